This design comes from an exercise in tuning for small area, a short achievable clock period and few clock cycles on the open sky130 flow, not from production work.
Only simulation tests tie the RTL to the original design; equivalence was not proved.
Runs are listed by start time; runs that overlapped did not see each other's results, and the first one shown may already differ from the original design.
Not every run is shown, and edits may drop behaviour that the tests do not exercise.
No activity file was given, so power comes from the tool's default toggle rates.

### flow/config.mk
export PLATFORM = sky130hd
export DESIGN_NAME = SRT4
export DESIGN_NICKNAME = SRT4
export VERILOG_FILES = /design/flow/design.v
export SDC_FILE = /design/flow/constraint.sdc
export NUM_CORES = 4
export LEC_CHECK = 0
export CAP_MARGIN = 20
export CORE_MARGIN = 2
export CORE_UTILIZATION = 40
export SLEW_MARGIN = 20
### flow/constraint.sdc
create_clock -name core_clock -period 10.0 [get_ports {clk}]
set_input_delay 2.0000 -clock core_clock [delete_from_list [all_inputs] [get_ports {clk}]]
set_output_delay 2.0000 -clock core_clock [all_outputs]
set_load 0.01 [all_outputs]
### flow/design.v
module find_1#
(
    parameter WID=8
)
(
    d_i     ,
    pos_o   
);
input   [WID-1:0]    d_i;
output  reg[WID-1:0]     pos_o;
wire [WID-1:0] pos_oh;
reg [WID-1:0] op_t; 
integer i;
always @(*) begin
	for(i=0; i<WID; i=i+1) begin
		op_t[i] <= d_i[WID-1-i];
	end
end
assign pos_oh = op_t & (~op_t+1);	 
integer j;
always @(*) begin
	pos_o <= {WID{1'b1}};
	for(j=0; j<WID; j=j+1) begin
		if(pos_oh[j]==1) begin
			pos_o <= j-1;
		end
	end
end
endmodule
module q_sel #(
    parameter WIDTH = 8
) (
    rem     ,
    d       ,
    q       ,
    neg
);
input[5:0]   rem;
input[3:0]   d;
output[1:0]  q;
output       neg;
wire    table_8,table_9,table_10,table_11,table_12,table_13,table_14,table_15;
assign table_8  = d==4'b1000;
assign table_9  = d==4'b1001;
assign table_10 = d==4'b1010;
assign table_11 = d==4'b1011;
assign table_12 = d==4'b1100;
assign table_13 = d==4'b1101;
assign table_14 = d==4'b1110;
assign table_15 = d==4'b1111;
wire   q2       ;
wire   q0       ;
assign neg = 
            table_8 &&(rem>=6'b110100&&rem<6'b111110)
            ||table_9 &&(rem>=6'b110010&&rem<6'b111101)
            ||table_10&&(rem>=6'b110001&&rem<6'b111101)
            ||table_11&&(rem>=6'b110000&&rem<6'b111101)
            ||table_12&&(rem>=6'b101110&&rem<6'b111100)
            ||table_13&&(rem>=6'b101101&&rem<6'b111100)
            ||table_14&&(rem>=6'b101100&&rem<6'b111100)
            ||table_15&&(rem>=6'b101010&&rem<6'b111100);
assign q2 = 
            table_8 &&((rem>=6'b110100&&rem<6'b111010)||(rem>=6'b000110&&rem<=6'b001011))
            ||table_9 &&((rem>=6'b110010&&rem<6'b111001)||(rem>=6'b000111&&rem<=6'b001101))
            ||table_10&&((rem>=6'b110001&&rem<6'b111000)||(rem>=6'b001000&&rem<=6'b001110))
            ||table_11&&((rem>=6'b110000&&rem<6'b110111)||(rem>=6'b001000&&rem<=6'b001111))
            ||table_12&&((rem>=6'b101110&&rem<6'b110110)||(rem>=6'b001001&&rem<=6'b010001))
            ||table_13&&((rem>=6'b101101&&rem<6'b110110)||(rem>=6'b001010&&rem<=6'b010010))
            ||table_14&&((rem>=6'b101100&&rem<6'b110101)||(rem>=6'b001010&&rem<=6'b010011))
            ||table_15&&((rem>=6'b101010&&rem<6'b110100)||(rem>=6'b001011&&rem<=6'b010101));
assign q0 = 
            table_8 &&((rem>=6'b111110&&rem<=6'b111111)||  (rem>=0&&rem<6'b000010))
            ||table_9 &&((rem>=6'b111101&&rem<=6'b111111)||(rem>=0&&rem<6'b000010))
            ||table_10&&((rem>=6'b111101&&rem<=6'b111111)||(rem>=0&&rem<6'b000010))
            ||table_11&&((rem>=6'b111101&&rem<=6'b111111)||(rem>=0&&rem<6'b000010))
            ||table_12&&((rem>=6'b111100&&rem<=6'b111111)||(rem>=0&&rem<6'b000011))
            ||table_13&&((rem>=6'b111100&&rem<=6'b111111)||(rem>=0&&rem<6'b000011))
            ||table_14&&((rem>=6'b111100&&rem<=6'b111111)||(rem>=0&&rem<6'b000011))
            ||table_15&&((rem>=6'b111100&&rem<=6'b111111)||(rem>=0&&rem<6'b000100));
assign q =   q2 ? 2'b10 
            :q0 ? 2'b00
            :2'b01;
endmodule
module SRT4 #(
    parameter WID=64
) (
    clk         ,
    rst         ,
    dividend    ,
    divisor     ,
    sign        ,
    valid       ,
    ready       ,
    quotient    ,
    error       ,
    remainder      
);
input           clk;
input           rst;
input[WID-1:0]  dividend;
input[WID-1:0]  divisor;
input           sign;
input           valid;
output          error;
output          ready; 
output[WID-1:0]  quotient;
output[WID-1:0]  remainder;
wire [2*WID:0]  rem; 
reg             ready_o;
wire[WID-1:0]   pos_1;
wire[1:0]       q;
wire            neg;
reg[WID-1:0]    div_shift;
reg[WID-1:0]    dividend_r;
reg[WID-1:0]    divisor_r;
reg[1:0]        div_sign; 
reg             sign_r;    
wire[3:0]       qds_table;
wire[WID-1:0]   dividend_u;
wire[WID-1:0]   divisor_u;
wire[WID:0]     shift_divisor_X2;
wire[WID:0]     shift_divisor;
wire[WID:0]     shift_divisor_X2n;
wire[WID:0]     shift_divisor_n;
reg[WID:0]      Q;
reg[WID:0]      QM;  
reg[2*WID:0]    shift_rem;
reg[WID-1:0]    shift_dividend;
reg[WID:0]      div_cnt;
reg[WID:0]      fin_q;
reg[WID:0]      fin_rem;
wire[WID:0]     q_signed;
wire[WID:0]     rem_signed;
wire[WID:0]     q_unsigned;
wire[WID:0]     rem_unsigned;
reg[2:0]        state;
assign dividend_u = sign&&dividend[WID-1]?(~dividend+1):dividend;
assign divisor_u  = sign&&divisor[WID-1]?(~divisor+1):divisor;
always @(posedge clk) begin
    if(rst)begin
        sign_r <= 'b0;
    end
    else if(valid)begin
        sign_r <= sign;
    end
end
always @(posedge clk) begin
    if(rst)begin
        dividend_r <= 'b0;
        divisor_r  <= 'b0;
        div_sign   <= 'b0;
    end
    else if(valid)begin
        dividend_r <= dividend_u;
        divisor_r  <= divisor_u;
        div_sign   <= {dividend[WID-1],divisor[WID-1]};
    end
end
find_1#
(
    .WID(WID)
)
find_1(
    .d_i     (divisor_u),
    .pos_o   (pos_1)
);
q_sel #(
    .WIDTH(WID)
)q_sel (
    .rem     (shift_rem[2*WID:2*WID-5]),
    .d       (qds_table),
    .q       (q),
    .neg     (neg)
);
always @(posedge clk) begin
    if(rst)begin
        div_shift <= 'b0;
    end
    else if(state==IDLE&&valid)begin
        div_shift <= pos_1+1;
    end
end
assign rem              = {{(WID+1){0}},dividend_r}<<div_shift;
assign qds_table        = shift_divisor[WID-1:WID-4];
assign shift_divisor    = divisor_r<<div_shift;
assign shift_divisor_n  = (~shift_divisor)+1;
assign shift_divisor_X2 = shift_divisor<<1;
assign shift_divisor_X2n=(~shift_divisor_X2)+1; 
parameter       IDLE = 3'b000,
                DIV_PRE = 3'b001,
                DIV_WORKING = 3'b010,
                DIV_END = 3'b011,
                DIV_1   = 3'b100,
                DIV_ERROR=3'b101;
always @(posedge clk) begin
    if(rst)begin
        state <= IDLE;
    end
    else begin
        case (state)
            IDLE:begin
                if(valid)begin
                    if(divisor==0)begin
                        state <= DIV_ERROR;
                    end
                    else if(divisor==1)begin
                        state <= DIV_1; 
                    end
                    else begin
                        state <= DIV_PRE;
                    end
                end
            end
            DIV_PRE:state <= DIV_WORKING;
            DIV_WORKING:begin
                if(div_cnt=='b0)
                    state <= DIV_END;
            end
            DIV_END:begin
                state <= IDLE;
            end
            DIV_ERROR:begin
                state <= IDLE;
            end  
            DIV_1:begin
                state <= IDLE;
            end
            default: state <= IDLE;
        endcase
    end
end
always @(posedge clk) begin
    if(rst)begin
        shift_rem <= 'b0;
    end
    else if(state==DIV_PRE)begin
        shift_rem <= rem;
    end
    else begin
        case ({neg,q})
            3'b000:shift_rem <= {shift_rem[2*WID-2:WID-2]+0                 ,shift_rem[WID-3:0],2'b0};
            3'b001:shift_rem <= {shift_rem[2*WID-2:WID-2]+shift_divisor_n   ,shift_rem[WID-3:0],2'b0};
            3'b010:shift_rem <= {shift_rem[2*WID-2:WID-2]+shift_divisor_X2n ,shift_rem[WID-3:0],2'b0};
            3'b100:shift_rem <= {shift_rem[2*WID-2:WID-2]+0                 ,shift_rem[WID-3:0],2'b0};
            3'b101:shift_rem <= {shift_rem[2*WID-2:WID-2]+shift_divisor     ,shift_rem[WID-3:0],2'b0};
            3'b110:shift_rem <= {shift_rem[2*WID-2:WID-2]+shift_divisor_X2  ,shift_rem[WID-3:0],2'b0};
            default: ;
        endcase 
    end
end
always @(posedge clk) begin
    if(rst)begin
        Q <= 'b0;
        QM<= 'b0;
    end
    else if(state==DIV_WORKING)begin
        if(~neg)begin
            Q <= {Q[WID-3:0],q};
        end
        else begin
            Q <= {QM[WID-3:0],1'b1,q[0]};
        end
        if ((~neg)&(|q))begin
            QM <= {Q[WID-3:0],1'b0,q[1]};
        end
        else begin
            QM <= {QM[WID-3:0],~q};
        end
    end
    else begin
        Q <= 'b0;
        QM<= 'b0;
    end
end
always @(posedge clk) begin
    if(rst)begin
        fin_q   <= 'b0;
        fin_rem <= 'b0;
    end
    else if(state==IDLE&&valid&&divisor==1)begin
        fin_rem <= 'b0;
        fin_q   <= {1'b0,dividend_u};
    end
    else if(state==DIV_END)begin
        if((shift_rem[2*WID]))begin
            fin_rem <= shift_rem[2*WID:WID] + shift_divisor;
            fin_q   <= Q-1;
        end
        else begin
            fin_rem <= shift_rem[2*WID:WID];
            fin_q   <= Q ;
        end
    end
end
always @(posedge clk) begin
    if(rst)begin
        div_cnt <= 'b0;
    end
    else if(valid)begin
        div_cnt <= (WID>>1)-1;
    end
    else if(state==DIV_WORKING)begin
        div_cnt <= div_cnt - 1 ;
    end
end
always @(posedge clk) begin
    if(rst)begin
        ready_o <= 'b0;
    end
    else if(state==DIV_END)begin
        ready_o <= 1'b1;
    end
    else begin
        ready_o <= 1'b0;
    end
end
assign  q_signed     = (div_sign==2'b11||div_sign==2'b00)?fin_q:(~fin_q+1);
assign  rem_signed   = (div_sign[1]==1'b1)?(~(fin_rem>>div_shift)+1):(fin_rem>>div_shift);
assign  q_unsigned   = fin_q;
assign  rem_unsigned = fin_rem>>div_shift;
assign  ready    = state==DIV_1?1'b1:ready_o;
assign  quotient = sign_r?q_signed:q_unsigned;
assign  remainder= sign_r?rem_signed:rem_unsigned;
assign  error    = state==DIV_ERROR;
endmodule
### flow/run.sh
#!/bin/bash
# synth_recipe.tcl (not shown) runs the flow's synth.tcl, then flattens the netlist and writes it again
# the make line also repeats each setting of config.mk as NAME=value (left out here)
make -C /OpenROAD-flow-scripts/flow DESIGN_CONFIG=/design/flow/config.mk WORK_HOME=/design/flow/orfs CLKGATE_MAP_FILE= SYNTH_SCRIPT=/design/flow/synth_recipe.tcl finish
==> flow_summary.json, run 1 <==
{
  "status": "finished clean",
  "clk_latency_ps": 740,
  "routed_wl_um": 299000,
  "p_sw_frac": 0.479,
  "cp-end-kind": "flip-flop",
  "fin_crit_sh": 0.938,
  "initial_core_util": 0.402,
  "fin_crit_ps": 9380,
  "whs_path_depth": 2,
  "clockBufferDepth": 3,
  "fin_ws_ps": 624,
  "preCtsSetupSlack_ps": 905,
  "power_leakage_uw": 0.0270,
  "num_vias": 69626,
  "area_growth_pct": 10.6,
  "synth_seq_cells": 608,
  "numClockSinks": 608,
  "track_usage": 0.352,
  "cp_max_fo": 72,
  "synthCells": 8805,
  "synth-main-ff-cell": "dfxtp_1",
  "drv_slew": 0,
  "ys_async_sr_fraction": 0,
  "reg2reg_setup_slack_ps": 620,
  "p_seq_frac": 0.220,
  "final.setup.tns_ps": 0,
  "regToRegEndpoint": "shift_rem[128]",
  "reg2regPathDepth": 24,
  "p_comb_frac": 0.561,
  "grt_pass1_vias": 64681,
  "final_cells": 10787,
  "yosys-top-cells-area": "dfxtp_1 (19%), a21oi_1 (7.2%), nor2_1 (6.6%), ha_1 (6.6%), nand2_1 (5.4%)",
  "p_int_uw": 7140,
  "hold_start": "QM[61]",
  "final_cell_mix": "nor2_1 (1,116), nand2_1 (916), a21oi_1 (911)",
  "timing.rr.start": "div_shift[1]",
  "vdd_drop_max_v": 0.000132,
  "critical_path_required_ps": 10550,
  "wl_per_cell_um": 27.8,
  "die_x_um": 403,
  "pin_count": 262,
  "grt_pass1_wl_um": 436000,
  "viasPerCell": 6.45,
  "synth_top_area_share": 0.191,
  "seq_area_um2": 12200,
  "switching_power_uw": 6560,
  "antenna_found_initial": 16,
  "antenna_left": 0,
  "slew_headroom": 0.182,
  "cts_htree_levels": 3,
  "core_um2": 158000,
  "synth.distinct_cells": 110,
  "grt_max_degree": 97,
  "tightestPinTransition_ps": 1230,
  "rsz0062_at_grt": "no",
  "cts_setup_buffers": 0,
  "synth_area_leader_cell": "dfxtp_1",
  "syn_avg_cell_area_um2": 7.23,
  "post-route-drc-count": 0,
  "total_power_uw": 13700,
  "cts_hold_buf": 0,
  "setup_viol": 0,
  "yosysSeqAreaShare": 0.191,
  "root_buffer": "clkbuf_16",
  "rows": 146,
  "fin_skew_ps": 62.0,
  "startpoint": "div_shift[1]",
  "grt_overflow": 0,
  "p_clk_frac": 0.218,
  "multi_input_area_um2": 48200,
  "drtIter0Drc": 8688,
  "fillers": 16304,
  "dp_hpwl_um": 232000,
  "worst-endpoint-arrival_ps": 9930,
  "whs_endpoint": "Q[63]",
  "clk_pin_slew_ps": 70,
  "fp.dieH_um": 403,
  "place.gp.congestion": 1.03,
  "drv_cap": 0,
  "first_pass_iters": 6,
  "p_per_area_nw_per_um2": 195,
  "dpl.cell_count": 10646,
  "timing.fmax_mhz": 107,
  "criticalPathCategory": "reg -> reg",
  "numCtsBuffers": 76,
  "synth_area_um2": 63600,
  "final_common_cell": "nor2_1",
  "fin_nets": 9126,
  "finalHoldViolations": 0,
  "dieArea_um2": 162000,
  "hp-class": "reg -> reg",
  "cts_tree": "built",
  "layout-drive-gt1-share": 0.0697,
  "cts_resized": 0,
  "port_buffers": 261,
  "yosys_warnings": 2,
  "synth_edf_count": 0,
  "start_kind": "flip-flop",
  "synth_fp_nets": 9278
}
cells in the mapped netlist, types with 111 or more instances:
cell and count:
mux2i_1 290, xor2_1 201, nand2_1 922, a211oi_1 254
dfxtp_1 608, o21ai_0 393, inv_1 247, nand3_1 159
xnor2_1 377, ha_1 336, mux4_2 128, a22oi_1 111
clkbuf_1 478, a21oi_1 912, nor2_1 1123, o22ai_1 114
nor3_1 263
cell type report:
class                      instances  area share
multi-input combinational       7308       0.685
sequential                       608       0.173
timing repair buffer             398      0.0523
tap                             2072      0.0369
clock buffer                     106      0.0318
inverter                         261      0.0141
clock inverter                    31     0.00639
antenna                            3    0.000107
worst max path at each step:
stage	slack, ps	end	cells after the start
after floorplan	1990	shift_rem[128]	35
after CTS	810	shift_rem[128]	22
final	620	shift_rem[128]	24
after global routing	340	shift_rem[128]	24
after detailed placement	910	shift_rem[128]	22
after global placement	1180	shift_rem[128]	22
registers in the layout, summed over array words and instances, names as in the netlist, 3 cells and up:
name        count
Q              64
QM             62
div_cnt        65
div_shift      24
dividend_r     64
divisor_r      64
fin_q          64
fin_rem        65
shift_rem     129
state           3
critical path: stages (launching register included):
cell,delay [ps]
dfxtp_4,1000
mux2i_1,280
o21ai_0,640
nand2_1,110
o21ai_0,150
nand2_1,120
o22ai_1,610
nand2_1,400
ha_1,520
or4_1,630
a211oi_1,580
nor4b_1,170
nor4_1,630
a2111oi_1,150
buf_4,200
nor3_1,510
a2111o_1,280
a31oi_1,120
buf_4,180
o41ai_1,520
a221oi_1,260
a2111oi_0,570
a21oi_1,140
a221oi_1,280
o31ai_1,110
stage by stage:
| stage | hold WS (ps) | area, um^2 | utilization |
|---|---|---|---|
| after floorplan | 422 | 63600 | - |
| after global placement | 427 | 67600 | 0.427 |
| after detailed placement | 433 | 67600 | 0.428 |
| after CTS | 406 | 70300 | 0.445 |
| after global routing | 435 | 70300 | 0.445 |
| final | 389 | 70300 | 0.445 |
cell families (layout without fill, tap and decap cells):
group | count (synthesis) | count (layout) | share of synthesized area
fa+ha+maj | 341 | 341 | 0.0676
simple gates | 3209 | 3209 | 0.233
xor+xnor | 578 | 578 | 0.0796
flops | 608 | 608 | 0.191
compound gates | 2671 | 2671 | 0.267
other cells | 0 | 3 | 0
buf+inv | 889 | 796 | 0.0545
mux | 509 | 509 | 0.107
power groups by stage:
stage | combinational, uW | clock, uW | sequential, uW
floorplan | 5290 | 0 | 2820
global placement | 7440 | 0 | 3050
detailed placement | 7410 | 0 | 3050
CTS | 7460 | 3030 | 3000
global route | 8190 | 3120 | 3030
finish | 7690 | 2990 | 3020
per-layer routing:
| layer | vias to the layer above | share of wire | track usage |
|---|---|---|---|
| met5 | - | 0.00040 | 0 |
| met4 | 20 | 0.065 | 0.195 |
| met3 | 715 | 0.092 | 0.0665 |
| met2 | 3635 | 0.43 | 0.533 |
| met1 | 33539 | 0.41 | 0.471 |
| li1 | 31717 | - | - |
Testbench counts, summed over its fixed seeds: cycles 844,518.
==> run 2, diff against run 1 <==
==> flow/design.v (replaced) <==
module find_1 #(
    parameter WID = 64
) (
    input  [WID-1:0] d_i,
    output reg [6:0] len_o
);
integer j;
always @(*) begin
    len_o = 7'd0;
    for (j = 0; j < WID; j = j + 1)
        if (d_i[j]) len_o = j + 1;
end
endmodule
module q_sel (
    input  [64:0] s,
    input         neg,
    output        acc
);
assign acc = neg ? (s[64] | ~(|s)) : ~s[64];
endmodule
module SRT4 #(
    parameter WID = 64
) (
    clk         ,
    rst         ,
    dividend    ,
    divisor     ,
    sign        ,
    valid       ,
    ready       ,
    quotient    ,
    error       ,
    remainder
);
input           clk;
input           rst;
input[WID-1:0]  dividend;
input[WID-1:0]  divisor;
input           sign;
input           valid;
output          error;
output          ready;
output[WID-1:0] quotient;
output[WID-1:0] remainder;
reg         s_set;       
reg         s_it;        
reg         rdy_r;
reg         err_r;
reg [5:0]   cnt;
wire        idle = ~(s_set | s_it | rdy_r);
reg [63:0]  R;           
reg [64:0]  D;           
reg [63:0]  Q;           
reg         an, bn;      
wire [6:0]  la0, lb;
find_1 #(.WID(64)) fa (.d_i(R ^ {64{an}}),               .len_o(la0));
find_1 #(.WID(64)) fb (.d_i((D[63:0] ^ {64{bn}}) | 64'd1), .len_o(lb));
wire [6:0]  la = la0 + {6'd0, an};
wire [7:0]  k  = {1'b0, la} - {1'b0, lb};
wire        bz = ~|D[63:0];
wire [64:0] Dsh = D << k[5:0];
wire        sub = ~(an ^ bn);
wire        qn  = an ^ bn;
wire [64:0] S   = {an & R[63], R} + (D ^ {65{sub}}) + {64'd0, sub};
wire        acc;
q_sel qs (.s(S), .neg(an), .acc(acc));
wire        last = (cnt == 6'd0);
wire [63:0] Qng = ~Q + 64'd1;
wire [63:0] Qnx = (last & qn) ? (acc ? {~Q[62:0], 1'b1} : {Qng[62:0], 1'b0})
                              : {Q[62:0], acc};
always @(posedge clk) begin
    if (rst) begin
        s_set <= 1'b0;
        s_it  <= 1'b0;
        rdy_r <= 1'b0;
        err_r <= 1'b0;
    end else begin
        rdy_r <= 1'b0;
        err_r <= 1'b0;
        s_set <= idle & valid;
        if (s_set) begin
            if (bz)
                err_r <= 1'b1;
            else if (k[7])
                rdy_r <= 1'b1;
            else
                s_it <= 1'b1;
        end
        if (s_it & last) begin
            s_it  <= 1'b0;
            rdy_r <= 1'b1;
        end
    end
end
always @(posedge clk) begin
    if (idle) begin
        R  <= dividend;
        D  <= {sign & divisor[63], divisor};
        an <= sign & dividend[63];
        bn <= sign & divisor[63];
        Q  <= 64'd0;
    end else if (s_set) begin
        D   <= Dsh;
        cnt <= k[5:0];
    end else if (s_it) begin
        if (acc) R <= S[63:0];
        D   <= {D[64], D[64:1]};
        Q   <= Qnx;
        cnt <= cnt - 6'd1;
    end
end
assign ready     = rdy_r;
assign error     = err_r;
assign quotient  = Q;
assign remainder = R;
endmodule
==> run 2 against run 1 <==
Synthesized cell count is 66% lower. Setup slack better by 260 ps. Wire length is 69% lower. Clock skew is 8.1 ps lower. Sequential share of layout area is 3.3 points higher. Critical path type unchanged. Largest cell class unchanged.
==> flow_summary.json, run 2 <==
{
  "cts_hold_buf": 0,
  "grt_pass1_wl_um": 139000,
  "clk_latency_ps": 620,
  "final_cell_mix": "nand2_1 (440), clkdlybuf4s50_1 (261), nor2_1 (229)",
  "area_growth_pct": 17.6,
  "seq_area_um2": 5480,
  "root_buffer": "clkbuf_16",
  "track_usage": 0.308,
  "viasPerCell": 6.36,
  "synth_edf_count": 137,
  "routed_wl_um": 92600,
  "cts_tree": "built",
  "final_common_cell": "nand2_1",
  "cts_setup_buffers": 0,
  "synth_seq_cells": 205,
  "first_pass_iters": 8,
  "antenna-diode-count": 0,
  "synth_top_area_share": 0.182,
  "fin_crit_ps": 9120,
  "final.setup.tns_ps": 0,
  "grt_max_degree": 103,
  "dp_hpwl_um": 68600,
  "synth_area_um2": 22600,
  "regMostFlops": "D",
  "timing.fmax_mhz": 110,
  "antenna_found_initial": 6,
  "pin_count": 262,
  "numCtsBuffers": 28,
  "synthCells": 2973,
  "multi_input_area_um2": 16000,
  "fp.dieH_um": 241,
  "fin_crit_sh": 0.912,
  "dpl.cell_count": 3776,
  "synth.most_common_cell": "nand2_1",
  "rows": 87,
  "clk_pin_slew_ps": 60,
  "fin_skew_ps": 53.9,
  "post-route-drc-count": 0,
  "slowest_stage": "buf_4",
  "clockBufferDepth": 3,
  "antenna_left": 0,
  "fillers": 5522,
  "crit_top_cell": "o21ai_0",
  "cts_resized": 0,
  "die_x_um": 241,
  "slew_headroom": 0.197,
  "start_kind": "flip-flop",
  "place.gp.congestion": 0.963,
  "ys_async_sr_fraction": 0,
  "rsz0062_at_grt": "no",
  "finalHoldViolations": 0,
  "hp-class": "reg -> reg",
  "crit_path_max_incr_delay_ps": 860,
  "synth_commonest_cells": "nand2_1 (444), nor2_1 (231), a21oi_1 (214)",
  "criticalPathCategory": "reg -> reg",
  "final_cells": 3827,
  "numClockSinks": 205,
  "yosys-top-cells-area": "edfxtp_1 (18%), nand2_1 (7.4%), dfxtp_1 (6.0%), xnor2_1 (5.6%), mux4_2 (5.4%)",
  "setup_viol": 0,
  "worst-endpoint-arrival_ps": 9380,
  "grt_pass1_vias": 22606,
  "synth.distinct_cells": 93,
  "crit_chain": "buf_4 > xor2_4 > buf_4 > xnor2_1 > ha_1 > a21oi_1 > o21ai_0 > a21o_1 > inv_1 > o31ai_1 > a21o_1 > a211oi_1 > o21ai_0 > a211oi_1 > o21ai_0 > xnor2_1 > nand4_1 > nor4bb_1 > nand4_1 > nand2_1 > nand2_1 > nand2_2 > buf_12",
  "synth_area_leader_cell": "edfxtp_1",
  "drv_cap": 0,
  "drtIter0Drc": 2513,
  "core_um2": 56100,
  "reg_top3": "D x65, Q x64, R x64",
  "syn_avg_cell_area_um2": 7.59,
  "yosysSeqAreaShare": 0.243,
  "num_vias": 24345,
  "wl_per_cell_um": 24.2,
  "port_buffers": 261,
  "cp-end-kind": "flip-flop",
  "grt_overflow": 0,
  "critical_path_required_ps": 10260,
  "initial_core_util": 0.402,
  "yosys_warnings": 2,
  "largest_reg_flops": 65,
  "fin_nets": 3258,
  "dieArea_um2": 58300,
  "tightestPinTransition_ps": 1200,
  "synth-main-ff-cell": "edfxtp_1",
  "cts_htree_levels": 1,
  "drv_slew": 0,
  "layout-drive-gt1-share": 0.0635,
  "synth_fp_nets": 3181,
  "cp_max_fo": 102,
  "status": "finished clean"
}
==> run 2: changes by cell type after synthesis, sizes merged, moves of 262 or more <==
cell | previous run | this run
nor2 | 1124 | 233
a21oi | 912 | 216
dfxtp | 608 | 68
nand2 | 922 | 444
clkbuf | 479 | 199
ha | 336 | 74
==> run 2: cell families after synthesis <==
family,after synthesis,synth area share
AND/OR/NAND/NOR,1211,0.256
AO/OA/AOI/OAI,840,0.238
buffers and inverters,312,0.0542
flip-flops,205,0.243
XOR/XNOR,180,0.0699
multiplexers,149,0.0963
adder cells (fa/ha/maj),76,0.0428
==> run 2: worst max-delay path: cells and delay by family (launching register included) <==
kind,cells,cell delay [ps]
simple gates,6,2140
flops,1,760
fa+ha+maj,1,470
buf+inv,4,1750
compound gates,9,2510
xor+xnor,3,990
==> run 2: path summary, 6_finish.rpt <==
path,startpoint,end,slack (ps),cells past startpoint
max,bn,R[56],880,23
min,Q[24],Q[24],490,2
max reg2reg,bn,R[56],880,23
min reg2reg,Q[24],Q[24],490,2
==> run 2: final cells by class <==
type / instances / area share
timing repair buffer: 298 / 0.110
multi-input combinational: 2456 / 0.604
sequential: 205 / 0.206
tap: 756 / 0.0357
clock inverter: 11 / 0.00406
clock buffer: 40 / 0.0302
inverter: 61 / 0.00882
==> run 2: metal layers <==
layer	global-route usage	vias up	wire, um
li1	-	11204	-
met1	0.395	11700	37500
met2	0.522	1226	43700
met4	0.0900	12	3000
met5	0	-	80
met3	0.0646	203	8270
==> run 2: per-stage QoR <==
step	utilization	instance area [um^2]	setup WS (ps)	hold WS (ps)
finish	0.473	26500	881	490
global route	0.473	26500	434	522
CTS	0.473	26500	1160	492
detailed placement	0.457	25600	1280	481
global placement	0.457	25600	1370	476
floorplan	-	22600	2210	499
Testbench counts for the RTL of run 2, summed over its fixed seeds: cycles 343,594.
Power of run 2 is left out: the tool's default activity adds up to more than one toggle a clock period on the data nets, which glitch-free logic cannot reach.
==> run 3, diff against run 2 <==
==> flow/design.v (replaced) <==
module find_1 (
    input  [63:0] d_i,
    output [6:0]  n_o
);
wire [31:0] z1;
wire [31:0] c1;
genvar i;
generate for (i = 0; i < 32; i = i + 1) begin : l1
    assign z1[i] = ~(d_i[2*i+1] | d_i[2*i]);
    assign c1[i] = ~d_i[2*i+1];
end endgenerate
wire [15:0] z2;
wire [31:0] c2;
generate for (i = 0; i < 16; i = i + 1) begin : l2
    assign z2[i] = z1[2*i+1] & z1[2*i];
    assign c2[2*i+1:2*i] = z1[2*i+1] ? {1'b1, c1[2*i]} : {1'b0, c1[2*i+1]};
end endgenerate
wire [7:0]  z3;
wire [23:0] c3;
generate for (i = 0; i < 8; i = i + 1) begin : l3
    assign z3[i] = z2[2*i+1] & z2[2*i];
    assign c3[3*i+2:3*i] = z2[2*i+1] ? {1'b1, c2[4*i+1:4*i]} : {1'b0, c2[4*i+3:4*i+2]};
end endgenerate
wire [3:0]  z4;
wire [15:0] c4;
generate for (i = 0; i < 4; i = i + 1) begin : l4
    assign z4[i] = z3[2*i+1] & z3[2*i];
    assign c4[4*i+3:4*i] = z3[2*i+1] ? {1'b1, c3[6*i+2:6*i]} : {1'b0, c3[6*i+5:6*i+3]};
end endgenerate
wire [1:0]  z5;
wire [9:0]  c5;
generate for (i = 0; i < 2; i = i + 1) begin : l5
    assign z5[i] = z4[2*i+1] & z4[2*i];
    assign c5[5*i+4:5*i] = z4[2*i+1] ? {1'b1, c4[8*i+3:8*i]} : {1'b0, c4[8*i+7:8*i+4]};
end endgenerate
wire        z6 = z5[1] & z5[0];
wire [5:0]  c6 = z5[1] ? {1'b1, c5[4:0]} : {1'b0, c5[9:5]};
assign n_o = z6 ? 7'd64 : {1'b0, c6};
endmodule
module q_sel #(
    parameter N = 67
) (
    input  [N-1:0] a,
    input  [N-1:0] b,
    output [N-1:0] s,
    output         n0,
    output         n1
);
localparam L = 7;    
wire [N-1:0] p = a ^ b;
wire [(L+1)*N-1:0] G;
wire [(L+1)*N-1:0] P;
assign G[N-1:0] = a & b;
assign P[N-1:0] = p;
genvar l, i;
generate for (l = 0; l < L; l = l + 1) begin : lv
    for (i = 0; i < N; i = i + 1) begin : bt
        if ((i >> l) & 1) begin : cmb
            localparam integer J = ((i >> l) << l) - 1;
            assign G[(l+1)*N+i] = G[l*N+i] | (P[l*N+i] & G[l*N+J]);
            assign P[(l+1)*N+i] = P[l*N+i] & P[l*N+J];
        end else begin : pas
            assign G[(l+1)*N+i] = G[l*N+i];
            assign P[(l+1)*N+i] = P[l*N+i];
        end
    end
end endgenerate
wire [N-1:0] Gf = G[(L+1)*N-1:L*N];
wire [N-1:0] Pf = P[(L+1)*N-1:L*N];
wire [N-1:0] c = {Gf[N-2:0] | Pf[N-2:0], 1'b1};
assign s  = p ^ c;
assign n1 = s[N-1];
assign n0 = p[N-1] ^ Gf[N-2];
endmodule
module SRT4 #(
    parameter WID = 64
) (
    clk         ,
    rst         ,
    dividend    ,
    divisor     ,
    sign        ,
    valid       ,
    ready       ,
    quotient    ,
    error       ,
    remainder
);
input           clk;
input           rst;
input[WID-1:0]  dividend;
input[WID-1:0]  divisor;
input           sign;
input           valid;
output          error;
output          ready;
output[WID-1:0] quotient;
output[WID-1:0] remainder;
reg         s_set;       
reg         s_it;        
reg         rdy_r;
reg         err_r;
reg [4:0]   cnt;         
wire        idle = ~(s_set | s_it | rdy_r);
reg [63:0]  R;           
reg [64:0]  E;           
reg [63:0]  Q;           
reg         an, bn;      
wire        sub = ~(an ^ bn);    
wire        qn  = an ^ bn;
wire [6:0]  lza, lzb;
find_1 fa (.d_i(R ^ {64{an}}),                 .n_o(lza));
find_1 fb (.d_i((E[63:0] ^ {64{bn}}) | 64'd1), .n_o(lzb));
wire [7:0]  k  = {1'b0, lzb} - {1'b0, lza} + {7'd0, an};
wire        bz = ~|E[63:0];
wire [64:0] Y  = sub ? ~E : E - 65'd1;
wire [64:0] y1 = k[1] ? {Y [62:0],  2'h3}        : Y;
wire [64:0] y2 = k[2] ? {y1[60:0],  4'hf}        : y1;
wire [64:0] y3 = k[3] ? {y2[56:0],  8'hff}       : y2;
wire [64:0] y4 = k[4] ? {y3[48:0], 16'hffff}     : y3;
wire [64:0] y5 = k[5] ? {y4[32:0], 32'hffffffff} : y4;
wire [66:0] Rx  = {{3{an & R[63]}}, R};
wire [66:0] E1  = {{2{E[64]}}, E};           
wire [66:0] E2  = {E[64], E, 1'b1};          
wire [66:0] cs_s = Rx ^ E1 ^ E2;
wire [66:0] cs_c = (Rx & E1) | (Rx & E2) | (E1 & E2);
wire [66:0] S1, S2, S3;
wire        m1, p1, m2, p2, m3, p3;
q_sel #(.N(67)) ad1 (.a(Rx),   .b(E1),               .s(S1), .n0(m1), .n1(p1));
q_sel #(.N(67)) ad2 (.a(Rx),   .b(E2),               .s(S2), .n0(m2), .n1(p2));
q_sel #(.N(67)) ad3 (.a(cs_s), .b({cs_c[65:0],1'b1}), .s(S3), .n0(m3), .n1(p3));
wire        a1 = an ? m1 : ~p1;
wire        a2 = an ? m2 : ~p2;
wire        a3 = an ? m3 : ~p3;
wire [1:0]  dg = {a2, a3 | (a1 & ~a2)};
wire [63:0] Rn = a3 ? S3[63:0] : a2 ? S2[63:0] : S1[63:0];
wire        last = (cnt == 5'd0);
wire [63:0] Qng = ~Q + 64'd1;
wire [63:0] Qnx = (last & qn) ? (a1 ? {~Q[61:0], dg[1] ^ dg[0], dg[0]} : {Qng[61:0], 2'd0})
                              : {Q[61:0], dg};
always @(posedge clk) begin
    if (rst) begin
        s_set <= 1'b0;
        s_it  <= 1'b0;
        rdy_r <= 1'b0;
        err_r <= 1'b0;
    end else begin
        rdy_r <= 1'b0;
        err_r <= 1'b0;
        s_set <= idle & valid;
        if (s_set) begin
            if (bz)
                err_r <= 1'b1;
            else if (k[7])
                rdy_r <= 1'b1;
            else
                s_it <= 1'b1;
        end
        if (s_it & last) begin
            s_it  <= 1'b0;
            rdy_r <= 1'b1;
        end
    end
end
always @(posedge clk) begin
    if (idle) begin
        R  <= dividend;
        E  <= {sign & divisor[63], divisor};
        an <= sign & dividend[63];
        bn <= sign & divisor[63];
        Q  <= 64'd0;
    end else if (s_set) begin
        E   <= y5;
        cnt <= k[5:1];
    end else if (s_it) begin
        if (a1) R <= Rn;
        E   <= {{2{E[64]}}, E[64:2]};
        Q   <= Qnx;
        cnt <= cnt - 5'd1;
    end
end
assign ready     = rdy_r;
assign error     = err_r;
assign quotient  = Q;
assign remainder = R;
endmodule
--- a/flow/config.mk
+++ b/flow/config.mk
@@ -9,3 +9,4 @@
 export CORE_MARGIN = 2
 export CORE_UTILIZATION = 40
+export SETUP_SLACK_MARGIN = 5
 export SLEW_MARGIN = 20
==> run 3 against run 2 <==
Still clean on timing, DRC and antenna. Synthesized cell count is 30% higher. Die area grew 29%. Final cell count up 37%. Sequential cell count is 1 lower. Area after synthesis grew 30%. First-iteration DRC count is 110% higher. Global-route usage rose by 4.1 points. Core utilization up 6.2 points. Wire length is 52% higher. Non-clock buffer count increased by 310. Clock skew fell by 20 ps. Critical endpoint is now E[46]. Largest cell class unchanged.
==> flow_summary.json, run 3 <==
{
  "multi_input_area_um2": 24800,
  "grt_overflow": 0,
  "wl_per_cell_um": 26.8,
  "drv_cap": 0,
  "first_pass_iters": 13,
  "numClockSinks": 204,
  "synth-main-ff-cell": "edfxtp_1",
  "criticalPathCategory": "reg -> reg",
  "cp-end-kind": "flip-flop",
  "worst-endpoint-arrival_ps": 6250,
  "core_um2": 72700,
  "routed_wl_um": 141000,
  "track_usage": 0.349,
  "die_x_um": 274,
  "slew_headroom": 0.236,
  "fillers": 6676,
  "reg_top3": "E x65, Q x64, R x64",
  "synth.distinct_cells": 91,
  "post-route-drc-count": 0,
  "fin_skew_ps": 33.7,
  "synth_top_area_share": 0.140,
  "synth_area_leader_cell": "edfxtp_1",
  "num_vias": 35048,
  "cts_tree": "built",
  "fin_nets": 4678,
  "synth_edf_count": 136,
  "finalHoldViolations": 0,
  "yosysSeqAreaShare": 0.186,
  "rsz0062_at_grt": "yes",
  "layout-drive-gt1-share": 0.185,
  "seq_area_um2": 5450,
  "synthCells": 3867,
  "setup_viol": 0,
  "largest_reg_flops": 65,
  "fp.dieH_um": 274,
  "numCtsBuffers": 29,
  "rows": 99,
  "crit_path_max_incr_delay_ps": 730,
  "clk_latency_ps": 640,
  "cts_hold_buf": 0,
  "grt_pass1_wl_um": 202000,
  "antenna_left": 0,
  "timing.fmax_mhz": 169,
  "initial_core_util": 0.402,
  "area_growth_pct": 33.0,
  "final_common_cell": "nand2_1",
  "synth_area_um2": 29300,
  "slowest_stage": "fa_4",
  "critical_path_required_ps": 10340,
  "port_buffers": 261,
  "drtIter0Drc": 5316,
  "synth_fp_nets": 4277,
  "regMostFlops": "E",
  "cp_max_fo": 18,
  "start_kind": "flip-flop",
  "drv_slew": 0,
  "cts_htree_levels": 1,
  "dp_hpwl_um": 95600,
  "fin_crit_sh": 0.591,
  "status": "finished clean",
  "dieArea_um2": 75300,
  "syn_avg_cell_area_um2": 7.57,
  "tightestPinTransition_ps": 1140,
  "root_buffer": "clkbuf_16",
  "viasPerCell": 6.67,
  "fin_crit_ps": 5910,
  "synth.most_common_cell": "nand2_1",
  "grt_pass1_vias": 31919,
  "pin_count": 262,
  "final_cell_mix": "nand2_1 (373), a21oi_1 (324), nor2_1 (307)",
  "clk_pin_slew_ps": 60,
  "clockBufferDepth": 3,
  "synth_commonest_cells": "nand2_1 (405), a21oi_1 (365), nor2_1 (349)",
  "antenna_found_initial": 2,
  "ys_async_sr_fraction": 0,
  "final.setup.tns_ps": 0,
  "yosys_warnings": 1,
  "hp-class": "reg -> reg",
  "synth_seq_cells": 204,
  "fin_ws_ps": 4090,
  "reg2reg_setup_slack_ps": 4090,
  "grt_max_degree": 71,
  "preCtsSetupSlack_ps": 2920,
  "place.gp.congestion": 1.06,
  "yosys-top-cells-area": "edfxtp_1 (14%), ha_1 (9.1%), a21oi_1 (6.2%), xnor2_1 (5.4%), nand2_1 (5.2%)"
}
-- run 3: final cells by class --
cell class,instances,share of cell area
diodes,2,0.000129
clock inverters,12,0.00264
flip-flops and latches,204,0.140
multi-input cells,3307,0.637
inverters,118,0.0120
clock buffers,42,0.0215
repair buffers,608,0.156
well taps,959,0.0308
-- run 3: repair_timing --
action	4_1_cts	5_1_grt
pin swaps	96	104
cloned	14	2
gates resized for setup	380	205
setup buffers	195	62
endpoints found under the setup margin	234	192
-- run 3: cells by family after synthesis --
kind of cell	after synthesis	synth area share
DFF	204	0.186
xor gates and xnor gates	264	0.0793
buffers and inverters	358	0.0467
adders and majority gates	278	0.136
AOI/OAI and AO/OA	1285	0.287
muxes	109	0.0420
and+or+nand+nor	1369	0.224
-- run 3: per-layer routing --
layer | vias up | GRT usage | wire, um
met5 | - | 0 | 70
met4 | 4 | 0.160 | 9550
met3 | 751 | 0.106 | 18500
met2 | 2459 | 0.523 | 58200
met1 | 16415 | 0.459 | 54500
li1 | 15419 | - | -
-- run 3: final timing paths --
kind	from	to	cells after the start
worst max register to register	an	E[46]	25
worst max-delay path	an	E[46]	25
worst min-delay path	Q[62]	Q[62]	2
worst min register to register	Q[62]	Q[62]	2
-- run 3: critical path: cells and delay by family, from the launching register on --
kind	cells	cell delay (ps)
buffers and inverters	5	760
and+or+nand+nor	5	710
muxes	1	320
AOI/OAI and AO/OA	12	2490
adders and majority gates	2	960
DFF	1	380
-- run 3: metrics by stage --
stage | hold WS, ps | instance area (um^2) | instances | util
2_1_floorplan | 483 | 29300 | 3867 | -
3_3_place_gp | 446 | 32900 | 4923 | 0.453
3_5_place_dp | 451 | 33000 | 4923 | 0.453
4_1_cts | 465 | 37400 | 5186 | 0.515
5_1_grt | 533 | 38900 | 5251 | 0.535
6_report | 460 | 38900 | 5252 | 0.535
Testbench counts for the RTL of run 3, summed over its fixed seeds: cycles 210,945.
Power of run 3 is left out for the same reason.
==> run 4, diff against run 3 <==
==> flow/flow/run.sh (new file) <==
#!/bin/bash
# Layout flow: the standard ORFS flow (standard synthesis, floorplan,
# placement, CTS, routing), with timing repair aimed at a period below the
# 10 ns constraint, so that the layout is made faster than the constraint
# alone asks for.  The constraints themselves (constraint.sdc) are unchanged.
set -euo pipefail
bash standard.sh SETUP_SLACK_MARGIN=6.5 finish > flow_make.log 2>&1
==> flow/standard.sh (new file) <==
#!/bin/bash
# synth_recipe.tcl (not shown) runs the flow's synth.tcl, then flattens the netlist and writes it again
# the make line also repeats each setting of config.mk as NAME=value (left out here)
make -C /OpenROAD-flow-scripts/flow DESIGN_CONFIG=/design/flow/config.mk WORK_HOME=/design/flow/orfs CLKGATE_MAP_FILE= SYNTH_SCRIPT=/design/flow/synth_recipe.tcl "${@:-finish}"
--- a/flow/config.mk
+++ b/flow/config.mk
@@ -9,4 +9,3 @@
 export CORE_MARGIN = 2
 export CORE_UTILIZATION = 40
-export SETUP_SLACK_MARGIN = 5
 export SLEW_MARGIN = 20
removed: flow/run.sh
==> run 4 against run 3 <==
Via count increased by 5.5%. Critical path type unchanged. Final area grew 11%. Highest routed layer unchanged. Fmax is 5.1% higher. Non-clock buffer count grew 250. Still clean. Critical path depth unchanged. First-iteration DRC count decreased by 3.2%. Register-to-register slack gained 290 ps.
==> flow_summary.json, run 4 <==
{
  "area_growth_pct": 48.1,
  "criticalPathCategory": "reg -> reg",
  "antenna_found_initial": 6,
  "root_buffer": "clkbuf_16",
  "cp_max_fo": 7,
  "fin_crit_sh": 0.562,
  "final_cell_mix": "nand2_1 (368), buf_4 (337), nor2_1 (305)",
  "final.setup.tns_ps": 0,
  "placed_area_um2": 33700,
  "fin_area_um2": 43300,
  "num_vias": 36969,
  "synth_edf_count": 136,
  "utilization": 0.596,
  "wl_per_cell_um": 27.9,
  "initial_core_util": 0.402,
  "crit_family": "adder cells",
  "finalHoldViolations": 0,
  "grt_pass1_wl_um": 220000,
  "yosysSeqAreaShare": 0.186,
  "start_kind": "flip-flop",
  "regMostFlops": "E",
  "crit_path_max_incr_delay_ps": 920,
  "fp.dieH_um": 274,
  "synth_top_family_by_area": "compound AO/OA/AOI/OAI gates",
  "routed_wl_um": 154000,
  "port_buffers": 261,
  "slowest_stage": "fa_4",
  "tightestPinTransition_ps": 1250,
  "final_common_cell": "nand2_1",
  "fin_crit_ps": 5620,
  "synth_xor_area_frac": 0.0793,
  "seq_area_um2": 5490,
  "synthSimpleGateAreaFrac": 0.224,
  "hp-class": "reg -> reg",
  "synth_seq_cells": 204,
  "cts_hold_buf": 0,
  "numCtsBuffers": 29,
  "multi_input_area_um2": 26100,
  "clk_latency_ps": 650,
  "largest_reg_flops": 65,
  "syn_avg_cell_area_um2": 7.57,
  "first_pass_iters": 11,
  "worst-endpoint-arrival_ps": 5980,
  "yosys-top-cells-area": "edfxtp_1 (14%), ha_1 (9.1%), a21oi_1 (6.2%), xnor2_1 (5.4%), nand2_1 (5.2%)",
  "synth_area_um2": 29300,
  "synth_fp_nets": 4277,
  "synth-adder-area-share": 0.136,
  "post-route-drc-count": 0,
  "synthCells": 3867,
  "drv_cap": 0,
  "rows": 99,
  "dp_hpwl_um": 95200,
  "core_um2": 72700,
  "reg_top3": "E x65, Q x64, R x64",
  "die_x_um": 274,
  "synthMuxAreaShare": 0.0420,
  "drv_slew": 0,
  "numClockSinks": 204,
  "place.gp.congestion": 1.01,
  "synth_area_leader_cell": "edfxtp_1",
  "dieArea_um2": 75300,
  "fillers": 6311,
  "critical_path_buf_inv_count": 7,
  "synth_commonest_cells": "nand2_1 (405), a21oi_1 (365), nor2_1 (349)",
  "viasPerCell": 6.71,
  "drtIter0Drc": 5148,
  "ys_async_sr_fraction": 0,
  "critical_path_required_ps": 10360,
  "synth.most_common_cell": "nand2_1",
  "timing.fmax_mhz": 178,
  "rsz0062_at_grt": "yes",
  "grt_overflow": 0,
  "status": "finished clean",
  "clk_pin_slew_ps": 60,
  "cp-end-kind": "flip-flop",
  "track_usage": 0.386,
  "crit_top_cell": "buf_4",
  "antenna_left": 0,
  "fin_nets": 4930,
  "grt_pass1_vias": 33982,
  "slew_headroom": 0.160,
  "cts_tree": "built",
  "clockBufferDepth": 3,
  "synth_compound_area_frac": 0.287,
  "fin_skew_ps": 38.2,
  "synth-main-ff-cell": "edfxtp_1",
  "layout-drive-gt1-share": 0.292,
  "cts_htree_levels": 1,
  "synth_top_area_share": 0.140,
  "grt_max_degree": 81,
  "synth.distinct_cells": 91,
  "setup_viol": 0,
  "yosys_warnings": 1,
  "pin_count": 262
}
==> run 4: cell counts after synthesis <==
Identical to the previous run, type by type.
==> run 4: worst paths after layout <==
kind / from / endpoint / slack, ps / cells after the start
worst max-delay path: an / E[63] / 4380 / 25
worst min-delay path: Q[63] / Q[63] / 460 / 2
worst max register to register: an / E[63] / 4380 / 25
worst min register to register: Q[63] / Q[63] / 460 / 2
==> run 4: cell type report <==
class                           count  area share
Clock buffer                       35      0.0180
Antenna cell                        4    0.000231
Inverter                          118      0.0111
Multi-Input combinational cell   3308       0.603
Tap cell                          959      0.0277
Clock inverter                     19     0.00433
Timing Repair inverter              1    0.000462
Timing Repair Buffer              858       0.209
Sequential cell                   204       0.127
==> run 4: timing repair <==
| action | 4_1_cts | 5_1_grt |
|---|---|---|
| endpoints found under the setup margin | 393 | 324 |
| resized for setup | 991 | 313 |
| buffers inserted | 410 | 78 |
| gates cloned | 34 | 6 |
| pin swaps | 174 | 176 |
==> run 4: worst register-to-register path: cells and delay by family (launching register included) <==
family / cells / cell delay (ps)
flops: 1 / 510
mux: 1 / 530
fa+ha+maj: 2 / 1200
simple gates: 7 / 820
buf+inv: 7 / 1130
compound gates: 8 / 1160
==> run 4: metrics by stage <==
stage	setup slack (ps)	cells	hold slack, ps
CTS	4490	5416	477
detailed placement	3080	4918	466
finish	4380	5506	458
global placement	3190	4918	443
global route	4220	5506	473
floorplan	5180	3867	483
==> run 4: cell families (layout without fill, tap and decap cells) <==
family / Yosys count / in the layout
AO/OA/AOI/OAI: 1285 / 1286
buffers and inverters: 358 / 1031
adder cells (fa/ha/maj): 278 / 278
XOR/XNOR: 264 / 264
multiplexers: 109 / 109
other: 0 / 4
flip-flops: 204 / 204
AND/OR/NAND/NOR: 1369 / 1371
==> run 4: layer usage <==
layer / GRT usage / vias to the layer above / wire length, um
met4: 0.197 / 2 / 11200
met2: 0.578 / 2753 / 63700
met5: 0 / - / 13
li1: - / 15970 / -
met3: 0.104 / 645 / 20300
met1: 0.507 / 17599 / 58600
Power of run 4 is left out for the same reason.
==> run 5, diff against run 4 <==
--- a/flow/design.v
+++ b/flow/design.v
@@ -100,5 +100,4 @@
 reg         s_it;        
 reg         rdy_r;
-reg         err_r;
 reg [4:0]   cnt;         
 wire        idle = ~(s_set | s_it | rdy_r);
@@ -109,9 +108,13 @@
 wire        sub = ~(an ^ bn);    
 wire        qn  = an ^ bn;
+wire [63:0] xa = {dividend[63] & ~sign, dividend[62:0] ^ dividend[63:1]};
+wire [63:0] xb = {divisor[63] & ~sign, divisor[62:1] ^ divisor[63:2], 1'b1};
 wire [6:0]  lza, lzb;
-find_1 fa (.d_i(R ^ {64{an}}),                 .n_o(lza));
-find_1 fb (.d_i((E[63:0] ^ {64{bn}}) | 64'd1), .n_o(lzb));
-wire [7:0]  k  = {1'b0, lzb} - {1'b0, lza} + {7'd0, an};
-wire        bz = ~|E[63:0];
+find_1 fa (.d_i(xa), .n_o(lza));
+find_1 fb (.d_i(xb), .n_o(lzb));
+reg  [6:0]  lza_r, lzb_r;
+reg         bz;          
+wire [7:0]  k  = {1'b0, lzb_r} - {1'b0, lza_r} + {7'd0, an};
+wire        fast = s_set & ~bz & k[7];
 wire [64:0] Y  = sub ? ~E : E - 65'd1;
 wire [64:0] y1 = k[1] ? {Y [62:0],  2'h3}        : Y;
@@ -144,17 +147,9 @@
         s_it  <= 1'b0;
         rdy_r <= 1'b0;
-        err_r <= 1'b0;
     end else begin
         rdy_r <= 1'b0;
-        err_r <= 1'b0;
         s_set <= idle & valid;
-        if (s_set) begin
-            if (bz)
-                err_r <= 1'b1;
-            else if (k[7])
-                rdy_r <= 1'b1;
-            else
-                s_it <= 1'b1;
-        end
+        if (s_set & ~bz & ~k[7])
+            s_it <= 1'b1;
         if (s_it & last) begin
             s_it  <= 1'b0;
@@ -170,4 +165,7 @@
         bn <= sign & divisor[63];
         Q  <= 64'd0;
+        lza_r <= lza;
+        lzb_r <= lzb;
+        bz <= ~|divisor;
     end else if (s_set) begin
         E   <= y5;
@@ -180,6 +178,6 @@
     end
 end
-assign ready     = rdy_r;
-assign error     = err_r;
+assign ready     = rdy_r | fast;
+assign error     = s_set & bz;
 assign quotient  = Q;
 assign remainder = R;
==> flow/run.sh (new file) <==
#!/bin/bash
# synth_recipe.tcl (not shown) runs the flow's synth.tcl, then flattens the netlist and writes it again
# the make line also repeats each setting of config.mk as NAME=value (left out here)
make -C /OpenROAD-flow-scripts/flow DESIGN_CONFIG=/design/flow/config.mk WORK_HOME=/design/flow/orfs CLKGATE_MAP_FILE= SYNTH_SCRIPT=/design/flow/synth_recipe.tcl finish
--- a/flow/config.mk
+++ b/flow/config.mk
@@ -8,4 +8,5 @@
 export CAP_MARGIN = 20
 export CORE_MARGIN = 2
-export CORE_UTILIZATION = 40
+export CORE_UTILIZATION = 65
+export SETUP_SLACK_MARGIN = 5
 export SLEW_MARGIN = 20
removed: flow/flow/run.sh
removed: flow/standard.sh
==> run 5 against run 4 <==
Still clean. Final cell count down 17%. Area after synthesis up 0.15%. First-iteration DRC count up 29%. Via count down 6.9%. Sequential share of layout area up 4.6 points. Critical endpoint is now E[61]. Highest routed layer unchanged.
==> flow_summary.json, run 5 <==
{
  "first_pass_iters": 14,
  "syn_avg_cell_area_um2": 7.82,
  "synth_seq_cells": 217,
  "cts_tree": "built",
  "dieArea_um2": 46800,
  "synth_area_leader_cell": "edfxtp_1",
  "cts_htree_levels": 1,
  "viasPerCell": 7.58,
  "start_kind": "flip-flop",
  "grt_busiest_layer": "met2",
  "reg2reg_setup_slack_ps": 4980,
  "critical_path_buf_inv_count": 2,
  "grt_pass1_wl_um": 190000,
  "regToRegEndpoint": "E[61]",
  "reg_top3": "E x65, Q x64, R x64",
  "fin_crit_sh": 0.502,
  "synth_edf_count": 150,
  "regMostFlops": "E",
  "dp_hpwl_um": 92600,
  "largest_reg_flops": 65,
  "synth_fp_nets": 4187,
  "initial_core_util": 0.661,
  "drv_slew": 0,
  "crit_family": "compound AO/OA/AOI/OAI gates",
  "area_growth_pct": 15.8,
  "numClockSinks": 217,
  "yosys_warnings": 1,
  "slew_headroom": 0.104,
  "worst-endpoint-arrival_ps": 5460,
  "num_vias": 34430,
  "yosys-top-cells-area": "edfxtp_1 (15%), ha_1 (10%), xnor2_1 (6.3%), a21oi_1 (5.6%), dfxtp_1 (4.6%)",
  "use_met1": 0.648,
  "final_cell_mix": "nand2_1 (339), a21oi_1 (322), nor2_1 (273)",
  "antenna_left": 0,
  "tightestPinTransition_ps": 1340,
  "rows": 77,
  "numCtsBuffers": 29,
  "fin_skew_ps": 19.6,
  "synth.distinct_cells": 86,
  "slowest_stage": "edfxtp_1",
  "track_usage": 0.520,
  "whs_path_depth": 2,
  "startpoint": "an",
  "status": "finished clean",
  "path_depth": 13,
  "grt_max_degree": 71,
  "synthCells": 3748,
  "yosysSeqAreaShare": 0.200,
  "antenna_found_initial": 2,
  "critical_path_required_ps": 10440,
  "drtIter0Drc": 6636,
  "fin_crit_ps": 5020,
  "drv_cap": 0,
  "layout-drive-gt1-share": 0.0631,
  "reg2regPathDepth": 13,
  "cts_hold_buf": 0,
  "rsz0062_at_grt": "no",
  "finalHoldViolations": 0,
  "core_um2": 44300,
  "pin_count": 262,
  "routed_wl_um": 126000,
  "synth_area_um2": 29300,
  "synth.most_common_cell": "nand2_1",
  "post-route-drc-count": 0,
  "final.setup.tns_ps": 0,
  "synth-main-ff-cell": "edfxtp_1",
  "fin_nets": 4365,
  "crit_chain": "nor2b_1 > fa_2 > clkinv_1 > buf_4 > a211oi_1 > nor4_1 > nor3_1 > o21ai_0 > mux2i_1 > nand2_1 > o21a_1 > nor2_1 > o31ai_1",
  "criticalPathCategory": "reg -> reg",
  "final_common_cell": "nand2_1",
  "fp.dieH_um": 216,
  "synth_top_area_share": 0.154,
  "cp-end-kind": "flip-flop",
  "cp_max_fo": 43,
  "die_x_um": 216,
  "setup_viol": 0,
  "grtUsageMet2": 0.758,
  "grtUsageMet3": 0.187,
  "grt_overflow": 0,
  "clk_pin_slew_ps": 60,
  "crit_path_end": "E[61]",
  "root_buffer": "clkbuf_16",
  "hp-class": "reg -> reg",
  "clockBufferDepth": 3,
  "place.gp.congestion": 1.13,
  "timing.rr.start": "an",
  "wl_per_cell_um": 27.8,
  "clk_latency_ps": 630,
  "synth_commonest_cells": "nand2_1 (344), a21oi_1 (327), nor2_1 (278)",
  "port_buffers": 261,
  "timing.fmax_mhz": 199,
  "crit_path_max_incr_delay_ps": 820,
  "ys_async_sr_fraction": 0,
  "grt_pass1_vias": 32485
}
## run 5: worst min-delay path by stage
stage / startpoint / to / slack [ps]
after floorplan: Q[63] / Q[63] / 480
after global placement: Q[63] / Q[63] / 440
after detailed placement: Q[62] / Q[62] / 440
after CTS: Q[62] / Q[62] / 460
after global routing: Q[62] / Q[62] / 510
final: Q[62] / Q[62] / 460
## run 5: through the flow
step	setup WS, ps	instances	cell area (um^2)	hold WS (ps)	utilization
3_5_place_dp	3860	4465	32500	444	0.734
4_1_cts	5010	4532	33700	459	0.761
6_report	4980	4544	33900	464	0.766
2_1_floorplan	5540	3748	29300	483	-
5_1_grt	5000	4541	33900	512	0.765
3_3_place_gp	4030	4464	32500	436	0.733
## run 5: kinds of logic after synthesis
family                   after synthesis  share of synthesized area
XOR/XNOR                             311                     0.0930
AO/OA/AOI/OAI                       1198                      0.262
buffers and inverters                396                     0.0508
multiplexers                         124                     0.0489
adder cells (fa/ha/maj)              307                      0.148
AND/OR/NAND/NOR                     1195                      0.198
flip-flops                           217                      0.200
## run 5: final cells by class
type / count / area (um^2)
clock inverter: 15 / 95.1
timing repair buffer: 334 / 3230
tap: 592 / 741
inverter: 209 / 791
sequential: 217 / 5850
fill: 3158 / 10400
clock buffer: 39 / 876
multi-input combinational: 3135 / 22300
antenna: 3 / 7.51
## run 5: repair_timing
| action | 4_1_cts | 5_1_grt |
|---|---|---|
| setup buffers | 13 | 8 |
| pin swaps | 3 | 1 |
| endpoints found under the setup margin | 69 | 59 |
| gates resized for setup | 30 | 26 |
| gates cloned | 0 | 0 |
## run 5: tightest hold or removal path: stages, from the launching register on
cell and delay (ps):
dfxtp_1 320, nand2_1 50, o21ai_0 60
## run 5: routing by layer
metal  up-vias  wire [um]
met2      3311      51000
li1      14388          -
met1     15831      42600
met4         2      11500
met5         -         70
met3       898      21100
Testbench counts for the RTL of run 5, summed over its fixed seeds: cycles 199,279.
Power of run 5 is not shown: the default activity estimate is doubtful for this run.
==> run 6, diff against run 5 <==
==> flow/flow/run.sh (new file) <==
#!/bin/bash
# Layout flow: the standard ORFS flow (standard synthesis, floorplan,
# placement, CTS, routing), with timing repair aimed at a period below the
# 10 ns constraint, so that the layout is made faster than the constraint
# alone asks for.  The constraints themselves (constraint.sdc) are unchanged.
set -euo pipefail
bash standard.sh SETUP_SLACK_MARGIN=6 finish > flow_make.log 2>&1
==> flow/standard.sh (new file) <==
#!/bin/bash
# synth_recipe.tcl (not shown) runs the flow's synth.tcl, then flattens the netlist and writes it again
# the make line also repeats each setting of config.mk as NAME=value (left out here)
make -C /OpenROAD-flow-scripts/flow DESIGN_CONFIG=/design/flow/config.mk WORK_HOME=/design/flow/orfs CLKGATE_MAP_FILE= SYNTH_SCRIPT=/design/flow/synth_recipe.tcl "${@:-finish}"
--- a/flow/config.mk
+++ b/flow/config.mk
@@ -9,4 +9,3 @@
 export CORE_MARGIN = 2
 export CORE_UTILIZATION = 65
-export SETUP_SLACK_MARGIN = 5
 export SLEW_MARGIN = 20
removed: flow/run.sh
==> run 6 against run 5 <==
The flow now stops in 5_1_grt. Area after synthesis is the same. Synthesized cell count unchanged.
==> flow_summary.json, run 6 <==
{
  "initial_core_util": 0.661,
  "stop_error": "[ERROR GRT-0232] Routing congestion too high. Check the congestion heatmap in the GUI.",
  "grt_overflow": 776,
  "worstEpCategory": "output port",
  "numCtsBuffers": 28,
  "status": "stopped before the end",
  "fp.dieH_um": 216,
  "synthMuxAreaShare": 0.0489,
  "synth_edf_count": 150,
  "yosys_warnings": 1,
  "root_buffer": "clkbuf_16",
  "grt_max_degree": 71,
  "synth_xor_area_frac": 0.0930,
  "rows": 77,
  "synth_compound_area_frac": 0.262,
  "synth.most_common_cell": "nand2_1",
  "syn_avg_cell_area_um2": 7.82,
  "track_usage": 0.910,
  "synthSimpleGateAreaFrac": 0.198,
  "synth_fp_nets": 4187,
  "synth.distinct_cells": 86,
  "die_x_um": 216,
  "place.gp.congestion": 1.14,
  "stop_stage": "5_1_grt",
  "synth_commonest_cells": "nand2_1 (344), a21oi_1 (327), nor2_1 (278)",
  "synth_area_leader_cell": "edfxtp_1",
  "cts_htree_levels": 1,
  "synth-adder-area-share": 0.148,
  "synth_top_area_share": 0.154,
  "pin_count": 262,
  "synth_area_um2": 29300,
  "synth-main-ff-cell": "edfxtp_1",
  "synth_seq_cells": 217,
  "clockBufferDepth": 3,
  "dp_hpwl_um": 90800,
  "synthCells": 3748,
  "yosys-top-cells-area": "edfxtp_1 (15%), ha_1 (10%), xnor2_1 (6.3%), a21oi_1 (5.6%), dfxtp_1 (4.6%)",
  "port_buffers": 261,
  "grt_worst_setup_endpoint": "ready",
  "numClockSinks": 217,
  "ys_async_sr_fraction": 0,
  "yosysSeqAreaShare": 0.200,
  "synth_top_family_by_area": "compound AO/OA/AOI/OAI gates"
}
## run 6: cell counts after synthesis
No cell type changed its count.
## run 6: what timing repair did
item                       CTS
pin swaps                   77
cloned                      15
resized for setup          338
hold buffers                 0
setup endpoints to repair  265
buffers inserted           220
## run 6: cells by family after synthesis
group                      Yosys count
AOI/OAI and AO/OA                 1198
xor gates and xnor gates           311
adders and majority gates          307
buffers and inverters              396
DFF                                217
muxes                              124
and+or+nand+nor                   1195
## run 6: worst min-delay path by stage
stage / startpoint / to / slack [ps]
CTS: Q[63] / Q[63] / 490
floorplan: Q[63] / Q[63] / 480
detailed placement: Q[63] / Q[63] / 470
global placement: Q[63] / Q[63] / 470
## run 6: per-layer routing
metal | overflow | GRT usage
met2 | 409 | 1.02
met5 | 6 | 0.601
met1 | 33 | 0.881
met4 | 276 | 0.957
met3 | 52 | 0.826
## run 6: stage by stage
| stage | util | area [um^2] | instances | worst slack (ps) | hold WS, ps |
|---|---|---|---|---|---|
| after floorplan | - | 29500 | 3748 | 5980 | 483 |
| after global placement | 0.736 | 32600 | 4464 | 4450 | 466 |
| after detailed placement | 0.737 | 32600 | 4466 | 4340 | 471 |
| after CTS | 0.840 | 37200 | 4751 | 5190 | 491 |
==> run 7, diff against run 6 <==
==> flow/flow/run.sh (replaced) <==
#!/bin/bash
# Layout flow: the standard ORFS flow (standard synthesis, floorplan,
# placement, CTS, routing) with two changes in how the layout is made:
#  - the port buffers are sky130_fd_sc_hd__buf_2 cells instead of the delay
#    buffers buffer_ports picks by default (every port still gets a buffer);
#  - timing repair aims 5 ns below the 10 ns constraint.
# The constraints themselves (constraint.sdc) are unchanged.
set -euo pipefail
bash standard.sh SETUP_SLACK_MARGIN=5 \
  "BUFFER_PORTS_ARGS=-buffer_cell sky130_fd_sc_hd__buf_2" \
  finish > flow_make.log 2>&1
==> run 7 against run 6 <==
The run now finishes clean. Area after synthesis unchanged. Synthesized cell count is the same.
==> flow_summary.json, run 7 <==
{
  "worst-endpoint-arrival_ps": 5440,
  "start_kind": "flip-flop",
  "dp_hpwl_um": 92400,
  "yosysSeqAreaShare": 0.200,
  "crit_family": "simple AND/OR/NAND/NOR gates",
  "drtIter0Drc": 6562,
  "fin_nets": 4418,
  "cts_htree_levels": 1,
  "viasPerCell": 7.50,
  "antenna-diode-count": 0,
  "critical_path_required_ps": 10340,
  "synth_edf_count": 150,
  "die_x_um": 216,
  "antenna_found_initial": 5,
  "fillers": 3323,
  "slowest_stage": "edfxtp_1",
  "synth_area_um2": 29300,
  "fin_skew_ps": 24.3,
  "cp-end-kind": "flip-flop",
  "grt_pass1_wl_um": 187000,
  "tightestPinTransition_ps": 1030,
  "cts_tree": "built",
  "antenna_left": 0,
  "yosys-top-cells-area": "edfxtp_1 (15%), ha_1 (10%), xnor2_1 (6.3%), a21oi_1 (5.6%), dfxtp_1 (4.6%)",
  "routed_wl_um": 126000,
  "yosys_warnings": 1,
  "grt_overflow": 0,
  "finalHoldViolations": 0,
  "numCtsBuffers": 30,
  "root_buffer": "clkbuf_16",
  "initial_core_util": 0.661,
  "largest_reg_flops": 65,
  "rows": 77,
  "final_cell_mix": "nand2_1 (339), a21oi_1 (322), nor2_1 (273)",
  "pin_count": 262,
  "crit_top_cell": "inv_1",
  "num_vias": 34461,
  "grt_pass1_vias": 31799,
  "numClockSinks": 217,
  "post-route-drc-count": 0,
  "synthCells": 3748,
  "crit_path_max_incr_delay_ps": 510,
  "synth_fp_nets": 4187,
  "setup_viol": 0,
  "reg_top3": "E x65, Q x64, R x64",
  "fp.dieH_um": 216,
  "cp_max_fo": 27,
  "first_pass_iters": 10,
  "grt_max_degree": 71,
  "drv_cap": 0,
  "drv_slew": 0,
  "core_um2": 44300,
  "syn_avg_cell_area_um2": 7.82,
  "synth_area_leader_cell": "edfxtp_1",
  "rsz0062_at_grt": "yes",
  "critical_path_buf_inv_count": 3,
  "fin_crit_ps": 5100,
  "regMostFlops": "E",
  "hp-class": "reg -> reg",
  "synth_commonest_cells": "nand2_1 (344), a21oi_1 (327), nor2_1 (278)",
  "synth.distinct_cells": 86,
  "synth_top_area_share": 0.154,
  "slew_headroom": 0.312,
  "status": "finished clean",
  "synth_seq_cells": 217,
  "crit_chain": "inv_1 > fa_1 > inv_1 > ha_1 > nand4_1 > or2_2 > nor3_2 > nor2b_1 > o31ai_2 > a31oi_1 > o21ai_2 > and2_1 > buf_4 > o211a_1 > a221oi_1",
  "clk_latency_ps": 620,
  "multi_input_area_um2": 22300,
  "place.gp.congestion": 1.11,
  "clockBufferDepth": 3,
  "clk_pin_slew_ps": 70,
  "final_common_cell": "nand2_1",
  "track_usage": 0.514,
  "synth.most_common_cell": "nand2_1",
  "cts_hold_buf": 0,
  "dieArea_um2": 46800,
  "final.setup.tns_ps": 0,
  "layout-drive-gt1-share": 0.140,
  "wl_per_cell_um": 27.5,
  "area_growth_pct": 12.8,
  "port_buffers": 261,
  "timing.fmax_mhz": 196,
  "seq_area_um2": 5850,
  "ys_async_sr_fraction": 0,
  "fin_crit_sh": 0.510,
  "criticalPathCategory": "reg -> reg",
  "synth-main-ff-cell": "edfxtp_1"
}
-- run 7: cell counts after synthesis --
No cell type changed its count.
-- run 7: cell type report --
type / instances / share of cell area
flip-flops and latches: 217 / 0.177
inverters: 209 / 0.0239
repair buffers: 386 / 0.0702
clock inverters: 14 / 0.00292
clock buffers: 42 / 0.0286
well taps: 592 / 0.0224
multi-input cells: 3135 / 0.675
-- run 7: through the flow --
step                cells  instance area [um^2]  hold WS, ps   util  setup slack [ps]
detailed placement   4466                 31200          437  0.704              4280
global route         4595                 33000          471  0.746              4880
CTS                  4535                 32400          450  0.732              5010
floorplan            3748                 29300          483      -              5540
global placement     4465                 31200          432  0.703              4450
finish               4595                 33000          449  0.746              4900
-- run 7: worst reg2reg max path, stage by stage (launching register included) --
cell,delay [ps]
edfxtp_1,510
inv_1,90
fa_1,510
inv_1,60
ha_1,360
nand4_1,190
or2_2,360
nor3_2,470
nor2b_1,390
o31ai_2,130
a31oi_1,440
o21ai_2,240
and2_1,190
buf_4,290
o211a_1,200
a221oi_1,430
-- run 7: cells by family (layout without fill, tap and decap cells) --
| family | after synthesis | after routing | share of synthesized area |
|---|---|---|---|
| flops | 217 | 217 | 0.200 |
| mux | 124 | 124 | 0.0489 |
| simple gates | 1195 | 1195 | 0.198 |
| buf+inv | 396 | 651 | 0.0508 |
| fa+ha+maj | 307 | 307 | 0.148 |
| compound gates | 1198 | 1198 | 0.262 |
| xor+xnor | 311 | 311 | 0.0930 |
-- run 7: worst paths after layout --
path,start,slack (ps),to,depth (start not counted)
max,R[28],4900,R[10],15
min,Q[63],450,Q[63],2
max reg2reg,R[28],4900,R[10],15
min reg2reg,Q[63],450,Q[63],2
-- run 7: routing by layer --
layer | vias to the layer above | track usage | wire length [um]
li1 | 14515 | - | -
met1 | 15825 | 0.651 | 43300
met2 | 3288 | 0.738 | 50900
met3 | 823 | 0.181 | 21000
met4 | 10 | 0.341 | 10900
met5 | - | 0 | 63
-- run 7: repair_timing --
action,CTS,global route
buffers inserted,13,59
endpoints found under the setup margin,147,131
resized for setup,26,26
pin swaps,3,5
Power of run 7 is not shown: the default activity estimate is doubtful for this run.
==> run 8, diff against run 7 <==
==> flow/flow/run.sh (replaced) <==
#!/bin/bash
# Layout flow: the standard ORFS flow (standard synthesis, floorplan,
# placement, CTS, routing) with two changes in how the layout is made:
#  - the port buffers are sky130_fd_sc_hd__buf_2 cells instead of the delay
#    buffers buffer_ports picks by default (every port still gets a buffer);
#  - timing repair aims 5.2 ns below the 10 ns constraint.
# The constraints themselves (constraint.sdc) are unchanged.
set -euo pipefail
bash standard.sh SETUP_SLACK_MARGIN=5.2 \
  "BUFFER_PORTS_ARGS=-buffer_cell sky130_fd_sc_hd__buf_2" \
  finish > flow_make.log 2>&1
--- a/flow/config.mk
+++ b/flow/config.mk
@@ -8,4 +8,4 @@
 export CAP_MARGIN = 20
 export CORE_MARGIN = 2
-export CORE_UTILIZATION = 65
+export CORE_UTILIZATION = 70
 export SLEW_MARGIN = 20
==> run 8 against run 7 <==
First-iteration DRC count increased by 7.5%. Synthesized cell count is the same. Final cell count down 1.3%. Core utilization is 5.7 points higher. Critical endpoint is now E[54]. Largest cell class unchanged.
==> flow_summary.json, run 8 <==
{
  "clockBufferDepth": 3,
  "layout-drive-gt1-share": 0.140,
  "crit_chain": "buf_4 > or4_1 > or3_1 > nor4_1 > a21oi_1 > xnor2_1 > a211oi_1 > a21oi_1 > mux2_2 > o22ai_1 > o21ai_0",
  "fin_crit_sh": 0.497,
  "synth_area_leader_cell": "edfxtp_1",
  "fin_ws_ps": 5030,
  "timing.fmax_mhz": 201,
  "synthCells": 3748,
  "largest_reg_flops": 65,
  "dieArea_um2": 43500,
  "dp_hpwl_um": 88600,
  "grt_pass1_wl_um": 184000,
  "crit_top_cell": "a21oi_1",
  "slew_headroom": 0.182,
  "synth_fp_nets": 4187,
  "status": "finished clean",
  "port_buffers": 261,
  "synth.most_common_cell": "nand2_1",
  "start_kind": "flip-flop",
  "cp-end-kind": "flip-flop",
  "hp-class": "reg -> reg",
  "setup_viol": 0,
  "final_cells": 4533,
  "viasPerCell": 7.67,
  "antenna_found_initial": 10,
  "dpl.cell_count": 4399,
  "critical_path_required_ps": 10390,
  "rsz0062_at_grt": "yes",
  "synth.distinct_cells": 86,
  "num_vias": 34787,
  "fp.dieH_um": 209,
  "syn_avg_cell_area_um2": 7.82,
  "clk_latency_ps": 620,
  "rows": 74,
  "tightestPinTransition_ps": 1230,
  "preCtsSetupSlack_ps": 4500,
  "antenna_left": 0,
  "synth_edf_count": 150,
  "post-route-drc-count": 0,
  "grt_pass1_vias": 32068,
  "place.gp.congestion": 1.13,
  "slowest_stage": "nor4_1",
  "crit_path_max_incr_delay_ps": 730,
  "area_growth_pct": 12.6,
  "cp_max_fo": 8,
  "fin_crit_ps": 4970,
  "numClockSinks": 217,
  "drv_cap": 0,
  "final.setup.tns_ps": 0,
  "fin_nets": 4414,
  "core_um2": 41100,
  "timing.hold.ws_ps": 463,
  "synth_area_um2": 29300,
  "yosysSeqAreaShare": 0.200,
  "wl_per_cell_um": 27.4,
  "initial_core_util": 0.713,
  "cts_htree_levels": 1,
  "synth_commonest_cells": "nand2_1 (344), a21oi_1 (327), nor2_1 (278)",
  "grt_overflow": 0,
  "final_cell_mix": "nand2_1 (340), a21oi_1 (320), nor2_1 (272)",
  "synth_seq_cells": 217,
  "drtIter0Drc": 7052,
  "cts_hold_buf": 0,
  "synth-main-ff-cell": "edfxtp_1",
  "track_usage": 0.541,
  "pin_count": 262,
  "synth_top_area_share": 0.154,
  "regMostFlops": "E",
  "routed_wl_um": 124000,
  "root_buffer": "clkbuf_16",
  "cts_tree": "built",
  "drv_slew": 0,
  "worst-endpoint-arrival_ps": 5370,
  "yosys-top-cells-area": "edfxtp_1 (15%), ha_1 (10%), xnor2_1 (6.3%), a21oi_1 (5.6%), dfxtp_1 (4.6%)",
  "clk_pin_slew_ps": 70,
  "ys_async_sr_fraction": 0,
  "finalHoldViolations": 0,
  "numCtsBuffers": 28,
  "criticalPathCategory": "reg -> reg",
  "reg_top3": "E x65, Q x64, R x64",
  "yosys_warnings": 1,
  "fin_skew_ps": 17.9,
  "grt_max_degree": 90,
  "final_common_cell": "nand2_1",
  "first_pass_iters": 15,
  "die_x_um": 209
}
run 8: final timing paths:
kind / start / end / slack [ps] / cells past startpoint
setup / recovery: E[25] / E[54] / 5030 / 11
setup reg to reg: E[25] / E[54] / 5030 / 11
hold / removal: Q[63] / Q[63] / 460 / 2
hold reg to reg: Q[63] / Q[63] / 460 / 2
run 8: per-stage QoR:
step                      cell area (um^2)   util
after floorplan                      29300      -
after global placement               31100  0.755
after detailed placement             31100  0.756
after CTS                            32300  0.787
after global routing                 33000  0.802
final                                33000  0.802
run 8: worst max-delay path, delay by kind of cell, from the launching register on:
family	cells	cell delay, ps
DFF	1	530
muxes	1	280
and+or+nand+nor	3	1910
xor gates and xnor gates	1	380
AOI/OAI and AO/OA	5	1430
buffers and inverters	1	200
run 8: what timing repair did:
| action | 4_1_cts | 5_1_grt |
|---|---|---|
| gates cloned | 2 | 0 |
| setup endpoints to repair | 158 | 133 |
| pin swaps | 9 | 12 |
| resized for setup | 37 | 46 |
| buffers inserted | 21 | 55 |
run 8: area by class of cell:
class	count	area (um^2)
clock buffers	44	853
multi-input cells	3137	22400
clock inverters	8	67.6
diodes	4	10.0
flip-flops and latches	217	5850
repair buffers	382	2310
fillers	2846	8120
well taps	532	666
inverters	209	792
run 8: routing by layer:
metal  GRT usage  share of wire
met1       0.663           0.33
met2       0.784           0.40
met3       0.216           0.18
met4       0.351          0.093
met5      0.0445         0.0034
run 8: logic make-up (layout without fill, tap and decap cells):
| kind of cell | after synthesis | in the layout | share of synthesized area |
|---|---|---|---|
| flops | 217 | 217 | 0.200 |
| buf+inv | 396 | 643 | 0.0508 |
| simple gates | 1195 | 1196 | 0.198 |
| mux | 124 | 124 | 0.0489 |
| fa+ha+maj | 307 | 307 | 0.148 |
| compound gates | 1198 | 1199 | 0.262 |
| xor+xnor | 311 | 311 | 0.0930 |
| other cells | 0 | 4 | 0 |
Power of run 8 is not shown: the default activity estimate is doubtful for this run.
==> run 9, diff against run 8 <==
==> flow/flow/run.sh (replaced) <==
#!/bin/bash
# Layout flow: the standard ORFS flow (standard synthesis, floorplan,
# placement, CTS, routing) with two changes in how the layout is made:
#  - the port buffers are sky130_fd_sc_hd__buf_2 cells instead of the delay
#    buffers buffer_ports picks by default (every port still gets a buffer);
#  - timing repair aims 5 ns below the 10 ns constraint.
# The constraints themselves (constraint.sdc) are unchanged.
set -euo pipefail
bash standard.sh SETUP_SLACK_MARGIN=5 \
  "BUFFER_PORTS_ARGS=-buffer_cell sky130_fd_sc_hd__buf_2" \
  finish > flow_make.log 2>&1
--- a/flow/config.mk
+++ b/flow/config.mk
@@ -8,4 +8,4 @@
 export CAP_MARGIN = 20
 export CORE_MARGIN = 2
-export CORE_UTILIZATION = 70
+export CORE_UTILIZATION = 68
 export SLEW_MARGIN = 20
==> run 9 against run 8 <==
Sequential share of layout area rose by 0.14 points. Area after synthesis did not move. Sequential cell count did not move. Critical path depth rose by 3. Largest cell class unchanged. Still clean on timing, DRC and antenna. Highest routed layer unchanged.
==> flow_summary.json, run 9 <==
{
  "status": "finished clean",
  "slowest_stage": "fa_2",
  "rsz0062_at_grt": "no",
  "viasPerCell": 7.58,
  "timing.fmax_mhz": 192,
  "synth.distinct_cells": 86,
  "post-route-drc-count": 0,
  "drv_cap": 0,
  "timing.rr.start": "lzb_r[0]",
  "whs_path_depth": 2,
  "die_x_um": 212,
  "cp-end-kind": "flip-flop",
  "setup_viol": 0,
  "synth_edf_count": 150,
  "syn_avg_cell_area_um2": 7.82,
  "synth_area_um2": 29300,
  "regToRegEndpoint": "E[58]",
  "start_kind": "flip-flop",
  "dpl.cell_count": 4419,
  "reg2regPathDepth": 14,
  "fp.dieH_um": 212,
  "critical_path_required_ps": 10250,
  "grt_pass1_wl_um": 183000,
  "num_vias": 34239,
  "track_usage": 0.530,
  "fillers": 3172,
  "antenna_left": 0,
  "yosysSeqAreaShare": 0.200,
  "synthSimpleGateAreaFrac": 0.198,
  "slew_headroom": 0.204,
  "synth-adder-area-share": 0.148,
  "place.gp.congestion": 1.12,
  "first_pass_iters": 10,
  "final_cells": 4516,
  "dp_hpwl_um": 90500,
  "criticalPathCategory": "reg -> reg",
  "synth_top_area_share": 0.154,
  "cts_tree": "built",
  "cts_hold_buf": 0,
  "yosys_warnings": 1,
  "synth_top_family_by_area": "compound AO/OA/AOI/OAI gates",
  "critical_path_buf_inv_count": 3,
  "rows": 76,
  "reg2reg_setup_slack_ps": 4790,
  "initial_core_util": 0.685,
  "numClockSinks": 217,
  "synth_commonest_cells": "nand2_1 (344), a21oi_1 (327), nor2_1 (278)",
  "grt_max_degree": 71,
  "dieArea_um2": 44800,
  "regMostFlops": "E",
  "drtIter0Drc": 6421,
  "worst-endpoint-arrival_ps": 5470,
  "clk_latency_ps": 630,
  "timing.hold.ws_ps": 456,
  "hold_start": "Q[63]",
  "crit_chain": "inv_2 > ha_2 > nor2b_1 > fa_2 > clkinv_1 > buf_6 > nand2_1 > a21oi_1 > nor3_1 > mux2i_1 > a21oi_2 > o311ai_0 > a211oi_1 > nand4_1",
  "crit_path_max_incr_delay_ps": 840,
  "hp-class": "reg -> reg",
  "synthCells": 3748,
  "fin_nets": 4384,
  "antenna_found_initial": 7,
  "final.setup.tns_ps": 0,
  "area_growth_pct": 11.7,
  "synth_xor_area_frac": 0.0930,
  "fin_skew_ps": 32.5,
  "fin_crit_ps": 5210,
  "cp_max_fo": 44,
  "fin_crit_sh": 0.521,
  "crit_family": "compound AO/OA/AOI/OAI gates",
  "synthMuxAreaShare": 0.0489,
  "synth.most_common_cell": "nand2_1",
  "synth-main-ff-cell": "edfxtp_1",
  "whs_endpoint": "Q[63]",
  "synth_area_leader_cell": "edfxtp_1",
  "grt_pass1_vias": 31494,
  "largest_reg_flops": 65,
  "ys_async_sr_fraction": 0,
  "yosys-top-cells-area": "edfxtp_1 (15%), ha_1 (10%), xnor2_1 (6.3%), a21oi_1 (5.6%), dfxtp_1 (4.6%)",
  "finalHoldViolations": 0,
  "synth_fp_nets": 4187,
  "cts_htree_levels": 1,
  "wl_per_cell_um": 27.4,
  "routed_wl_um": 124000,
  "clk_pin_slew_ps": 60,
  "core_um2": 42800,
  "pin_count": 262,
  "grt_overflow": 0,
  "synth_compound_area_frac": 0.262,
  "utilization": 0.765,
  "root_buffer": "clkbuf_16",
  "reg_top3": "E x65, Q x64, R x64",
  "final_cell_mix": "nand2_1 (340), a21oi_1 (323), nor2_1 (272)",
  "final_common_cell": "nand2_1",
  "clockBufferDepth": 3,
  "drv_slew": 0,
  "layout-drive-gt1-share": 0.131,
  "numCtsBuffers": 29,
  "tightestPinTransition_ps": 1190,
  "synth_seq_cells": 217,
  "port_buffers": 261
}
==> run 9: cell counts after synthesis <==
Identical to the previous run, type by type.
==> run 9: repair_timing <==
item	CTS	global route
setup buffers	9	32
endpoints found under the hold margin	0	0
gates resized for setup	18	35
setup endpoints to repair	73	150
pin swaps	4	3
==> run 9: worst max path at each step <==
stage / start / endpoint / slack (ps) / cells after the start
4_1_cts: E[2] / R[58] / 5000 / 12
3_3_place_gp: E[0] / R[62] / 4290 / 13
6_report: lzb_r[0] / E[58] / 4790 / 14
3_5_place_dp: E[0] / R[62] / 4210 / 13
2_1_floorplan: E[38] / R[10] / 5540 / 10
5_1_grt: E[2] / E[61] / 4860 / 10
==> run 9: layout make-up <==
class	count	area, um^2	share of cell area
clock inverters	8	109	0.00333
diodes	2	5.00	0.000153
clock buffers	46	936	0.0286
flip-flops and latches	217	5850	0.179
multi-input cells	3135	22300	0.681
inverters	209	787	0.0240
repair buffers	353	2080	0.0636
well taps	546	683	0.0209
==> run 9: worst reg2reg max path, delay by kind of cell, from the launching register on <==
kind | cells | cell delay (ps)
AO/OA/AOI/OAI | 4 | 1240
adder cells (fa/ha/maj) | 2 | 1170
buffers and inverters | 3 | 560
flip-flops | 1 | 440
multiplexers | 1 | 240
AND/OR/NAND/NOR | 4 | 1220
==> run 9: per-layer routing <==
layer,GRT usage,wire length (um),vias to the layer above
met5,0.0189,195,-
met4,0.374,11900,14
met3,0.192,20500,961
met2,0.768,49900,3292
met1,0.651,41300,15543
li1,-,-,14429
==> run 9: stage by stage <==
| step | area [um^2] | setup WS [ps] |
|---|---|---|
| final | 32700 | 4790 |
| after global routing | 32700 | 4860 |
| after CTS | 32300 | 5000 |
| after detailed placement | 31100 | 4210 |
| after global placement | 31100 | 4290 |
| after floorplan | 29300 | 5540 |
==> run 9: logic make-up (layout without fill, tap and decap cells) <==
family,Yosys count,in the layout
buffers and inverters,396,616
xor gates and xnor gates,311,311
adders and majority gates,307,307
DFF,217,217
and+or+nand+nor,1195,1195
muxes,124,124
AOI/OAI and AO/OA,1198,1198
other,0,2
Power of run 9 is not shown: the default activity estimate is doubtful for this run.
==> run 10, diff against run 9 <==
==> flow/flow/run.sh (replaced) <==
#!/bin/bash
# Layout flow: the standard ORFS flow (standard synthesis, floorplan,
# placement, CTS, routing) with two changes in how the layout is made:
#  - the port buffers are sky130_fd_sc_hd__buf_2 cells instead of the delay
#    buffers buffer_ports picks by default (every port still gets a buffer);
#  - timing repair aims 5.4 ns below the 10 ns constraint.
# The constraints themselves (constraint.sdc) are unchanged.
set -euo pipefail
bash standard.sh SETUP_SLACK_MARGIN=5.4 \
  "BUFFER_PORTS_ARGS=-buffer_cell sky130_fd_sc_hd__buf_2" \
  finish > flow_make.log 2>&1
--- a/flow/config.mk
+++ b/flow/config.mk
@@ -8,4 +8,4 @@
 export CAP_MARGIN = 20
 export CORE_MARGIN = 2
-export CORE_UTILIZATION = 68
+export CORE_UTILIZATION = 70
 export SLEW_MARGIN = 20
==> run 10 against run 9 <==
Wire length grew 5.7%. Clock-buffer cell count is 2 lower. Die area down 2.8%. Largest cell class unchanged. Register-to-register slack improved by 300 ps. Still clean.
==> flow_summary.json, run 10 <==
{
  "criticalPathCategory": "reg -> out",
  "grt_overflow": 0,
  "crit_path_max_incr_delay_ps": 530,
  "final.setup.tns_ps": 0,
  "antenna_found_initial": 12,
  "hold_start": "Q[62]",
  "root_buffer": "clkbuf_16",
  "setup_viol": 0,
  "area_growth_pct": 15.8,
  "grt_max_degree": 90,
  "initial_core_util": 0.713,
  "core_um2": 41100,
  "first_pass_iters": 14,
  "worst-endpoint-arrival_ps": 2920,
  "ys_async_sr_fraction": 0,
  "synthCells": 3748,
  "reg2reg_setup_slack_ps": 5090,
  "hp-class": "reg -> reg",
  "synth_area_leader_cell": "edfxtp_1",
  "grt_pass1_vias": 32426,
  "fin_nets": 4488,
  "fin_skew_ps": 18.2,
  "drv_cap": 0,
  "reg2regPathDepth": 15,
  "reg_top3": "E x65, Q x64, R x64",
  "regToRegEndpoint": "R[32]",
  "dieArea_um2": 43500,
  "crit_chain": "ha_2 > inv_4 > ha_4 > and3b_1 > o21a_1 > o21ai_4 > a21oi_2 > o21ai_1 > nand2b_1 > o21bai_1 > buf_2",
  "cp_max_fo": 3,
  "cts_htree_levels": 1,
  "track_usage": 0.548,
  "final_cell_mix": "nand2_1 (339), a21oi_1 (319), nor2_1 (271)",
  "grt_pass1_wl_um": 187000,
  "clockBufferDepth": 3,
  "place.gp.congestion": 1.13,
  "drtIter0Drc": 7788,
  "tightestPinTransition_ps": 1370,
  "timing.rr.start": "E[14]",
  "synth_seq_cells": 217,
  "yosys_warnings": 1,
  "clk_pin_slew_ps": 60,
  "viasPerCell": 7.79,
  "post-route-drc-count": 0,
  "rsz0062_at_grt": "yes",
  "utilization": 0.825,
  "layout-drive-gt1-share": 0.163,
  "synth_top_area_share": 0.154,
  "yosysSeqAreaShare": 0.200,
  "rows": 74,
  "start_kind": "flip-flop",
  "cts_hold_buf": 0,
  "numClockSinks": 217,
  "synth_commonest_cells": "nand2_1 (344), a21oi_1 (327), nor2_1 (278)",
  "fp.dieH_um": 209,
  "regMostFlops": "E",
  "cts_tree": "built",
  "whs_endpoint": "Q[62]",
  "finalHoldViolations": 0,
  "antenna_left": 0,
  "synth-main-ff-cell": "edfxtp_1",
  "synth_fp_nets": 4187,
  "syn_avg_cell_area_um2": 7.82,
  "critical_path_required_ps": 8000,
  "slew_headroom": 0.0874,
  "clk_latency_ps": 630,
  "largest_reg_flops": 65,
  "port_buffers": 261,
  "num_vias": 35926,
  "synth_edf_count": 150,
  "fin_crit_sh": 0.492,
  "yosys-top-cells-area": "edfxtp_1 (15%), ha_1 (10%), xnor2_1 (6.3%), a21oi_1 (5.6%), dfxtp_1 (4.6%)",
  "final_common_cell": "nand2_1",
  "numCtsBuffers": 28,
  "timing.fmax_mhz": 203,
  "synth_area_um2": 29300,
  "fin_crit_ps": 4920,
  "dp_hpwl_um": 88600,
  "drv_slew": 0,
  "cp-end-kind": "output pin",
  "status": "finished clean",
  "pin_count": 262,
  "synth.distinct_cells": 86,
  "synth.most_common_cell": "nand2_1",
  "die_x_um": 209,
  "whs_path_depth": 2,
  "slowest_stage": "edfxtp_1",
  "routed_wl_um": 131000,
  "wl_per_cell_um": 28.4
}
run 10: cell counts after synthesis:
Identical to the previous run, type by type.
run 10: per-stage QoR:
| step | setup slack, ps | hold slack, ps | std cells | instance area [um^2] |
|---|---|---|---|---|
| final | 5080 | 463 | 4610 | 33900 |
| after global routing | 4970 | 513 | 4604 | 33900 |
| after CTS | 5160 | 466 | 4493 | 32600 |
| after detailed placement | 4500 | 449 | 4399 | 31100 |
| after global placement | 4340 | 431 | 4398 | 31100 |
| after floorplan | 5540 | 483 | 3748 | 29300 |
run 10: routing by layer:
| layer | vias to the layer above | share of wire | track usage |
|---|---|---|---|
| met5 | - | 0.0017 | 0.0234 |
| met4 | 14 | 0.11 | 0.377 |
| met3 | 1297 | 0.19 | 0.229 |
| met2 | 3875 | 0.39 | 0.782 |
| met1 | 16078 | 0.32 | 0.670 |
| li1 | 14662 | - | - |
run 10: layout make-up:
type / count / area, um^2
multi-input combinational: 3140 / 22700
timing repair buffer: 453 / 3020
clock buffer: 44 / 853
inverter: 209 / 793
tap: 532 / 666
clock inverter: 8 / 67.6
sequential: 217 / 5850
fill: 2677 / 7180
antenna: 7 / 17.5
run 10: worst max path at each step:
stage,from,depth (start not counted),endpoint
6_report,lza_r[0],11,ready
5_1_grt,E[14],14,R[14]
4_1_cts,lzb_r[1],10,ready
3_5_place_dp,E[19],13,R[58]
3_3_place_gp,E[27],13,R[55]
2_1_floorplan,E[38],10,R[10]
run 10: logic make-up (layout without fill, tap and decap cells):
logic type,Yosys count,in the layout,synth area share
compound gates,1198,1199,0.262
simple gates,1195,1198,0.198
buf+inv,396,714,0.0508
xor+xnor,311,312,0.0930
fa+ha+maj,307,307,0.148
flops,217,217,0.200
mux,124,124,0.0489
other cells,0,7,0
run 10: worst max-delay path, delay by kind of cell, from the launching register on:
kind                     cells  cell delay, ps
AO/OA/AOI/OAI                5             810
adder cells (fa/ha/maj)      2             450
buffers and inverters        2             230
flip-flops                   1             530
AND/OR/NAND/NOR              2             260
run 10: what timing repair did:
| action | 4_1_cts | 5_1_grt |
|---|---|---|
| resized for setup | 55 | 81 |
| buffers inserted | 39 | 105 |
| gates cloned | 3 | 5 |
| pin swaps | 10 | 20 |
| endpoints found under the setup margin | 176 | 166 |
Power of run 10 is left out: the tool's default activity adds up to more than one toggle a clock period on the data nets, which glitch-free logic cannot reach.

[separate check: timing with driven ports]
Ports are ideal in the flow. The routed layouts listed here were re-timed in OpenROAD. Step 1, drivers: a clkbuf_16 drives clk and a buf_2 each remaining input, both assumed. Step 2 times the ports against the registers' clock, not the clock port: input delays grow and output delays shrink by t, the midpoint of the rising clock arrivals with the driver on. a / b / c = no drivers / after step 1 / after step 2; a / b = the first two.
| run | shift t [ns] | slack for setup (ns) | hold WS [ns] | latest minus earliest clock arrival (ns) |
|---|---|---|---|---|
| run 1 | 0.795 | 0.624 / 0.624 / 0.624 | 0.389 / 0.389 / 0.389 | 0.062 / 0.062 |
| run 2 | 0.652 | 0.881 / 0.881 / 0.881 | 0.490 / 0.490 / 0.490 | 0.054 / 0.054 |
| run 3 | 0.678 | 4.092 / 4.092 / 4.092 | 0.460 / 0.460 / 0.460 | 0.034 / 0.034 |
| run 4 | 0.698 | 4.380 / 4.380 / 4.380 | 0.458 / 0.458 / 0.458 | 0.038 / 0.038 |
| run 5 | 0.684 | 4.980 / 4.980 / 4.560 | 0.464 / 0.464 / 0.464 | 0.020 / 0.019 |
| run 7 | 0.671 | 4.897 / 4.897 / 4.897 | 0.449 / 0.449 / 0.449 | 0.024 / 0.024 |
| run 8 | 0.673 | 5.027 / 5.027 / 4.904 | 0.463 / 0.463 / 0.463 | 0.018 / 0.018 |
| run 9 | 0.674 | 4.786 / 4.786 / 4.786 | 0.456 / 0.456 / 0.456 | 0.033 / 0.032 |
| run 10 | 0.682 | 5.075 / 5.010 / 5.056 | 0.463 / 0.463 / 0.463 | 0.018 / 0.019 |
After both steps every run listed still meets setup and hold. The setup slack of run 5, which loses most, moves by 0.000 ns with the drivers and by -0.420 ns with both steps.
